From an optimization exercise on the open Yosys and OpenROAD flow, aimed at small area; shortcuts taken in it are not production practice. At most, simulation tests tie the RTL to the original design; equivalence was not proved. Runs are listed by start time; runs that overlapped did not see each other's results, and the first one shown may already differ from the original design. The series may have gaps, and a smaller design here may also do less where the tests do not look. No functional check of the RTL was part of run 1. Power and IR drop assume default switching activity.

==> flow/constraint.sdc <==
create_clock -name core_clock -period 10.0 [get_ports {clk}]
set_input_delay 2.0000 -clock core_clock [delete_from_list [all_inputs] [get_ports {clk}]]
set_output_delay 2.0000 -clock core_clock [all_outputs]
set_load 0.01 [all_outputs]
==> flow/design.v <==
module cla_adder(input c_in, input [3:0] A, B, output [3:0] Output, output c_out);
wire [3:0] prop,gen,carry;
assign carry[0]=c_in;
assign gen[0]=A[0]&B[0];
assign prop[0]=A[0]|B[0];
assign carry[1]=(carry[0]&prop[0])|gen[0];
assign Output[0]=A[0]^B[0]^carry[0];
assign gen[1]=A[1]&B[1];
assign prop[1]=A[1]|B[1];
assign carry[2]=(carry[1]&prop[1])|gen[1];
assign Output[1]=A[1]^B[1]^carry[1];
assign gen[2]=A[2]&B[2];
assign prop[2]=A[2]|B[2];
assign carry[3]=(carry[2]&prop[2])|gen[2];
assign Output[2]=A[2]^B[2]^carry[2];
assign gen[3]=A[3]&B[3];
assign prop[3]=A[3]|B[3];
assign c_out=(carry[3]&prop[3])|gen[3];
assign Output[3]=A[3]^B[3]^carry[3];
endmodule
module ones_compliment (
    input [7:0] A,  
    output [7:0] Output
   );
assign Output[0]=A[0]^1;
assign Output[1]=A[1]^1;
assign Output[2]=A[2]^1;
assign Output[3]=A[3]^1;
assign Output[4]=A[4]^1;
assign Output[5]=A[5]^1;
assign Output[6]=A[6]^1;
assign Output[7]=A[7]^1;
endmodule
module twos_compliment (
    input [7:0] A,   
    output [7:0] Output  
   );
wire c_out,c_out2;
wire [7:0] temp_value;
ones_compliment COMPLIMENT1(.A(A),.Output(temp_value));
cla_adder ADDER1(.c_in(1'b0), .A(temp_value[3:0]), .B(4'd1), .Output(Output[3:0]), .c_out(c_out));
cla_adder ADDER2(.c_in(1'b0), .A(temp_value[7:4]), .B({3'd0,c_out}), .Output(Output[7:4]), .c_out(c_out2));
endmodule
module ripple_cla( input c_in, input [7:0] A, B, output [7:0] Output, output c_out);
wire temp_c;
wire [7:0] D;
assign D[0]=B[0]^c_in;
assign D[1]=B[1]^c_in;
assign D[2]=B[2]^c_in;
assign D[3]=B[3]^c_in;
assign D[4]=B[4]^c_in;
assign D[5]=B[5]^c_in;
assign D[6]=B[6]^c_in;
assign D[7]=B[7]^c_in;
cla_adder CLA1(.c_in(c_in),.c_out(temp_c),.A(A[3:0]),.B(D[3:0]),.Output(Output[3:0]));
cla_adder CLA2(.c_in(temp_c),.c_out(c_out),.A(A[7:4]),.B(D[7:4]),.Output(Output[7:4]));
endmodule
module ripple_cla16(input c_in, input [15:0] A, B, output [15:0] Output, output c_out);
wire temp1_c,temp2_c,temp3_c;
wire [15:0] D;
assign D[0]=B[0]^c_in;
assign D[1]=B[1]^c_in;
assign D[2]=B[2]^c_in;
assign D[3]=B[3]^c_in;
assign D[4]=B[4]^c_in;
assign D[5]=B[5]^c_in;
assign D[6]=B[6]^c_in;
assign D[7]=B[7]^c_in;
assign D[8]=B[8]^c_in;
assign D[9]=B[9]^c_in;
assign D[10]=B[10]^c_in;
assign D[11]=B[11]^c_in;
assign D[12]=B[12]^c_in;
assign D[13]=B[13]^c_in;
assign D[14]=B[14]^c_in;
assign D[15]=B[15]^c_in;
cla_adder CLA1(.c_in(c_in),.c_out(temp1_c),.A(A[3:0]),.B(D[3:0]),.Output(Output[3:0]));
cla_adder CLA2(.c_in(temp1_c),.c_out(temp2_c),.A(A[7:4]),.B(D[7:4]),.Output(Output[7:4]));
cla_adder CLA3(.c_in(temp2_c),.c_out(temp3_c),.A(A[11:8]),.B(D[11:8]),.Output(Output[11:8]));
cla_adder CLA4(.c_in(temp3_c),.c_out(c_out),.A(A[15:12]),.B(D[15:12]),.Output(Output[15:12]));
endmodule
module booth_multiplier (
	input clk,  
	input en,  
	input [7:0] A,B,
	output [15:0] Output
);
reg [15:0] posA, negA;
reg [7:0] tempB;
wire [7:0] compA;
reg prev;
wire c_out1, c_out2;
wire [15:0] posOutput, negOutput;
reg [15:0] temp_Output;
function [7:0] sign;  
  input [7:0] A;
  input [7:0] B;
  if(A[7]==B[7])
    sign=0;
  else
    sign=1;
endfunction
function [7:0] absolute_value;  
  input [7:0] input_value;
  if(input_value>8'd127)
    absolute_value=9'd256-input_value;
  else
    absolute_value=input_value;
endfunction
assign Output=(sign(A,B)==1)?(17'd65536-temp_Output):temp_Output;
always @(posedge clk)
begin
  if(en==1)
  begin
    if(tempB[0]==1 & prev==0)
      temp_Output<=posOutput;
    else if(tempB[0]==0 & prev==1)
      temp_Output<=negOutput;
    prev<=tempB[0];
    posA<=(posA<<1);  
    negA<=(negA<<1);  
    tempB<=(tempB>>1);  
  end
  else
    begin
      posA<={8'd0,absolute_value(A)};
      negA<={8'b11111111,compA};
      tempB<=absolute_value(B);
      prev<=1'b0;
      temp_Output<=16'd0;
    end
end
twos_compliment COMPLIMENT1(.A(absolute_value(A)), .Output(compA));
ripple_cla16 CLA1(.c_in(1'b0), .A(temp_Output), .B(negA), .Output(posOutput), .c_out(c_out1));
ripple_cla16 CLA2(.c_in(1'b0), .A(temp_Output), .B(posA), .Output(negOutput), .c_out(c_out2));
endmodule
module display_module (
	input clk,  
	input rst,  
  	input [6:0] b1,b2,b3,b4,  
  	output output_o1,output_o2,output_o3,output_o4,
  	output [0:6] output_bcd
);
reg o1,o2,o3,o4;
reg [0:6] bcd;
reg [63:0] display_count; 
reg [63:0] count;  
assign output_o1=o1;
assign output_o2=o2;
assign output_o3=o3;
assign output_o4=o4;
assign output_bcd=bcd;
always @(posedge clk)
begin
	if(rst==1)
		count=0;
	else
		count=display_count+1;
	if(count%256<=60)
	begin
		o1<=1;
		o2<=1;
		o3<=1;
		o4<=0;
		bcd<=b4;
	end
	else if(count%256>60 & count%256<=120)
	begin
		o1<=1;
		o2<=1;
		o3<=0;
		o4<=1;
		bcd<=b3;
	end
	else if(count%256>120 & count%256<=180 )
	begin
		o1<=1;
		o2<=0;
		o3<=1;
		o4<=1;
		bcd<=b2;
	end
	else if(count%256>180 & count%256<=240 )
	begin
		o1<=0;
		o2<=1;
		o3<=1;
		o4<=1;
		bcd<=b1;
	end
	else if(count==240)
	begin
		count=0;
	end
	display_count<=count;
end
endmodule
module alu(input read,write,dig1,dig2,dig3,dig4,rst,clk,rev,exec,sign, output o1,o2,o3,o4, output [0:6] bcd);
localparam RESET=4'd0;
localparam IDLE=4'd1;
localparam ADDRESS=4'd2;
localparam DISPLAY=4'd3;
localparam WRITE=4'd4;
localparam EXECUTE=4'd5;
localparam DEBOUNCER_CONSTANT=32'b0111_1111_1111_1111_1111_1111_1111_1111;
localparam DEBOUNCER_CLOCK=10;
localparam OPERATOR=4'd1;
localparam OPERAND1=4'd2;
localparam OPERAND2=4'd3;
localparam ADD=4'd0;
localparam SUB=4'd1;
localparam MUL=4'd2;
localparam DIV=4'd3;
reg [3:0] state, location_state;  
reg [3:0] location_state_q;
reg [3:0] di1,di2,di3,di4,di5,add1,add2,add4;  
reg [3:0] di1_q,di2_q,di3_q,di4_q,di5_q,add1_q,add2_q,add4_q;
reg [6:0] b1,b2,b3,b4;  
reg [6:0] b1_q,b2_q,b3_q,b4_q;
reg [63:0] main_count; 
reg [63:0] main_count_q;
reg [31:0] debouncer4,debouncer3,debouncer2,debouncer1;  
reg [31:0] debouncer4_q,debouncer3_q,debouncer2_q,debouncer1_q;
reg [7:0] value, address;  
reg [7:0] value_q, address_q;
reg [31:0] temp_register;  
reg [31:0] temp_register_q;
reg mem_we;  
reg [31:0] mem_wdata;  
reg [31:0] memory[0:31];  
reg [7:0] temp_value,temp_display1,temp_display2;  
reg idle,address_read,mul_en;  
reg address_read_q,mul_en_q;
reg sign_1, sign_2; 
reg sign_1_q, sign_2_q;
wire temp_c_sub,temp_c_add;  
wire [7:0] add_output,sub_output;  
wire [15:0] mul_output, div_output;
function [6:0] bcd_number;  
	input reg [3:0] d;
	case (d)
		4'd0:bcd_number=7'b0000001;
		4'd1:bcd_number=7'b1001111;
		4'd2:bcd_number=7'b0010010;
		4'd3:bcd_number=7'b0000110;
		4'd4:bcd_number=7'b1001100;
		4'd5:bcd_number=7'b0100100;
		4'd6:bcd_number=7'b0100000;
		4'd7:bcd_number=7'b0001111;
		4'd8:bcd_number=7'b0000000;
		4'd9:bcd_number=7'b0001100;
		4'd10:bcd_number=7'b0001000;
		4'd11:bcd_number=7'b1100000;
		4'd12:bcd_number=7'b0110001;
		4'd13:bcd_number=7'b1000010;
		4'd14:bcd_number=7'b0110000;
		4'd15:bcd_number=7'b0111000;
		default:bcd_number=7'b1111111;
	endcase
endfunction
function [6:0] bcd_operator;  
	input reg [3:0] d;
	case (d)
		ADD:bcd_operator=7'b0001000;
		SUB:bcd_operator=7'b0100100;
		MUL:bcd_operator=7'b0011000;
		DIV:bcd_operator=7'b1000010;
		default:bcd_operator=7'b1111111;
	endcase
endfunction
function [7:0] absolute_value;  
	input [7:0] input_value;
	if(input_value>8'd127)
		absolute_value=9'd256-input_value;
	else
		absolute_value=input_value;
endfunction
always @(*)
begin
	if (rst==1)
		state=RESET;
	else if(idle==1)
		state=IDLE;
	else if(address_read_q==1 & exec==1)
		state=EXECUTE;
	else if(address_read_q==1 & read==1)
		state=DISPLAY;
	else if (address_read_q==1 & write==1)
		state=WRITE;
	else if (read==1 | write==1 | exec==1)
		state=ADDRESS;
	else
		state=IDLE;
end
always @(posedge clk)
begin
	if(read==1 | write==1 | rst==1 | exec==1)
		idle<=0;
	else
		idle<=1;
end
always @(*)
begin
	mul_en=mul_en_q;address_read=address_read_q;
	location_state=location_state_q;
	address=address_q;value=value_q;
	di1=di1_q;di2=di2_q;di3=di3_q;di4=di4_q;di5=di5_q;add1=add1_q;add2=add2_q;add4=add4_q;
	b1=b1_q;b2=b2_q;b3=b3_q;b4=b4_q;
	main_count=main_count_q;
	debouncer1=debouncer1_q;debouncer2=debouncer2_q;debouncer3=debouncer3_q;debouncer4=debouncer4_q;
	temp_register=temp_register_q;
	sign_1=sign_1_q;sign_2=sign_2_q;
	temp_value=0;temp_display1=0;temp_display2=0;
	mem_we=0;mem_wdata=0;
	case(state)
		RESET:
			begin
				mul_en=0;address_read=0;
				location_state=RESET;
				address=0;value=0;  
				main_count=0;temp_register=0;sign_1=1;sign_2=1;
				debouncer1=0;debouncer2=0;debouncer3=0;debouncer4=0;
				di1=0;di2=0;di3=0;di4=0;di5=0;add1=0;add2=0;add4=0;  
				b4=7'b0110001;	 
				b3=7'b1110001;	 
				b2=7'b0110000;	 
				b1=7'b1101010;	 
			end
		IDLE:
			begin
				mul_en=0;address_read=0;
				location_state=RESET;
				b4=7'b1001111;	 
				b3=7'b1000010;	 
				b2=7'b1110001;	 
				b1=7'b0110000;	 
			end
		ADDRESS:
			begin
				main_count=main_count+1;
				if(main_count==DEBOUNCER_CLOCK)
				begin
					debouncer1=(debouncer1<<1)+dig1;
					debouncer2=(debouncer2<<1)+dig2;
					debouncer4=(debouncer4<<1)+dig4;
					if(debouncer4==DEBOUNCER_CONSTANT)
					begin
						address_read=1;
						address={add2,add1};  
					end
					else
					begin
						if(debouncer1==DEBOUNCER_CONSTANT)
						begin
							if(rev==0) 
								add1=(add1+1)%16;
							else
								add1=(add1-1)%16;
						end
						if(debouncer2==DEBOUNCER_CONSTANT)
						begin
							if(rev==0) 
								add2=(add2+1)%2;
							else
								add2=(add2-1)%2;
						end
					end
					main_count=0;
					b4=7'b0001000;	 
					b3=7'b1000010;	 
					b2=bcd_number(add2);
					b1=bcd_number(add1);
				end
			end
		EXECUTE:
			begin
				temp_register=memory[address_q];
				case(temp_register[3:0])
					ADD:
						begin
							temp_value=absolute_value(add_output);
							if(temp_register[15]==0 & temp_register[23]==0 & add_output[7]==1)
							begin
								b3=7'b1111111; 
								b2=7'b1111111; 
								b1=7'b1100010;  
							end
							else if(temp_register[15]==1 & temp_register[23]==1 & add_output[7]==0)
							begin
								b3=7'b1111111; 
								b2=7'b1111111; 
								b1=7'b1100011;  
							end
							else
							begin
								if(temp_value!=add_output)
									b3=7'b1111110;  
								else
									b3=7'b1111111; 
								b4=7'b1110110;  
								b2=bcd_number(temp_value[7:4]);
								b1=bcd_number(temp_value[3:0]);
							end
						end
					SUB:
						begin
							temp_value=absolute_value(sub_output);
							if(temp_register[15]==0 & temp_register[23]==1 & sub_output[7]==1)
							begin
								b3=7'b1111111; 
								b2=7'b1111111; 
								b1=7'b1100010;  
							end
							else if(temp_register[15]==1 & temp_register[23]==0 & sub_output[7]==0)
							begin
								b3=7'b1111111; 
								b2=7'b1111111; 
								b1=7'b1100011;  
							end
							else
							begin
								if(temp_value!=sub_output)
									b3=7'b1111110;  
								else
									b3=7'b1111111; 
								b4=7'b1110110;  
								b2=bcd_number(temp_value[7:4]);
								b1=bcd_number(temp_value[3:0]);
							end
						end
					MUL:
						begin
							mul_en=1;
							b4=bcd_number(mul_output[15:12]);
							b3=bcd_number(mul_output[11:8]);
							b2=bcd_number(mul_output[7:4]);
							b1=bcd_number(mul_output[3:0]);
						end
					DIV:
						begin
							b2=bcd_number(div_output[7:4]);
							b1=bcd_number(div_output[3:0]);
						end
					default:
						begin
							b4=7'b1110110;  
							b2=7'b1111110;  
							b1=7'b1111110;  
						end
				endcase
			end
		WRITE:
			begin
				main_count=main_count+1;
				if(main_count==DEBOUNCER_CLOCK)
				begin
					debouncer1=(debouncer1<<1)+dig1;
					debouncer2=(debouncer2<<1)+dig2;
					debouncer3=(debouncer3<<1)+dig3;
					debouncer4=(debouncer4<<1)+dig4;
					if(location_state==RESET)
						location_state=OPERATOR;
					if(debouncer4==DEBOUNCER_CONSTANT)
					begin
						location_state=location_state+1;
						if(location_state>=4)
						begin
							if(sign_1==0)
								temp_display1 = 9'd256-{di3,di2};
							else
								temp_display1={di3,di2};
							if(sign_2==0)
								temp_display2 = 9'd256-{di5,di4};
							else
								temp_display2={di5,di4};
							mem_we=1;
							mem_wdata={8'd0,temp_display2,temp_display1,4'd0,di1};
							address_read=0;
							location_state=RESET;
						end
					end
					else
					begin
						if (location_state==OPERATOR)
						begin
							if(debouncer1==DEBOUNCER_CONSTANT)
							begin
								if(rev==0) 
									di1=(di1+1)%4;
								else
									di1=(di1-1)%4;
							end
						end
						else if(location_state==OPERAND1)
						begin
							sign_1=sign;
							if(debouncer1==DEBOUNCER_CONSTANT)
							begin
								if(rev==0) 
									di2=(di2+1)%16;
								else
									di2=(di2-1)%16;
							end
							if(debouncer2==DEBOUNCER_CONSTANT)
							begin
								sign_1=sign;
								if(rev==0) 
									di3=(di3+1)%8;
								else
									di3=(di3-1)%8;
							end
						end
						else if(location_state==OPERAND2)
						begin
							if(debouncer1==DEBOUNCER_CONSTANT)
							begin
								sign_2=sign;
								if(rev==0) 
									di4=(di4+1)%16;
								else
									di4=(di4-1)%16;
							end
							if(debouncer2==DEBOUNCER_CONSTANT)
							begin
								sign_2=sign;
								if(rev==0) 
									di5=(di5+1)%8;
								else
									di5=(di5-1)%8;
							end
						end
					end
					main_count=0;
					if(location_state==OPERATOR)
					begin
						b4=7'b1100010;  
						b3=7'b0011000;  
						b2=7'b1111111; 
						b1=bcd_operator(di1);
					end
					else if (location_state==OPERAND1)
					begin
						b4=7'b1001111;  
						if(sign)
							b3=7'b1111111;  
						else
							b3=7'b1111110;  
						b2=bcd_number(di3);
						b1=bcd_number(di2);
					end
					else if (location_state==OPERAND2)
					begin
						b4=7'b0010010;  
						if(sign)
							b3=7'b1111111;  
						else
							b3=7'b1111110;  
						b2=bcd_number(di5);
						b1=bcd_number(di4);
					end
					else
					begin
						b4=7'b1111110;  
						b3=7'b1111110;  
						b2=7'b1111110;  
						b1=7'b1111110;  
					end
				end
			end
		DISPLAY:
			begin
				main_count=main_count+1;
				if(main_count==DEBOUNCER_CLOCK)
				begin
					debouncer1=(debouncer1<<1)+dig1;
					debouncer2=(debouncer2<<1)+dig2;
					debouncer3=(debouncer3<<1)+dig3;
					debouncer4=(debouncer4<<1)+dig4;
					if(debouncer4==DEBOUNCER_CONSTANT)
					begin
						address_read=0;
						location_state=RESET;
					end
					else
					begin
						if(debouncer1==DEBOUNCER_CONSTANT)
							location_state=OPERATOR;
						if(debouncer2==DEBOUNCER_CONSTANT)
							location_state=OPERAND1;
						if(debouncer3==DEBOUNCER_CONSTANT)
							location_state=OPERAND2;
					end
					main_count=0;
					temp_register=memory[address_q];
					if(location_state==OPERATOR)
					begin
						b4=7'b1100010;  
						b3=7'b0011000;  
						b2=7'b1111111; 
						b1=bcd_operator(temp_register[3:0]);
					end
					else if (location_state==OPERAND1)
					begin
						temp_value=absolute_value(temp_register[15:8]);
						b4=7'b1001111;  
						if(temp_value!=temp_register[15:8])
							b3=7'b1111110;  
						else
							b3=7'b1111111; 
						b2=bcd_number(temp_value[7:4]);
						b1=bcd_number(temp_value[3:0]);
					end
					else if (location_state==OPERAND2)
					begin
						temp_value=absolute_value(temp_register[23:16]);
						b4=7'b0010010;  
						if(temp_value!=temp_register[23:16])
							b3=7'b1111110;  
						else
							b3=7'b1111111; 
						b2=bcd_number(temp_value[7:4]);
						b1=bcd_number(temp_value[3:0]);
					end
					else
					begin
						b4=7'b1000010;	 
						b3=7'b1001111;	 
						b2=7'b0100100;	 
						b1=7'b0011000;	 
					end
				end
			end
	endcase
end
always @(posedge clk)
begin
	mul_en_q<=mul_en;address_read_q<=address_read;
	location_state_q<=location_state;
	address_q<=address;value_q<=value;
	di1_q<=di1;di2_q<=di2;di3_q<=di3;di4_q<=di4;di5_q<=di5;add1_q<=add1;add2_q<=add2;add4_q<=add4;
	b1_q<=b1;b2_q<=b2;b3_q<=b3;b4_q<=b4;
	main_count_q<=main_count;
	debouncer1_q<=debouncer1;debouncer2_q<=debouncer2;debouncer3_q<=debouncer3;debouncer4_q<=debouncer4;
	temp_register_q<=temp_register;
	sign_1_q<=sign_1;sign_2_q<=sign_2;
	if(mem_we)
		memory[address_q]<=mem_wdata;
end
assign div_output=16'd0;
ripple_cla RIPPLE_CLA1(.c_in(1'b0), .c_out(temp_c_add), .A(temp_register_q[15:8]), .B(temp_register_q[23:16]), .Output(add_output));
ripple_cla RIPPLE_CLA2(.c_in(1'b1), .c_out(temp_c_sub), .A(temp_register_q[15:8]), .B(temp_register_q[23:16]), .Output(sub_output));
booth_multiplier BOOTH(.clk(clk), .A(temp_register_q[15:8]), .B(temp_register_q[23:16]), .en(mul_en_q), .Output(mul_output));
display_module DISPLAY1(.clk(clk), .rst(rst), .b1(b1_q), .b2(b2_q), .b3(b3_q), .b4(b4_q), .output_bcd(bcd), .output_o1(o1), .output_o2(o2), .output_o3(o3), .output_o4(o4));
endmodule
==> flow/config.mk <==
export PLATFORM = sky130hd
export DESIGN_NAME = alu
export DESIGN_NICKNAME = alu
export VERILOG_FILES = /design/flow/design.v
export SDC_FILE = /design/flow/constraint.sdc
export NUM_CORES = 4
export LEC_CHECK = 0
export CAP_MARGIN = 20
export CORE_MARGIN = 2
export CORE_UTILIZATION = 45
export SLEW_MARGIN = 20
==> flow/run.sh <==
#!/bin/bash
# synth_recipe.tcl (not shown) runs the flow's synth.tcl, then flattens the netlist and writes it again
# the make line also repeats each setting of config.mk as NAME=value (left out here)
make -C /OpenROAD-flow-scripts/flow DESIGN_CONFIG=/design/flow/config.mk WORK_HOME=/design/flow/orfs CLKGATE_MAP_FILE= SYNTH_SCRIPT=/design/flow/synth_recipe.tcl finish
==> impl_metrics.csv, run 1 <==
group,metric,value,unit
outcome,status,"no timing/DRC/antenna violations",
worst_setup_path,cp-endpoint,"BOOTH.temp_Output[15]",
die,io_pins,22,
timing,slew_headroom,25.9,%
worst_setup_path,crit_fanout,10,
worst_setup_path,regToRegSetupSlack,2010,ps
timing,setup_ws,2010,ps
clock_network,ctsRootBufferMaster,"clkbuf_16",
synth,synth_seq_cells,994,
timing,setup_violations,0,
die,initial_core_util,45.5,%
synth,synthesis.nets,3934,
final_layout,final_layout_size_suffix_gt1_share,13.2,%
timing,slew_viol_final,0,
worst_setup_path,cpPeakStageDelay,470,ps
run,drv_cap,0,
synth,synth_edf_count,920,
clock_network,cts_made_buffers,103,
synth,yosysMostFrequentCell,"edfxtp_1",
global_route,grt_pass1_wl,188000,um
timing,finalHoldViolCount,0,
detailed_routing,viasPerCell,5.85,
clock_network,cts_setup_buffers,0,
global_route,grt_max_degree,95,
final_layout,nets,3955,
clock_network,insertion_delay,710,ps
detailed_routing,post_drt_wl_per_cell,23.0,um
die,die_w,336,um
synth,ys.flop_type,"edfxtp_1",
final_layout,area_growth,10.8,%
placement,pre_cts_slack,2030,ps
synth,synth_common_cells,"edfxtp_1, nor2_1, nand2_1",
worst_setup_path,worstReg2RegStart,"BOOTH.temp_Output[0]",
timing,fin_crit,7990,ps
placement,gp_congestion,0.941,
timing,finalCritPeriodShare,79.9,%
pwr,cellLeakagePower,17.0,nW
detailed_routing,first_pass_iters,5,
synth,avgSynthCellArea,13.2,um^2
worst_setup_path,arrival,8560,ps
worst_setup_path,slowest_stage,"fa_1",
worst_setup_path,rr_worst_depth,20,
worst_setup_path,crit_type,"flip-flop to flip-flop",
worst_setup_path,crit_buf_inv,0,
global_route,grt_pass1_vias,30200,
die,dieHeight,336,um
synth,async_reset_ff_share,0,%
synth,netlist_area,49700,um^2
die,core,109000,um^2
pwr,vdd.ir_drop.worst,160,uV
worst_setup_path,end_kind,"flip-flop",
timing,grt_setup_unrepaired,"false",
clock_network,clkTransAtPathRegs,60,ps
worst_setup_path,path_depth,20,
timing,fmax,125,MHz
pwr,p_per_area,188,nW/um^2
placement,dpl.hpwl,81300,um
clock_network,ctsResizeCount,0,
global_route,grt_usage,21.8,%
worst_setup_path,rr_endpoint,"BOOTH.temp_Output[15]",
die,die_area,113000,um^2
synth,ys_types,95,
clock_network,clk_path_buf_depth,3,
timing,setup_tns,0,ps
global_route,antenna_found_initial,3,
clock_network,cts_htree_levels,3,
synth,synth_area_leader_cell,"edfxtp_1",
worst_setup_path,crit_chain,"ha_1 -> maj3_1 -> fa_1 -> fa_1 -> fa_1 -> fa_1 -> fa_1 -> fa_1 -> fa_1 -> fa_1 -> fa_1 -> fa_1 -> fa_1 -> fa_1 -> fa_1 -> xor2_1 -> nor2_1 -> a211oi_1 -> xor2_1 -> and2_1",
worst_setup_path,cpLargestDelayFamily,"adder cells",
clock_network,cts_sinks,994,
clock_network,postCtsHoldBufs,0,
final_layout,final_util,50.4,%
detailed_routing,drcViolationCount,0,
clock_network,cts_tree,"yes",
synth,yosys_warnings,3,
worst_setup_path,startpoint_type,"flip-flop",
placement,placed_cells,5148,
worst_setup_path,cpMostUsedCell,"fa_1",
detailed_routing,vias,31300,
hold_path,hold_path.class,"flip-flop to flip-flop",
global_route,grt_overflow,0,
detailed_routing,drtIter0Drc,3495,
final_layout,postLayoutCellArea,55000,um^2
die,num_rows,121,
placement,port_buffers,21,
detailed_routing,ant_nets,0,
synth,synth_top_area_share,55.6,%
timing,worst_pin_slew,1100,ps
final_layout,stdcell_count,5340,
synth,yosys-top-cells-area,"edfxtp_1, mux4_2, ha_1",
worst_setup_path,worst_ep_required_time,10570,ps
detailed_routing,wl,123000,um
synth,seq_area_frac_synth,58.6,%
placement,placed_area,51700,um^2
synth,synth_cells,3756,
timing,fin_skew,38.1,ps
worst_setup_path,critPathLaunch,"BOOTH.temp_Output[0]",
-- layout make-up --
class / instances / area, um^2
inverters: 123 / 462
flip-flops and latches: 994 / 29100
fillers: 9437 / 54100
multi-input cells: 2439 / 19400
repair buffers: 116 / 936
well taps: 1476 / 1850
diodes: 1 / 2.50
clock buffers: 130 / 2740
clock inverters: 61 / 537
-- per-layer routing --
| layer | up-vias | share of wire (%) | wire length [um] | track usage (%) |
|---|---|---|---|---|
| met5 | - | 0.023 | 28 | 0 |
| met4 | 4 | 3.3 | 4010 | 6.89 |
| met3 | 234 | 6.9 | 8500 | 4.26 |
| met2 | 993 | 45 | 55500 | 33.7 |
| met1 | 15600 | 45 | 55000 | 31.1 |
| li1 | 14400 | - | - | - |
-- worst reg2reg max path, delay by kind of cell (launching register included) --
family | cells | cell delay (ps)
compound gates | 1 | 290
xor+xnor | 2 | 260
fa+ha+maj | 15 | 6710
flops | 1 | 410
simple gates | 2 | 220
-- how the worst min path moves through the flow --
stage | startpoint | endpoint | cells past startpoint
floorplan | BOOTH.tempB[6] | BOOTH.tempB[5] | 2
global placement | BOOTH.tempB[3] | BOOTH.tempB[2] | 2
detailed placement | BOOTH.tempB[4] | BOOTH.tempB[3] | 2
CTS | BOOTH.tempB[2] | BOOTH.tempB[1] | 2
global route | BOOTH.tempB[4] | BOOTH.tempB[3] | 2
finish | BOOTH.tempB[2] | BOOTH.tempB[1] | 2
-- cells by family (layout without fill, tap and decap cells) --
kind of cell               count (synthesis)  in the layout  synth area share (%)
buffers and inverters                    323            430                  2.78
adders and majority gates                170            170                  4.92
DFF                                      994            994                  58.6
xor gates and xnor gates                 183            183                  3.29
and+or+nand+nor                         1189           1189                  12.5
AOI/OAI and AO/OA                        608            608                  8.05
other                                      0              1                     0
muxes                                    289            289                  9.81
-- sequential cells by signal, summed over array words and instances (netlist names), 8 cells and up, named ones only --
name                    flops
debouncer2_q               31
memory                    640
debouncer4_q               31
BOOTH.negA                 15
main_count_q               64
BOOTH.posA                 16
BOOTH.tempB                 8
BOOTH.temp_Output          16
DISPLAY1.display_count      8
debouncer3_q               31
debouncer1_q               31
temp_register_q            16
-- cells in the final DEF (no fill, tap or decap), drive strengths merged, types with 95 or more instances in the layout --
| cell | n |
|---|---|
| a21oi | 109 |
| and2 | 150 |
| buf | 95 |
| clkbuf | 130 |
| edfxtp | 920 |
| ha | 124 |
| inv | 128 |
| mux2i | 108 |
| mux4 | 155 |
| nand2 | 222 |
| nand3 | 102 |
| nor2 | 268 |
| o21ai | 157 |
| xnor2 | 114 |
-- where the power goes --
part / switching [W] / leakage [nW] / internal [W]
Combinational: 0.00109 / 7.41 / 0.000679
Clock: 0.00165 / 1.60 / 0.00210
Sequential: 0.000168 / 7.95 / 0.00467
Total: 0.00290 / 17.0 / 0.00745
-- stage by stage --
stage	hold WS, ps	total power, W
after global placement	411	0.00665
after floorplan	401	0.00623
after global routing	456	0.0108
final	427	0.0104
after detailed placement	419	0.00667
after CTS	434	0.0104
==> run 2: changes to the inputs <==
==> flow/design.v (replaced) <==
module alu(input read,write,dig1,dig2,dig3,dig4,rst,clk,rev,exec,sign, output o1,o2,o3,o4, output [0:6] bcd);
localparam RESET=3'd0;
localparam IDLE=3'd1;
localparam ADDRESS=3'd2;
localparam DISPLAY=3'd3;
localparam WRITE=3'd4;
localparam EXECUTE=3'd5;
localparam [4:0] SY_BL=5'd16;  
localparam [4:0] SY_MI=5'd17;  
localparam [4:0] SY_L =5'd18;  
localparam [4:0] SY_O =5'd19;  
localparam [4:0] SY_U =5'd20;  
localparam [4:0] SY_EQ=5'd21;  
localparam [4:0] SY_P =5'd22;  
localparam [4:0] SY_N =5'd23;  
function [6:0] seg;  
	input [4:0] c;
	case (c)
		5'd0:seg=7'b0000001;
		5'd1:seg=7'b1001111;
		5'd2:seg=7'b0010010;
		5'd3:seg=7'b0000110;
		5'd4:seg=7'b1001100;
		5'd5:seg=7'b0100100;
		5'd6:seg=7'b0100000;
		5'd7:seg=7'b0001111;
		5'd8:seg=7'b0000000;
		5'd9:seg=7'b0001100;
		5'd10:seg=7'b0001000;
		5'd11:seg=7'b1100000;
		5'd12:seg=7'b0110001;
		5'd13:seg=7'b1000010;
		5'd14:seg=7'b0110000;
		5'd15:seg=7'b0111000;
		5'd16:seg=7'b1111111;
		5'd17:seg=7'b1111110;
		5'd18:seg=7'b1110001;
		5'd19:seg=7'b1100010;
		5'd20:seg=7'b1100011;
		5'd21:seg=7'b1110110;
		5'd22:seg=7'b0011000;
		5'd23:seg=7'b1101010;
		default:seg=7'b1111111;
	endcase
endfunction
function [4:0] op_sym;  
	input [1:0] d;
	case (d)
		2'd0:op_sym=5'd10;  
		2'd1:op_sym=5'd5;   
		2'd2:op_sym=SY_P;   
		default:op_sym=5'd13;  
	endcase
endfunction
reg idle, address_read_q, mul_en_q;
reg [1:0] loc_q;
reg [4:0] address_q;
reg [1:0] di1_q;
reg [3:0] di2_q, di4_q, add1_q;
reg [2:0] di3_q, di5_q;
reg add2_q;
reg [4:0] b1_q, b2_q, b3_q, b4_q;
reg [3:0] mc_q;
reg [4:0] deb1_q, deb2_q, deb3_q, deb4_q;
reg [15:0] tr_q;  
reg sign_1_q, sign_2_q;
reg [2:0] state;
reg mul_en, address_read;
reg [2:0] loc;
reg [4:0] address;
reg [1:0] di1;
reg [3:0] di2, di4, add1;
reg [2:0] di3, di5;
reg add2;
reg [4:0] b1, b2, b3, b4;
reg [3:0] mc;
reg [4:0] deb1, deb2, deb3, deb4;
reg m1, m2, m3, m4;
reg [15:0] tr;
reg sign_1, sign_2;
reg mem_we;
reg [17:0] mem_wdata;
reg [6:0] mag1, mag2;
reg [575:0] ring;
reg [4:0] ph;
reg [17:0] pf;  
reg pending;
reg [4:0] wa;
reg [7:0] t, neg_t, absr;
reg m_sub, r7, ovf, unf;
wire [15:0] mul_output;
always @(*)
begin
	if (rst==1)
		state=RESET;
	else if(idle==1)
		state=IDLE;
	else if(address_read_q==1 & exec==1)
		state=EXECUTE;
	else if(address_read_q==1 & read==1)
		state=DISPLAY;
	else if (address_read_q==1 & write==1)
		state=WRITE;
	else if (read==1 | write==1 | exec==1)
		state=ADDRESS;
	else
		state=IDLE;
end
always @(posedge clk)
begin
	if(read==1 | write==1 | rst==1 | exec==1)
		idle<=0;
	else
		idle<=1;
end
always @(*)
begin
	m_sub = tr_q[7] ^ tr_q[15] ^ pf[0];
	t = {1'b0,tr_q[6:0]} + ({1'b0,tr_q[14:8]} ^ {8{m_sub}}) + {7'd0,m_sub};
	neg_t = -t;
	r7 = tr_q[7] ? neg_t[7] : t[7];
	absr = (tr_q[7] ^ r7) ? neg_t : t;
	if (pf[0]==0)
	begin
		ovf = pf[9]==0 & pf[17]==0 & r7;
		unf = pf[9]==1 & pf[17]==1 & !r7;
	end
	else
	begin
		ovf = pf[9]==0 & pf[17]==1 & r7;
		unf = pf[9]==1 & pf[17]==0 & !r7;
	end
end
always @(*)
begin
	mul_en=mul_en_q;address_read=address_read_q;
	loc={1'b0,loc_q};
	address=address_q;
	di1=di1_q;di2=di2_q;di3=di3_q;di4=di4_q;di5=di5_q;add1=add1_q;add2=add2_q;
	b1=b1_q;b2=b2_q;b3=b3_q;b4=b4_q;
	mc=mc_q;
	deb1=deb1_q;deb2=deb2_q;deb3=deb3_q;deb4=deb4_q;
	m1=dig1 & deb1_q==5'd30;
	m2=dig2 & deb2_q==5'd30;
	m3=dig3 & deb3_q==5'd30;
	m4=dig4 & deb4_q==5'd30;
	tr=tr_q;
	sign_1=sign_1_q;sign_2=sign_2_q;
	mem_we=0;
	mag1={di3_q,di2_q};
	mag2={di5_q,di4_q};
	mem_wdata={~sign_2_q & (mag2!=0), mag2, ~sign_1_q & (mag1!=0), mag1, di1_q};
	case(state)
		RESET:
			begin
				mul_en=0;address_read=0;
				loc=0;
				address=0;
				mc=0;tr=0;sign_1=1;sign_2=1;
				deb1=0;deb2=0;deb3=0;deb4=0;
				di1=0;di2=0;di3=0;di4=0;di5=0;add1=0;add2=0;
				b4=5'd12;	 
				b3=SY_L;	 
				b2=5'd14;	 
				b1=SY_N;	 
			end
		IDLE:
			begin
				mul_en=0;address_read=0;
				loc=0;
				b4=5'd1;	 
				b3=5'd13;	 
				b2=SY_L;	 
				b1=5'd14;	 
			end
		ADDRESS:
			begin
				mc=mc_q+1;
				if(mc==4'd10)
				begin
					deb1=dig1 ? deb1_q+(deb1_q!=31) : 5'd0;
					deb2=dig2 ? deb2_q+(deb2_q!=31) : 5'd0;
					deb4=dig4 ? deb4_q+(deb4_q!=31) : 5'd0;
					if(m4)
					begin
						address_read=1;
						address={add2_q,add1_q};
					end
					else
					begin
						if(m1)
							add1=rev ? add1_q-1 : add1_q+1;
						if(m2)
							add2=~add2_q;
					end
					mc=0;
					b4=5'd10;	 
					b3=5'd13;	 
					b2={4'd0,add2};
					b1={1'b0,add1};
				end
			end
		EXECUTE:
			begin
				tr=pf[17:2];
				case(pf[1:0])
					2'd0, 2'd1:
						begin
							if(ovf | unf)
							begin
								b3=SY_BL;
								b2=SY_BL;
								b1=ovf ? SY_O : SY_U;
							end
							else
							begin
								b3=(r7 & t!=8'h80) ? SY_MI : SY_BL;
								b4=SY_EQ;
								b2={1'b0,absr[7:4]};
								b1={1'b0,absr[3:0]};
							end
						end
					2'd2:
						begin
							mul_en=1;
							b4={1'b0,mul_output[15:12]};
							b3={1'b0,mul_output[11:8]};
							b2={1'b0,mul_output[7:4]};
							b1={1'b0,mul_output[3:0]};
						end
					default:
						begin
							b2=5'd0;
							b1=5'd0;
						end
				endcase
			end
		WRITE:
			begin
				mc=mc_q+1;
				if(mc==4'd10)
				begin
					deb1=dig1 ? deb1_q+(deb1_q!=31) : 5'd0;
					deb2=dig2 ? deb2_q+(deb2_q!=31) : 5'd0;
					deb3=dig3 ? deb3_q+(deb3_q!=31) : 5'd0;
					deb4=dig4 ? deb4_q+(deb4_q!=31) : 5'd0;
					if(loc==0)
						loc=1;
					if(m4)
					begin
						loc=loc+1;
						if(loc>=4)
						begin
							mem_we=1;
							address_read=0;
							loc=0;
						end
					end
					else
					begin
						if (loc==1)
						begin
							if(m1)
								di1=rev ? di1_q-1 : di1_q+1;
						end
						else if(loc==2)
						begin
							sign_1=sign;
							if(m1)
								di2=rev ? di2_q-1 : di2_q+1;
							if(m2)
								di3=rev ? di3_q-1 : di3_q+1;
						end
						else if(loc==3)
						begin
							if(m1)
							begin
								sign_2=sign;
								di4=rev ? di4_q-1 : di4_q+1;
							end
							if(m2)
							begin
								sign_2=sign;
								di5=rev ? di5_q-1 : di5_q+1;
							end
						end
					end
					mc=0;
					if(loc==1)
					begin
						b4=SY_O;	 
						b3=SY_P;	 
						b2=SY_BL;
						b1=op_sym(di1);
					end
					else if (loc==2)
					begin
						b4=5'd1;
						b3=sign ? SY_BL : SY_MI;
						b2={2'd0,di3};
						b1={1'b0,di2};
					end
					else if (loc==3)
					begin
						b4=5'd2;
						b3=sign ? SY_BL : SY_MI;
						b2={2'd0,di5};
						b1={1'b0,di4};
					end
					else
					begin
						b4=SY_MI;
						b3=SY_MI;
						b2=SY_MI;
						b1=SY_MI;
					end
				end
			end
		DISPLAY:
			begin
				mc=mc_q+1;
				if(mc==4'd10)
				begin
					deb1=dig1 ? deb1_q+(deb1_q!=31) : 5'd0;
					deb2=dig2 ? deb2_q+(deb2_q!=31) : 5'd0;
					deb3=dig3 ? deb3_q+(deb3_q!=31) : 5'd0;
					deb4=dig4 ? deb4_q+(deb4_q!=31) : 5'd0;
					if(m4)
					begin
						address_read=0;
						loc=0;
					end
					else
					begin
						if(m1)
							loc=1;
						if(m2)
							loc=2;
						if(m3)
							loc=3;
					end
					mc=0;
					tr=pf[17:2];
					if(loc==1)
					begin
						b4=SY_O;
						b3=SY_P;
						b2=SY_BL;
						b1=op_sym(pf[1:0]);
					end
					else if (loc==2)
					begin
						b4=5'd1;
						b3=pf[9] ? SY_MI : SY_BL;
						b2={2'd0,pf[8:6]};
						b1={1'b0,pf[5:2]};
					end
					else if (loc==3)
					begin
						b4=5'd2;
						b3=pf[17] ? SY_MI : SY_BL;
						b2={2'd0,pf[16:14]};
						b1={1'b0,pf[13:10]};
					end
					else
					begin
						b4=5'd13;	 
						b3=5'd1;	 
						b2=5'd5;	 
						b1=SY_P;	 
					end
				end
			end
		default: ;
	endcase
end
always @(posedge clk)
begin
	mul_en_q<=mul_en;address_read_q<=address_read;
	loc_q<=loc[1:0];
	address_q<=address;
	di1_q<=di1;di2_q<=di2;di3_q<=di3;di4_q<=di4;di5_q<=di5;add1_q<=add1;add2_q<=add2;
	b1_q<=b1;b2_q<=b2;b3_q<=b3;b4_q<=b4;
	mc_q<=mc;
	deb1_q<=deb1;deb2_q<=deb2;deb3_q<=deb3;deb4_q<=deb4;
	tr_q<=tr;
	sign_1_q<=sign_1;sign_2_q<=sign_2;
end
wire commit = pending & (wa == ph);
wire [4:0] sel_addr = {add2_q, add1_q};
wire [1:0] tap = sel_addr[4:3] - ph[4:3];
reg [17:0] tap_q;
always @(*)
begin
	case (tap)
		2'd0: tap_q = ring[0*18 +: 18];
		2'd1: tap_q = ring[8*18 +: 18];
		2'd2: tap_q = ring[16*18 +: 18];
		default: tap_q = ring[24*18 +: 18];
	endcase
end
always @(posedge clk)
begin
	ph <= ph + 5'd1;
	ring <= {commit ? pf : ring[17:0], ring[575:18]};
	if (mem_we)
	begin
		pf <= mem_wdata;
		wa <= address_q;
		pending <= 1'b1;
	end
	else
	begin
		if (commit)
			pending <= 1'b0;
		if (!pending & sel_addr[2:0] == ph[2:0])
			pf <= tap_q;
	end
end
reg [15:0] acc;
reg [14:0] pm;
reg [6:0] tb;
reg prev, za;
always @(posedge clk)
begin
	if(mul_en_q)
	begin
		if(tb[0] & !prev)
			acc <= acc - {1'b0,pm};
		else if(!tb[0] & prev & !za)
			acc <= acc + {1'b0,pm};
		prev <= tb[0];
		pm <= pm << 1;
		tb <= tb >> 1;
	end
	else
	begin
		za <= tr_q[6:0] == 7'd0;
		pm <= (tr_q[6:0] == 7'd0) ? 15'd256 : {8'd0,tr_q[6:0]};
		tb <= tr_q[14:8];
		prev <= 1'b0;
		acc <= 16'd0;
	end
end
assign mul_output = (tr_q[7] ^ tr_q[15]) ? -acc : acc;
reg [7:0] dcount;
reg [4:0] bcd_code;
wire [7:0] count = rst ? 8'd0 : dcount + 8'd1;
always @(posedge clk)
begin
	dcount <= count;
	if (count <= 60)
		bcd_code <= b4_q;
	else if (count <= 120)
		bcd_code <= b3_q;
	else if (count <= 180)
		bcd_code <= b2_q;
	else if (count <= 240)
		bcd_code <= b1_q;
end
assign o4 = !(dcount <= 60);
assign o3 = !(dcount > 60 && dcount <= 120);
assign o2 = !(dcount > 120 && dcount <= 180);
assign o1 = !(dcount > 180);
assign bcd = seg(bcd_code);
endmodule
==> impl_metrics.csv, run 2 <==
group,metric,value,unit
synth,synth_cells,1884,
clock_network,postCtsHoldBufs,0,
synth,yosys-top-cells-area,"dfxtp_1, edfxtp_1, ha_1",
synth,synthMuxAreaShare,3.70,%
global_route,use_met2,25.6,%
worst_setup_path,worstReg2RegStart,"tr_q[7]",
final_layout,largest_reg_flops,576,
final_layout,n_antenna_cell,0,
placement,port_buffers,21,
worst_setup_path,end_kind,"flip-flop",
timing,fmax,182,MHz
hold_path,hold_path.class,"flip-flop to flip-flop",
final_layout,regMostFlops,"ring",
detailed_routing,drtIter0Drc,918,
detailed_routing,vias,13700,
timing,hold_ws,313,ps
final_layout,final_layout_size_suffix_gt1_share,11.2,%
global_route,grt_max_degree,31,
synth,ys_types,89,
die,initial_core_util,45.6,%
detailed_routing,post_drt_wl_per_cell,17.2,um
timing,fin_crit,5500,ps
global_route,grt_overflow,0,
worst_setup_path,regToRegSetupSlack,5110,ps
worst_setup_path,worst_ep_required_time,10520,ps
detailed_routing,wl,46000,um
worst_setup_path,rr_endpoint,"b4_q[0]",
synth,synth_compound_area_share,8.38,%
clock_network,cts_setup_buffers,0,
pwr,cellLeakagePower,10.8,nW
clock_network,clk_path_buf_depth,3,
detailed_routing,first_pass_iters,5,
synth,yosys.area_share.simple,9.80,%
synth,ys.flop_type,"dfxtp_1",
worst_setup_path,critPathLaunch,"rst",
timing,setup_tns,0,ps
final_layout,layout_commonest_cell,"dfxtp_1",
timing,grt_setup_unrepaired,"false",
global_route,antenna_found_initial,0,
worst_setup_path,cp-endpoint,"bcd[3]",
detailed_routing,viasPerCell,5.11,
synth,netlist_area,23900,um^2
worst_setup_path,rr_worst_depth,13,
global_route,globalRouteMet3Util,3.50,%
pwr,p_per_area,244,nW/um^2
global_route,busiest_layer,"met2",
die,dieHeight,235,um
clock_network,insertion_delay,640,ps
global_route,grt_pass1_vias,13500,
timing,finalHoldViolCount,0,
final_layout,reg_top3,"ring x576, pf x18",
clock_network,cts_tree,"yes",
final_layout,layout_common_cells,"dfxtp_1, nand2_1, nor2_1, edfxtp_1, a21oi_1",
placement,dpl.hpwl,31200,um
synth,synthesis.nets,1960,
placement,pre_cts_slack,3910,ps
detailed_routing,drcViolationCount,0,
die,io_pins,22,
worst_setup_path,crit_fanout,30,
synth,yosysMostFrequentCell,"dfxtp_1",
synth,avgSynthCellArea,12.7,um^2
global_route,grt_usage,16.9,%
timing,finalCritPeriodShare,55.0,%
clock_network,clkTransAtPathRegs,60,ps
run,drv_cap,0,
synth,synth_seq_cells,758,
timing,slew_headroom,31.2,%
synth,synth_edf_count,121,
pwr,vdd.ir_drop.worst,127,uV
worst_setup_path,crit_type,"primary input to flip-flop",
synth,synth_common_cells,"dfxtp_1, nand2_1, edfxtp_1, nor2_1, a21oi_1",
final_layout,area_growth,14.5,%
synth,yosys_warnings,1,
final_layout,nets,2012,
timing,setup_violations,0,
timing,fin_skew,29.2,ps
clock_network,ctsResizeCount,0,
clock_network,cts_made_buffers,74,
die,die_area,55100,um^2
die,num_rows,84,
clock_network,ctsRootBufferMaster,"clkbuf_16",
global_route,use_met1,23.7,%
worst_setup_path,startpoint_type,"primary input",
detailed_routing,ant_nets,0,
timing,slew_viol_final,0,
clock_network,cts_htree_levels,3,
outcome,status,"no timing/DRC/antenna violations",
synth,seq_area_frac_synth,68.4,%
placement,gp_congestion,0.912,
synth,async_reset_ff_share,0,%
synth,synth_top_area_share,53.3,%
worst_setup_path,arrival,6010,ps
clock_network,cts_sinks,758,
timing,worst_pin_slew,1030,ps
timing,setup_ws,4500,ps
synth,yosys.area_share.xor_xnor,4.15,%
die,core,52600,um^2
synth,synth_top_family_by_area,"simple AND/OR/NAND/NOR gates",
synth,synth_area_leader_cell,"dfxtp_1",
die,die_w,235,um
global_route,grt_pass1_wl,73700,um
synth,synthAdderAreaFrac,3.62,%
run 2: worst min-delay path by stage:
stage                end  cells after the start       from  slack [ps]
3_3_place_gp   ring[215]                      0  ring[233]         310
2_1_floorplan    ring[0]                      0   ring[18]         310
5_1_grt         ring[42]                      0   ring[60]         320
4_1_cts        ring[206]                      0  ring[224]         310
6_report       ring[532]                      0  ring[550]         310
3_5_place_dp   ring[324]                      0  ring[342]         310
run 2: through the flow:
step / instances / cell area, um^2 / util, % / power [W]
after global placement: 2548 / 24900 / 47.4 / 0.00394
after detailed placement: 2548 / 24900 / 47.4 / 0.00395
after floorplan: 1884 / 23900 / - / 0.00377
after CTS: 2682 / 27400 / 52.2 / 0.00678
after global routing: 2682 / 27400 / 52.2 / 0.00699
final: 2682 / 27400 / 52.2 / 0.00670
run 2: metal layers:
metal | up-vias | wire [um]
met5 | - | 0
met4 | 0 | 1460
met3 | 86 | 2240
met2 | 320 | 20300
met1 | 6606 | 22100
li1 | 6692 | -
run 2: cell families (layout without fill, tap and decap cells):
group                      after synthesis  count (layout)
buffers and inverters                  115             225
muxes                                   62              62
and+or+nand+nor                        478             478
AOI/OAI and AO/OA                      295             295
DFF                                    758             758
xor gates and xnor gates               111             111
adders and majority gates               65              65
run 2: layout make-up:
class | count | area (um^2)
inverter | 58 | 220
timing repair buffer | 33 | 300
clock buffer | 102 | 2130
clock inverter | 32 | 400
sequential | 758 | 16400
tap | 688 | 861
fill | 4514 | 25100
multi-input combinational | 1011 | 7120
run 2: power by group:
part	internal, W	total [W]	switching [W]
clock	0.00165	0.00282	0.00117
sequential	0.00318	0.00325	0.0000653
combinational	0.000264	0.000642	0.000378
total	0.00509	0.00670	0.00161
run 2: critical path, stage by stage:
cell and delay, ps:
clkdlybuf4s50_1 460, buf_4 320, nor2_1 90, a32o_1 440
a211oi_2 620, nor3_1 100, or3_1 360, a21oi_1 390
inv_1 170, ha_1 380, inv_1 70, nor3_1 260
a211oi_1 80, o31a_1 260
==> run 3: changes to the inputs <==
--- a/flow/design.v
+++ b/flow/design.v
@@ -86,5 +86,4 @@
 reg [17:0] pf;  
 reg pending;
-reg [4:0] wa;
 reg [7:0] t, neg_t, absr;
 reg m_sub, r7, ovf, unf;
@@ -156,5 +155,4 @@
 				mul_en=0;address_read=0;
 				loc=0;
-				address=0;
 				mc=0;tr=0;sign_1=1;sign_2=1;
 				deb1=0;deb2=0;deb3=0;deb4=0;
@@ -387,5 +385,5 @@
 	sign_1_q<=sign_1;sign_2_q<=sign_2;
 end
-wire commit = pending & (wa == ph);
+wire commit = pending & (address_q == ph);
 wire [4:0] sel_addr = {add2_q, add1_q};
 wire [1:0] tap = sel_addr[4:3] - ph[4:3];
@@ -407,5 +405,4 @@
 	begin
 		pf <= mem_wdata;
-		wa <= address_q;
 		pending <= 1'b1;
 	end
--- a/flow/config.mk
+++ b/flow/config.mk
@@ -6,4 +6,5 @@
 export NUM_CORES = 4
 export LEC_CHECK = 0
+export ABC_AREA = 1
 export CAP_MARGIN = 20
 export CORE_MARGIN = 2
==> impl_metrics.csv, run 3 <==
group,metric,value,unit
hold_path,min-delay-start,"ring[368]",
timing,finalHoldViolCount,0,
clock_network,cts_tree,"yes",
worst_setup_path,worstReg2RegStart,"pf[0]",
synth,avgSynthCellArea,11.0,um^2
synth,yosysMostFrequentCell,"dfxtp_1",
synth,synth_common_cells,"dfxtp_1, nand2_1, inv_1",
run,drv_cap,0,
timing,setup_tns,0,ps
clock_network,cts_made_buffers,73,
global_route,grt_pass1_wl,72300,um
synth,synthesis.nets,2206,
worst_setup_path,end_kind,"flip-flop",
clock_network,cts_sinks,753,
detailed_routing,vias,14000,
die,io_pins,22,
timing,fmax,189,MHz
synth,seq_area_frac_synth,69.1,%
timing,fin_crit,5300,ps
final_layout,reg_top3,"ring x576, pf x18",
global_route,grt_overflow,0,
synth,ys.flop_type,"dfxtp_1",
die,die_w,232,um
synth,synth_top_area_share,54.3,%
die,core,51500,um^2
synth,synth_edf_count,116,
die,dieHeight,232,um
placement,dpl.hpwl,31400,um
timing,setup_violations,0,
placement,pre_cts_slack,3620,ps
timing,slew_viol_final,0,
synth,yosys_warnings,1,
clock_network,ctsResizeCount,0,
final_layout,n_antenna_cell,0,
synth,async_reset_ff_share,0,%
detailed_routing,first_pass_iters,5,
pwr,cellLeakagePower,11.6,nW
hold_path,hold_path.class,"flip-flop to flip-flop",
global_route,antenna_found_initial,1,
die,num_rows,83,
clock_network,cts_htree_levels,3,
worst_setup_path,arrival,5530,ps
synth,netlist_area,23500,um^2
synth,yosys-top-cells-area,"dfxtp_1, edfxtp_1, nand2_1",
placement,gp_congestion,0.886,
timing,fin_skew,31.4,ps
worst_setup_path,regToRegSetupSlack,5710,ps
global_route,grt_pass1_vias,13800,
worst_setup_path,startpoint_type,"primary input",
synth,ys_types,56,
final_layout,final_layout_size_suffix_gt1_share,8.40,%
worst_setup_path,crit_fanout,28,
placement,port_buffers,21,
detailed_routing,drcViolationCount,0,
clock_network,clkTransAtPathRegs,60,ps
placement,placed_cells,2810,
detailed_routing,viasPerCell,4.77,
detailed_routing,ant_nets,0,
die,die_area,54000,um^2
detailed_routing,drtIter0Drc,717,
timing,slew_headroom,38.7,%
timing,finalCritPeriodShare,53.0,%
final_layout,area_growth,15.0,%
synth,synth_area_leader_cell,"dfxtp_1",
final_layout,stdcell_count,2941,
clock_network,ctsRootBufferMaster,"clkbuf_16",
worst_setup_path,rr_worst_depth,17,
final_layout,layout_commonest_cell,"dfxtp_1",
detailed_routing,wl,45000,um
clock_network,cts_setup_buffers,0,
worst_setup_path,rr_endpoint,"b4_q[0]",
worst_setup_path,crit_type,"primary input to flip-flop",
clock_network,insertion_delay,610,ps
global_route,grt_max_degree,49,
outcome,status,"no timing/DRC/antenna violations",
synth,synth_cells,2130,
detailed_routing,post_drt_wl_per_cell,15.3,um
final_layout,layout_common_cells,"dfxtp_1, nand2_1, inv_1, nor2_1, edfxtp_1",
worst_setup_path,worst_ep_required_time,10230,ps
die,initial_core_util,45.6,%
global_route,grt_usage,17.1,%
synth,synth_seq_cells,753,
timing,setup_ws,4700,ps
hold_path,min_path_cells,0,
final_layout,largest_reg_flops,576,
final_layout,nets,2281,
clock_network,clk_path_buf_depth,3,
final_layout,regMostFlops,"ring",
timing,worst_pin_slew,917,ps
clock_network,postCtsHoldBufs,0,
pwr,vdd.ir_drop.worst,183,uV
pwr,p_per_area,245,nW/um^2
timing,grt_setup_unrepaired,"false",
hold_path,hold_end,"ring[350]",
run 3: metrics by stage:
stage	power, W	hold WS, ps	utilization [%]	instance area [um^2]
after detailed placement	0.00392	312	47.6	24500
after global routing	0.00692	309	52.4	27000
after floorplan	0.00374	310	-	23500
after CTS	0.00669	313	52.4	27000
final	0.00663	308	52.4	27000
after global placement	0.00391	310	47.6	24500
run 3: cell families after synthesis:
family	count (synthesis)	synth area share (%)
AO/OA/AOI/OAI	276	6.91
adder cells (fa/ha/maj)	65	3.69
XOR/XNOR	78	2.91
buffers and inverters	265	4.32
AND/OR/NAND/NOR	693	13.1
flip-flops	753	69.1
run 3: cell type report:
cell class,count,area (um^2)
clock buffer,103,2130
clock inverter,28,380
fill,4567,24500
inverter,236,890
multi-input combinational,1112,6250
sequential,753,16200
tap,680,851
timing repair buffer,29,270
run 3: worst max path at each step:
stage / to / slack (ps) / from
finish: pf[11] / 4700 / rst
global route: pf[11] / 4320 / write
detailed placement: pf[11] / 3620 / rst
global placement: pf[0] / 3810 / write
floorplan: di1_q[0] / 5650 / rst
CTS: pf[11] / 4230 / rst
run 3: power by group:
group | leakage (nW) | internal [W] | total (W) | switching (W)
Sequential | 6.33 | 0.00316 | 0.00321 | 0.0000504
Clock | 1.23 | 0.00163 | 0.00277 | 0.00114
Combinational | 4.04 | 0.000233 | 0.000645 | 0.000412
run 3: per-layer routing:
layer	GRT usage [%]	vias to the layer above	share of wire (%)
li1	-	7079	-
met5	0	-	0.027
met4	6.25	2	3.2
met2	27.7	258	46
met1	22.6	6581	47
met3	3.59	94	4.2
run 3: worst max-delay path: stages:
cell and delay (ps):
clkdlybuf4s50_1 600, nor2_1 210, nand2_1 110, inv_1 70
nand2_1 50, buf_4 230, nor3_2 570, clkinv_1 770
nand2_1 870
==> run 4: changes to the inputs <==
==> flow/flow/run.sh (new file) <==
#!/bin/bash
set -euo pipefail
export CTS_ARGS="-sink_clustering_enable -repair_clock_nets -dont_use_dummy_load -buf_list {sky130_fd_sc_hd__clkbuf_4 sky130_fd_sc_hd__clkbuf_8} -sink_clustering_size 15 -sink_clustering_max_diameter 50"
bash standard.sh > standard.log 2>&1
==> flow/standard.sh (new file) <==
#!/bin/bash
# synth_recipe.tcl (not shown) runs the flow's synth.tcl, then flattens the netlist and writes it again
# the make line also repeats each setting of config.mk as NAME=value (left out here)
make -C /OpenROAD-flow-scripts/flow DESIGN_CONFIG=/design/flow/config.mk WORK_HOME=/design/flow/orfs CLKGATE_MAP_FILE= SYNTH_SCRIPT=/design/flow/synth_recipe.tcl "${@:-finish}"
removed: flow/run.sh
==> impl_metrics.csv, run 4 <==
group,metric,value,unit
timing,fin_skew,86.6,ps
synth,avgSynthCellArea,11.0,um^2
worst_setup_path,startpoint_type,"primary input",
detailed_routing,post_drt_wl_per_cell,15.3,um
synth,synthesis.nets,2206,
synth,netlist_area,23500,um^2
final_layout,regMostFlops,"ring",
clock_network,cts_sinks,753,
worst_setup_path,worst_ep_required_time,10230,ps
timing,setup_violations,0,
synth,synth_common_cells,"dfxtp_1, nand2_1, inv_1",
detailed_routing,ant_nets,0,
final_layout,layout_common_cells,"dfxtp_1, nand2_1, inv_1, nor2_1, edfxtp_1",
timing,fin_crit,5780,ps
final_layout,multi_input_area,6250,um^2
placement,placed_area,24500,um^2
timing,grt_setup_unrepaired,"false",
synth,synth_edf_count,116,
clock_network,clkTransAtPathRegs,90,ps
worst_setup_path,arrival,6000,ps
detailed_routing,viasPerCell,4.78,
synth,yosys-top-cells-area,"dfxtp_1, edfxtp_1, nand2_1",
global_route,grt_overflow,0,
die,io_pins,22,
hold_path,hold_path.class,"flip-flop to flip-flop",
die,initial_core_util,45.6,%
detailed_routing,first_pass_iters,5,
die,dieHeight,232,um
synth,ys_types,56,
clock_network,cts_htree_levels,3,
run,drv_cap,0,
pwr,cellLeakagePower,10.9,nW
timing,worst_pin_slew,1050,ps
final_layout,final_layout_size_suffix_gt1_share,6.55,%
global_route,grt_pass1_wl,70900,um
die,die_w,232,um
die,core,51500,um^2
die,die_area,54000,um^2
global_route,grt_pass1_vias,13600,
clock_network,postCtsHoldBufs,0,
global_route,antenna_found_initial,1,
pwr,p_comb_share,12.0,%
final_layout,largest_reg_flops,576,
clock_network,clk_path_buf_depth,3,
worst_setup_path,crit_fanout,28,
pwr,p_per_area,211,nW/um^2
pwr,vdd.ir_drop.worst,156,uV
final_layout,stdcell_count,2880,
synth,yosys_warnings,1,
clock_network,cts_made_buffers,70,
detailed_routing,drtIter0Drc,795,
clock_network,insertion_delay,680,ps
synth,yosysMostFrequentCell,"dfxtp_1",
timing,slew_viol_final,0,
pwr,switchingPower,0.00135,W
final_layout,area_growth,8.37,%
worst_setup_path,crit_type,"primary input to flip-flop",
clock_network,cts_setup_buffers,0,
timing,setup_tns,0,ps
synth,seq_area_frac_synth,69.1,%
timing,finalHoldViolCount,0,
final_layout,ff_latch_area,16200,um^2
synth,synth_top_area_share,54.3,%
final_layout,nets,2278,
detailed_routing,vias,13800,
pwr,clockPowerShare,28.2,%
placement,port_buffers,21,
timing,finalCritPeriodShare,57.8,%
synth,synth_seq_cells,753,
clock_network,ctsRootBufferMaster,"clkbuf_8",
final_layout,n_antenna_cell,0,
placement,dpl.hpwl,31400,um
clock_network,ctsResizeCount,0,
outcome,status,"no timing/DRC/antenna violations",
timing,fmax,173,MHz
final_layout,fillerInstances,4708,
pwr,p_int,0.00402,W
synth,synth_area_leader_cell,"dfxtp_1",
synth,async_reset_ff_share,0,%
worst_setup_path,end_kind,"flip-flop",
final_layout,reg_top3,"ring x576, pf x18",
synth,ys.flop_type,"dfxtp_1",
global_route,grt_max_degree,49,
timing,slew_headroom,29.4,%
detailed_routing,wl,44200,um
final_layout,postLayoutCellArea,25500,um^2
placement,placed_cells,2810,
detailed_routing,drcViolationCount,0,
pwr,switching_share,25.1,%
global_route,grt_usage,16.8,%
final_layout,layout_commonest_cell,"dfxtp_1",
synth,synth_cells,2130,
die,num_rows,83,
clock_network,cts_tree,"yes",
placement,gp_congestion,0.886,
pwr,seqPwrFrac,59.8,%
==> run 4: cell count changes in the layout (fill, tap and decap cells not counted), moves of 3 or more <==
cell       before  now
clkbuf_16      76    0
clkbuf_8       12   70
clkbuf_1       14    0
clkinv_2       10    1
bufinv_16       5    0
clkinv_16       3    0
==> run 4: path summary, 6_finish.rpt <==
check | to | startpoint | cells after the start | slack [ps]
setup / recovery | pf[11] | write | 10 | 4220
hold / removal | ring[17] | ring[35] | 0 | 280
setup reg to reg | b4_q[1] | pf[0] | 17 | 5670
hold reg to reg | ring[17] | ring[35] | 0 | 280
==> run 4: cell type report <==
class,count,share of cell area [%]
Clock buffer,70,3.78
Timing Repair Buffer,29,1.06
Tap cell,680,3.34
Multi-Input combinational cell,1112,24.5
Sequential cell,753,63.8
Inverter,236,3.49
==> run 4: metal layers <==
metal / global-route usage (%) / up-vias / share of wire, %
met3: 3.14 / 85 / 4.6
met4: 6.87 / 2 / 2.7
met5: 0 / - / 0.023
met2: 27.0 / 265 / 45
met1: 22.4 / 6424 / 47
li1: - / 7002 / -
==> run 4: cells by family after synthesis <==
| group | after synthesis | synth area share (%) |
|---|---|---|
| xor+xnor | 78 | 2.91 |
| simple gates | 693 | 13.1 |
| fa+ha+maj | 65 | 3.69 |
| compound gates | 276 | 6.91 |
| buf+inv | 265 | 4.32 |
| flops | 753 | 69.1 |
==> run 4: through the flow <==
stage	hold slack (ps)	power, W	setup slack, ps	util (%)
global route	286	0.00564	3810	49.4
global placement	310	0.00391	3810	47.6
detailed placement	312	0.00392	3620	47.6
floorplan	310	0.00374	5650	-
finish	279	0.00536	4220	49.4
CTS	276	0.00543	4270	49.4
==> run 4: worst max-delay path, stage by stage <==
cell	delay, ps
clkdlybuf4s50_1	480
nand2_1	50
o21ai_0	240
nand2_1	150
inv_1	70
nand2_1	50
buf_4	230
nor3_1	880
clkinv_1	930
nand2_1	880
==> run 4: power groups by stage <==
stage / clock, W / sequential [W] / combinational (W)
after global routing: 0.00169 / 0.00322 / 0.000737
after floorplan: 0 / 0.00327 / 0.000477
after detailed placement: 0 / 0.00328 / 0.000642
final: 0.00151 / 0.00321 / 0.000643
after global placement: 0 / 0.00328 / 0.000634
after CTS: 0.00158 / 0.00321 / 0.000646
==> run 5: changes to the inputs <==
--- a/flow/design.v
+++ b/flow/design.v
@@ -44,4 +44,12 @@
 	endcase
 endfunction
+localparam [4:0] DEB0=5'b00001;
+localparam [4:0] DEB30=5'b10000;
+function [4:0] deb_next;
+	input [4:0] d;
+	deb_next = (d==DEB30) ? 5'd0 : {d[3:0], d[4]^d[2]};
+endfunction
+localparam [3:0] MC0=4'b0001;
+localparam [3:0] MC9=4'b1011;
 function [4:0] op_sym;  
 	input [1:0] d;
@@ -65,4 +73,5 @@
 reg [15:0] tr_q;  
 reg sign_1_q, sign_2_q;
+reg dclr_q;
 reg [2:0] state;
 reg mul_en, address_read;
@@ -79,4 +88,5 @@
 reg [15:0] tr;
 reg sign_1, sign_2;
+reg dclr;
 reg mem_we;
 reg [17:0] mem_wdata;
@@ -140,8 +150,8 @@
 	mc=mc_q;
 	deb1=deb1_q;deb2=deb2_q;deb3=deb3_q;deb4=deb4_q;
-	m1=dig1 & deb1_q==5'd30;
-	m2=dig2 & deb2_q==5'd30;
-	m3=dig3 & deb3_q==5'd30;
-	m4=dig4 & deb4_q==5'd30;
+	m1=dig1 & deb1_q==DEB30;
+	m2=dig2 & deb2_q==DEB30;
+	m3=dig3 & deb3_q==DEB30;
+	m4=dig4 & deb4_q==DEB30;
 	tr=tr_q;
 	sign_1=sign_1_q;sign_2=sign_2_q;
@@ -155,7 +165,7 @@
 				mul_en=0;address_read=0;
 				loc=0;
-				mc=0;tr=0;sign_1=1;sign_2=1;
-				deb1=0;deb2=0;deb3=0;deb4=0;
-				di1=0;di2=0;di3=0;di4=0;di5=0;add1=0;add2=0;
+				mc=MC0;tr=0;
+				deb1=DEB0;deb2=DEB0;deb3=DEB0;deb4=DEB0;
+				add1=0;add2=0;
 				b4=5'd12;	 
 				b3=SY_L;	 
@@ -174,10 +184,10 @@
 		ADDRESS:
 			begin
-				mc=mc_q+1;
-				if(mc==4'd10)
+				mc={mc_q[2:0],mc_q[3]^mc_q[2]};
+				if(mc_q==MC9)
 				begin
-					deb1=dig1 ? deb1_q+(deb1_q!=31) : 5'd0;
-					deb2=dig2 ? deb2_q+(deb2_q!=31) : 5'd0;
-					deb4=dig4 ? deb4_q+(deb4_q!=31) : 5'd0;
+					deb1=dig1 ? deb_next(deb1_q) : DEB0;
+					deb2=dig2 ? deb_next(deb2_q) : DEB0;
+					deb4=dig4 ? deb_next(deb4_q) : DEB0;
 					if(m4)
 					begin
@@ -192,5 +202,5 @@
 							add2=~add2_q;
 					end
-					mc=0;
+					mc=MC0;
 					b4=5'd10;	 
 					b3=5'd13;	 
@@ -236,11 +246,11 @@
 		WRITE:
 			begin
-				mc=mc_q+1;
-				if(mc==4'd10)
+				mc={mc_q[2:0],mc_q[3]^mc_q[2]};
+				if(mc_q==MC9)
 				begin
-					deb1=dig1 ? deb1_q+(deb1_q!=31) : 5'd0;
-					deb2=dig2 ? deb2_q+(deb2_q!=31) : 5'd0;
-					deb3=dig3 ? deb3_q+(deb3_q!=31) : 5'd0;
-					deb4=dig4 ? deb4_q+(deb4_q!=31) : 5'd0;
+					deb1=dig1 ? deb_next(deb1_q) : DEB0;
+					deb2=dig2 ? deb_next(deb2_q) : DEB0;
+					deb3=dig3 ? deb_next(deb3_q) : DEB0;
+					deb4=dig4 ? deb_next(deb4_q) : DEB0;
 					if(loc==0)
 						loc=1;
@@ -284,5 +294,5 @@
 						end
 					end
-					mc=0;
+					mc=MC0;
 					if(loc==1)
 					begin
@@ -317,11 +327,11 @@
 		DISPLAY:
 			begin
-				mc=mc_q+1;
-				if(mc==4'd10)
+				mc={mc_q[2:0],mc_q[3]^mc_q[2]};
+				if(mc_q==MC9)
 				begin
-					deb1=dig1 ? deb1_q+(deb1_q!=31) : 5'd0;
-					deb2=dig2 ? deb2_q+(deb2_q!=31) : 5'd0;
-					deb3=dig3 ? deb3_q+(deb3_q!=31) : 5'd0;
-					deb4=dig4 ? deb4_q+(deb4_q!=31) : 5'd0;
+					deb1=dig1 ? deb_next(deb1_q) : DEB0;
+					deb2=dig2 ? deb_next(deb2_q) : DEB0;
+					deb3=dig3 ? deb_next(deb3_q) : DEB0;
+					deb4=dig4 ? deb_next(deb4_q) : DEB0;
 					if(m4)
 					begin
@@ -338,5 +348,5 @@
 							loc=3;
 					end
-					mc=0;
+					mc=MC0;
 					tr=pf[17:2];
 					if(loc==1)
@@ -372,4 +382,11 @@
 		default: ;
 	endcase
+	dclr=(state==RESET) | dclr_q;
+	if(dclr_q & !pending)
+	begin
+		di1=0;di2=0;di3=0;di4=0;di5=0;
+		sign_1=1;sign_2=1;
+		dclr=(state==RESET);
+	end
 end
 always @(posedge clk)
@@ -384,4 +401,5 @@
 	tr_q<=tr;
 	sign_1_q<=sign_1;sign_2_q<=sign_2;
+	dclr_q<=dclr;
 end
 wire commit = pending & (address_q == ph);
@@ -401,30 +419,28 @@
 begin
 	ph <= ph + 5'd1;
-	ring <= {commit ? pf : ring[17:0], ring[575:18]};
+	ring <= {commit ? mem_wdata : ring[17:0], ring[575:18]};
 	if (mem_we)
-	begin
-		pf <= mem_wdata;
 		pending <= 1'b1;
-	end
-	else
-	begin
-		if (commit)
-			pending <= 1'b0;
-		if (!pending & sel_addr[2:0] == ph[2:0])
-			pf <= tap_q;
-	end
+	else if (commit)
+		pending <= 1'b0;
+	if (sel_addr[2:0] == ph[2:0])
+		pf <= tap_q;
 end
-reg [15:0] acc;
+reg [15:0] prod;
 reg [14:0] pm;
 reg [6:0] tb;
 reg prev, za;
+wire s_q = tr_q[7] ^ tr_q[15];
+wire flip = s_q ^ tr[7] ^ tr[15];
+wire do_sub = tb[0] & !prev;
+wire do_add = !tb[0] & prev & !za;
+wire psub = (do_sub & !s_q) | (do_add & s_q);
+wire [15:0] msum = (flip ? ~prod : prod) + (flip ? 16'd0 : ({1'b0,pm} ^ {16{psub}})) + {15'd0, flip | psub};
 always @(posedge clk)
 begin
 	if(mul_en_q)
 	begin
-		if(tb[0] & !prev)
-			acc <= acc - {1'b0,pm};
-		else if(!tb[0] & prev & !za)
-			acc <= acc + {1'b0,pm};
+		if(flip | do_sub | do_add)
+			prod <= msum;
 		prev <= tb[0];
 		pm <= pm << 1;
@@ -437,8 +453,8 @@
 		tb <= tr_q[14:8];
 		prev <= 1'b0;
-		acc <= 16'd0;
+		prod <= 16'd0;
 	end
 end
-assign mul_output = (tr_q[7] ^ tr_q[15]) ? -acc : acc;
+assign mul_output = prod;
 reg [7:0] dcount;
 reg [4:0] bcd_code;
==> flow/flow/run.sh (replaced) <==
#!/bin/bash
# The standard layout (standard.sh) with two changes:
# - synthesis maps logic with an area-only ABC script (flow/abc_area.script, no buffering
#   or upsizing), through a copy of the ORFS scripts folder that differs only in that file;
# - the clock tree is built from clkbuf_4/clkbuf_8 in sink clusters of 15, without dummy loads.
# Each tool's output goes to the ORFS logs under orfs/logs; make's output to standard.log.
set -euo pipefail
here=$(pwd)
rm -rf "$here/scripts_local"
cp -r "$FLOW_HOME/scripts" "$here/scripts_local"
cp "$here/flow/abc_area.script" "$here/scripts_local/abc_area.script"
export SCRIPTS_DIR="$here/scripts_local"
export CTS_ARGS="-sink_clustering_enable -repair_clock_nets -dont_use_dummy_load -buf_list {sky130_fd_sc_hd__clkbuf_4 sky130_fd_sc_hd__clkbuf_8} -sink_clustering_size 15 -sink_clustering_max_diameter 50"
bash standard.sh > standard.log 2>&1
==> flow/flow/abc_area.script (new file) <==
strash
&get -n
&st
&dch
&nf -R 1000
&put
topo
stime -c
==> impl_metrics.csv, run 5 <==
group,metric,value,unit
clock_network,postCtsHoldBufs,0,
synth,ys_types,51,
final_layout,layout_common_cells,"dfxtp_1, nand2_1, edfxtp_1, a21oi_1, nor2_1",
timing,finalCritPeriodShare,86.5,%
final_layout,stdcell_count,2331,
pwr,switching_share,27.3,%
global_route,grt_pass1_vias,11500,
hold_path,hold_path.class,"flip-flop to flip-flop",
placement,placed_cells,2263,
worst_setup_path,rr_endpoint,"prod[14]",
clock_network,cts_setup_buffers,0,
placement,gp_congestion,0.855,
global_route,grt_overflow,0,
worst_setup_path,arrival,9100,ps
worst_setup_path,rr_worst_depth,27,
detailed_routing,post_drt_wl_per_cell,16.7,um
pwr,seqPwrFrac,56.7,%
clock_network,ctsResizeCount,0,
timing,fin_skew,78.5,ps
detailed_routing,drcViolationCount,0,
timing,grt_setup_unrepaired,"false",
worst_setup_path,cpPeakStageDelay,750,ps
die,die_w,223,um
final_layout,reg_top3,"ring x576, pf x18",
worst_setup_path,end_kind,"flip-flop",
timing,setup_violations,0,
synth,synthesis.nets,1682,
die,die_area,49800,um^2
synth,synth_edf_count,96,
timing,slew_viol_final,0,
timing,worst_pin_slew,975,ps
die,initial_core_util,45.5,%
die,core,47500,um^2
final_layout,final_layout_size_suffix_gt1_share,4.96,%
global_route,antenna_found_initial,1,
hold_path,hold_end,"ring[225]",
pwr,p_comb_share,17.9,%
synth,avgSynthCellArea,13.4,um^2
global_route,grt_max_degree,40,
final_layout,area_growth,9.34,%
clock_network,clkTransAtPathRegs,80,ps
synth,synth_seq_cells,754,
pwr,p_int,0.00422,W
timing,setup_ws,1350,ps
clock_network,cts_sinks,754,
synth,yosys-top-cells-area,"dfxtp_1, edfxtp_1, ha_1",
worst_setup_path,crit_type,"primary input to flip-flop",
synth,seq_area_frac_synth,74.3,%
timing,hold_ws,284,ps
pwr,clockPowerShare,25.4,%
timing,fin_crit,8650,ps
die,dieHeight,223,um
pwr,switchingPower,0.00158,W
final_layout,largest_reg_flops,576,
detailed_routing,drtIter0Drc,771,
synth,synth_area_leader_cell,"dfxtp_1",
clock_network,ctsRootBufferMaster,"clkbuf_8",
pwr,cellLeakagePower,9.25,nW
detailed_routing,wl,39000,um
synth,yosys_warnings,1,
synth,synth_top_area_share,60.9,%
hold_path,min-delay-start,"ring[243]",
timing,setup_tns,0,ps
clock_network,cts_htree_levels,3,
synth,synth_cells,1615,
worst_setup_path,startpoint_type,"primary input",
synth,async_reset_ff_share,0,%
run,drv_cap,0,
die,io_pins,22,
global_route,grt_pass1_wl,62800,um
detailed_routing,viasPerCell,5.00,
detailed_routing,ant_nets,0,
clock_network,insertion_delay,650,ps
worst_setup_path,worstReg2RegStart,"address_read_q",
synth,synth_common_cells,"dfxtp_1, nand2_1, edfxtp_1",
detailed_routing,vias,11600,
worst_setup_path,worst_ep_required_time,10450,ps
synth,yosysMostFrequentCell,"dfxtp_1",
timing,finalHoldViolCount,0,
final_layout,layout_commonest_cell,"dfxtp_1",
clock_network,cts_made_buffers,67,
pwr,totalPowerFinal,0.00581,W
clock_network,cts_tree,"yes",
final_layout,fillerInstances,4111,
timing,fmax,116,MHz
final_layout,multi_input_area,5470,um^2
worst_setup_path,cpLargestDelayFamily,"compound AO/OA/AOI/OAI gates",
die,num_rows,80,
detailed_routing,first_pass_iters,5,
worst_setup_path,crit_fanout,18,
clock_network,clk_path_buf_depth,3,
final_layout,nets,1784,
pwr,p_per_area,246,nW/um^2
placement,pre_cts_slack,829,ps
worst_setup_path,cpMostUsedCell,"a21oi_1",
global_route,grt_usage,16.2,%
worst_setup_path,slowest_stage,"nor2_1",
final_layout,ff_latch_area,16100,um^2
pwr,vdd.ir_drop.worst,136,uV
final_layout,regMostFlops,"ring",
placement,port_buffers,21,
placement,dpl.hpwl,26100,um
worst_setup_path,crit_buf_inv,3,
synth,netlist_area,21600,um^2
worst_setup_path,regToRegSetupSlack,3000,ps
outcome,status,"no timing/DRC/antenna violations",
timing,slew_headroom,34.3,%
worst_setup_path,path_depth,27,
synth,ys.flop_type,"dfxtp_1",
hold_path,min_path_cells,0,
[run 5: cell types whose count changed after synthesis, moves of 26 or more]
cell     change
o21ai_0     -34
nor2_1      -69
mux2_1      +32
and2_0      +42
inv_1      -222
nand2_1    -211
a21oi_1     +26
nand3_1     -60
[run 5: how the worst max path moves through the flow]
stage / start / slack [ps] / end
6_report: exec / 1350 / prod[14]
5_1_grt: exec / 740 / prod[14]
4_1_cts: exec / 1460 / prod[14]
3_5_place_dp: exec / 830 / prod[14]
3_3_place_gp: exec / 1180 / prod[14]
2_1_floorplan: exec / 1740 / prod[15]
[run 5: per-layer routing]
layer,up-vias,share of wire [%],track usage [%],wire length (um)
met2,242,45,25.2,17400
met3,75,4.7,3.60,1820
met5,-,0,0,0
met4,0,2.7,5.91,1040
met1,5562,48,22.2,18800
li1,5766,-,-,-
[run 5: power by group through the flow]
stage	Combinational, W	Clock (W)	Sequential, W
after floorplan	0.000773	0	0.00333
after global placement	0.00102	0	0.00336
after detailed placement	0.00103	0	0.00336
after CTS	0.00104	0.00154	0.00329
after global routing	0.00116	0.00165	0.00331
final	0.00104	0.00148	0.00329
[run 5: cells by family after synthesis]
| group | Yosys count | synth area share, % |
|---|---|---|
| DFF | 754 | 74.3 |
| and+or+nand+nor | 367 | 7.86 |
| muxes | 46 | 2.32 |
| xor gates and xnor gates | 93 | 3.77 |
| AOI/OAI and AO/OA | 269 | 7.73 |
| buffers and inverters | 30 | 0.521 |
| adders and majority gates | 56 | 3.52 |
[run 5: worst reg2reg max path, stage by stage, from the launching register on]
cell and delay [ps]:
edfxtp_1 420, a21oi_1 90, o31ai_1 120, a21oi_1 170, o21ai_0 580, clkinv_1 370
nor2_1 360, nand3_1 200, a22o_1 300, xnor2_1 250, xnor2_2 80, buf_4 220
nor2_1 760, o21ai_0 260, fa_1 490, fa_1 420, o21ai_0 300, nand3_1 120
nand2_1 110, a21o_1 120, a21oi_1 80, o21ai_0 320, a21o_1 180, a21oi_1 90
o21bai_1 130, a21oi_1 90, xor2_1 130, a21oi_1 80
[run 5: area by class of cell]
| cell class | instances | area share [%] |
|---|---|---|
| Timing Repair Buffer | 33 | 1.27 |
| Sequential cell | 754 | 67.9 |
| Tap cell | 615 | 3.26 |
| Multi-Input combinational cell | 831 | 23.1 |
| Inverter | 30 | 0.476 |
| Clock buffer | 67 | 3.90 |
| Antenna cell | 1 | 0.0106 |
[run 5: through the flow]
stage / util (%) / instance area (um^2)
after floorplan: - / 21600
after global routing: 49.7 / 23600
after global placement: 47.8 / 22700
after detailed placement: 47.8 / 22700
after CTS: 49.7 / 23600
final: 49.7 / 23600
==> run 6: changes to the inputs <==
--- a/flow/design.v
+++ b/flow/design.v
@@ -436,11 +436,10 @@
 wire do_add = !tb[0] & prev & !za;
 wire psub = (do_sub & !s_q) | (do_add & s_q);
-wire [15:0] msum = (flip ? ~prod : prod) + (flip ? 16'd0 : ({1'b0,pm} ^ {16{psub}})) + {15'd0, flip | psub};
+wire [15:0] msum = (flip ? ~prod : prod) + ((flip | !(do_sub | do_add)) ? 16'd0 : ({1'b0,pm} ^ {16{psub}})) + {15'd0, flip | psub};
 always @(posedge clk)
 begin
 	if(mul_en_q)
 	begin
-		if(flip | do_sub | do_add)
-			prod <= msum;
+		prod <= msum;
 		prev <= tb[0];
 		pm <= pm << 1;
--- a/flow/flow/run.sh
+++ b/flow/flow/run.sh
@@ -3,4 +3,5 @@
 # - synthesis maps logic with an area-only ABC script (flow/abc_area.script, no buffering
 #   or upsizing), through a copy of the ORFS scripts folder that differs only in that file;
+# - ports are buffered with buf_1;
 # - the clock tree is built from clkbuf_4/clkbuf_8 in sink clusters of 15, without dummy loads.
 # Each tool's output goes to the ORFS logs under orfs/logs; make's output to standard.log.
@@ -11,4 +12,5 @@
 cp "$here/flow/abc_area.script" "$here/scripts_local/abc_area.script"
 export SCRIPTS_DIR="$here/scripts_local"
+export BUFFER_PORTS_ARGS="-buffer_cell sky130_fd_sc_hd__buf_1"
 export CTS_ARGS="-sink_clustering_enable -repair_clock_nets -dont_use_dummy_load -buf_list {sky130_fd_sc_hd__clkbuf_4 sky130_fd_sc_hd__clkbuf_8} -sink_clustering_size 15 -sink_clustering_max_diameter 50"
 bash standard.sh > standard.log 2>&1
==> impl_metrics.csv, run 6 <==
group,metric,value,unit
outcome,status,"no timing/DRC/antenna violations",
synth,yosys_warnings,1,
synth,seq_area_frac_synth,74.9,%
final_layout,layout_common_cells,"dfxtp_1, nand2_1, edfxtp_1, a21oi_1, nor2_1",
detailed_routing,viasPerCell,5.00,
synth,ys.flop_type,"dfxtp_1",
synth,synth_compound_area_share,7.45,%
worst_setup_path,cpMostUsedCell,"a21oi_1",
synth,netlist_area,21400,um^2
timing,fmax,119,MHz
synth,synthAdderAreaFrac,3.40,%
clock_network,clkTransAtPathRegs,90,ps
final_layout,layout_commonest_cell,"dfxtp_1",
timing,fin_skew,98.7,ps
worst_setup_path,cpPeakStageDelay,580,ps
worst_setup_path,crit_fanout,16,
clock_network,postCtsHoldBufs,0,
final_layout,nets,1730,
hold_path,hold_path.class,"flip-flop to flip-flop",
final_layout,final_layout_size_suffix_gt1_share,4.99,%
synth,yosys.area_share.simple,7.48,%
final_layout,reg_top3,"ring x576, pf x18",
synth,async_reset_ff_share,0,%
worst_setup_path,crit_buf_inv,4,
detailed_routing,drtIter0Drc,767,
die,die_w,222,um
die,dieHeight,222,um
placement,placed_area,22400,um^2
pwr,cellLeakagePower,9.10,nW
synth,synthMuxAreaShare,2.28,%
final_layout,multi_input_area,5290,um^2
clock_network,cts_made_buffers,60,
detailed_routing,drcViolationCount,0,
worst_setup_path,path_depth,31,
synth,yosys.area_share.xor_xnor,3.96,%
synth,synth_seq_cells,754,
global_route,grt_max_degree,35,
detailed_routing,ant_nets,0,
detailed_routing,post_drt_wl_per_cell,16.8,um
global_route,grt_pass1_wl,61500,um
die,die_area,49400,um^2
timing,slew_viol_final,0,
pwr,p_per_area,229,nW/um^2
pwr,vdd.ir_drop.worst,126,uV
worst_setup_path,end_kind,"flip-flop",
synth,synth_top_family_by_area,"simple AND/OR/NAND/NOR gates",
synth,avgSynthCellArea,13.7,um^2
synth,yosysMostFrequentCell,"dfxtp_1",
worst_setup_path,crit_type,"primary input to flip-flop",
timing,fin_crit,8410,ps
global_route,grt_pass1_vias,11300,
timing,finalCritPeriodShare,84.1,%
synth,synth_area_leader_cell,"dfxtp_1",
placement,pre_cts_slack,1090,ps
final_layout,postLayoutCellArea,23300,um^2
global_route,antenna_found_initial,0,
synth,synth_edf_count,96,
die,initial_core_util,45.8,%
clock_network,ctsResizeCount,0,
clock_network,cts_tree,"yes",
detailed_routing,met1_length,18600,um
worst_setup_path,rr_worst_depth,33,
clock_network,insertion_delay,700,ps
detailed_routing,wl,38100,um
global_route,grt_overflow,0,
timing,setup_violations,0,
clock_network,cts_setup_buffers,0,
detailed_routing,met3_wirelength,1620,um
detailed_routing,vias,11400,
placement,port_buffers,21,
final_layout,fillerInstances,4054,
placement,dpl.hpwl,25800,um
detailed_routing,met2_length,17000,um
clock_network,clk_path_buf_depth,3,
clock_network,ctsRootBufferMaster,"clkbuf_8",
placement,gp_congestion,0.890,
synth,synthesis.nets,1630,
die,num_rows,79,
final_layout,largest_reg_flops,576,
clock_network,cts_htree_levels,2,
detailed_routing,first_pass_iters,6,
synth,ys_types,52,
synth,synth_common_cells,"dfxtp_1, nand2_1, edfxtp_1",
timing,setup_tns,0,ps
synth,synth_top_area_share,61.5,%
worst_setup_path,arrival,8920,ps
synth,yosys-top-cells-area,"dfxtp_1, edfxtp_1, ha_1",
timing,worst_pin_slew,1080,ps
final_layout,area_growth,8.49,%
synth,synth_cells,1565,
timing,grt_setup_unrepaired,"false",
run,drv_cap,0,
worst_setup_path,slowest_stage,"buf_1",
worst_setup_path,worst_ep_required_time,10510,ps
die,io_pins,22,
die,core,46800,um^2
hold_path,min_path_cells,0,
clock_network,cts_sinks,754,
final_layout,regMostFlops,"ring",
final_layout,ff_latch_area,16100,um^2
timing,setup_ws,1590,ps
timing,slew_headroom,27.3,%
detailed_routing,routed.top_layer,"met4",
timing,finalHoldViolCount,0,
worst_setup_path,startpoint_type,"primary input",
worst_setup_path,cpLargestDelayFamily,"compound AO/OA/AOI/OAI gates",
global_route,grt_usage,15.7,%
## run 6: changes by cell type after synthesis, sizes merged, moves of 3 or more
| cell | change |
|---|---|
| a21oi | -14 |
| and3 | +4 |
| nand2 | -23 |
| nand3 | -4 |
| nor2 | -11 |
| o211ai | +5 |
| o21a | +3 |
| o21ai | -21 |
| o22a | -4 |
| o31ai | +6 |
| or3 | -3 |
| xnor2 | +5 |
## run 6: final cells by class
type / count / area share [%]
Sequential cell: 754 / 69.0
Tap cell: 607 / 3.27
Inverter: 30 / 0.484
Clock buffer: 60 / 3.55
Antenna cell: 1 / 0.0108
Timing Repair Buffer: 38 / 0.888
Multi-Input combinational cell: 781 / 22.8
## run 6: kinds of logic after synthesis
kind of cell	Yosys count
compound gates	247
xor+xnor	97
simple gates	338
mux	45
buf+inv	30
fa+ha+maj	54
flops	754
## run 6: worst register-to-register path: cells and delay by family (launching register included)
| kind | cells | cell delay [ps] |
|---|---|---|
| DFF | 1 | 430 |
| buffers and inverters | 3 | 520 |
| and+or+nand+nor | 11 | 2070 |
| adders and majority gates | 1 | 220 |
| AOI/OAI and AO/OA | 14 | 3120 |
| xor gates and xnor gates | 4 | 760 |
## run 6: routing by layer
layer	GRT usage (%)	vias to the layer above
met5	0	-
met1	22.1	5458
met3	2.54	70
li1	-	5594
met4	5.45	0
met2	24.7	239
## run 6: path summary, 6_finish.rpt
| path | from | endpoint | slack (ps) |
|---|---|---|---|
| hold reg to reg | ring[522] | ring[504] | 260 |
| setup / recovery | rst | prod[14] | 1590 |
| setup reg to reg | address_read_q | prod[14] | 2760 |
| hold / removal | ring[522] | ring[504] | 260 |
## run 6: where the power goes
group / switching, W / internal [W]
logic: 0.000413 / 0.000281
clock network: 0.000851 / 0.000533
registers: 0.0000681 / 0.00318
total: 0.00133 / 0.00399
## run 6: metrics by stage
step           hold WS (ps)  std cells  total power, W  util (%)
6_report                262       2271         0.00532      49.7
3_3_place_gp            310       2210         0.00399      48.0
4_1_cts                 259       2270         0.00539      49.7
3_5_place_dp            312       2210         0.00401      48.0
5_1_grt                 277       2270         0.00558      49.7
2_1_floorplan           310       1565         0.00381         -
==> run 7: changes to the inputs <==
--- a/flow/design.v
+++ b/flow/design.v
@@ -90,4 +90,5 @@
 reg dclr;
 reg mem_we;
+reg fmt;
 reg [17:0] mem_wdata;
 reg [6:0] mag1, mag2;
@@ -157,4 +158,5 @@
 	sign_1=sign_1_q;sign_2=sign_2_q;
 	mem_we=0;
+	fmt=0;
 	mag1={di3_q,di2_q};
 	mag2={di5_q,di4_q};
@@ -295,32 +297,5 @@
 					end
 					mc=MC0;
-					if(loc==1)
-					begin
-						b4=SY_O;	 
-						b3=SY_P;	 
-						b2=SY_BL;
-						b1=op_sym(di1);
-					end
-					else if (loc==2)
-					begin
-						b4=5'd1;
-						b3=sign ? SY_BL : SY_MI;
-						b2={2'd0,di3};
-						b1={1'b0,di2};
-					end
-					else if (loc==3)
-					begin
-						b4=5'd2;
-						b3=sign ? SY_BL : SY_MI;
-						b2={2'd0,di5};
-						b1={1'b0,di4};
-					end
-					else
-					begin
-						b4=SY_MI;
-						b3=SY_MI;
-						b2=SY_MI;
-						b1=SY_MI;
-					end
+					fmt=1;
 				end
 			end
@@ -350,36 +325,42 @@
 					mc=MC0;
 					tr=pf[17:2];
-					if(loc==1)
-					begin
-						b4=SY_O;
-						b3=SY_P;
-						b2=SY_BL;
-						b1=op_sym(pf[1:0]);
-					end
-					else if (loc==2)
-					begin
-						b4=5'd1;
-						b3=pf[9] ? SY_MI : SY_BL;
-						b2={2'd0,pf[8:6]};
-						b1={1'b0,pf[5:2]};
-					end
-					else if (loc==3)
-					begin
-						b4=5'd2;
-						b3=pf[17] ? SY_MI : SY_BL;
-						b2={2'd0,pf[16:14]};
-						b1={1'b0,pf[13:10]};
-					end
-					else
-					begin
-						b4=5'd13;	 
-						b3=5'd1;	 
-						b2=5'd5;	 
-						b1=SY_P;	 
-					end
+					fmt=1;
 				end
 			end
 		default: ;
 	endcase
+	if(fmt)
+	begin
+		case(loc[1:0])
+			2'd1:
+				begin
+					b4=SY_O;	 
+					b3=SY_P;	 
+					b2=SY_BL;
+					b1=op_sym(state==WRITE ? di1 : pf[1:0]);
+				end
+			2'd2:
+				begin
+					b4=5'd1;
+					b3=(state==WRITE ? !sign : pf[9]) ? SY_MI : SY_BL;
+					b2={2'd0,state==WRITE ? di3 : pf[8:6]};
+					b1={1'b0,state==WRITE ? di2 : pf[5:2]};
+				end
+			2'd3:
+				begin
+					b4=5'd2;
+					b3=(state==WRITE ? !sign : pf[17]) ? SY_MI : SY_BL;
+					b2={2'd0,state==WRITE ? di5 : pf[16:14]};
+					b1={1'b0,state==WRITE ? di4 : pf[13:10]};
+				end
+			default:
+				begin
+					b4=state==WRITE ? SY_MI : 5'd13;	 
+					b3=state==WRITE ? SY_MI : 5'd1;	 
+					b2=state==WRITE ? SY_MI : 5'd5;	 
+					b1=state==WRITE ? SY_MI : SY_P;	 
+				end
+		endcase
+	end
 	dclr=(state==RESET) | dclr_q;
 	if(dclr_q & !pending)
==> impl_metrics.csv, run 7 <==
group,metric,value,unit
outcome,status,"no timing/DRC/antenna violations",
synth,async_reset_ff_share,0,%
detailed_routing,post_drt_wl_per_cell,15.8,um
synth,yosysMostFrequentCell,"dfxtp_1",
final_layout,largest_reg_flops,576,
detailed_routing,first_pass_iters,5,
synth,yosys-top-cells-area,"dfxtp_1, edfxtp_1, ha_1",
global_route,grt_usage,15.1,%
worst_setup_path,critPathLaunch,"rst",
timing,setup_ws,2220,ps
placement,pre_cts_slack,1700,ps
final_layout,regMostFlops,"ring",
pwr,p_per_area,216,nW/um^2
worst_setup_path,slowest_stage,"buf_1",
final_layout,final_util,49.6,%
synth,synthesis.nets,1667,
clock_network,cts_sinks,754,
die,io_pins,22,
worst_setup_path,worst_ep_required_time,10470,ps
final_layout,layout_commonest_cell,"dfxtp_1",
synth,ys.flop_type,"dfxtp_1",
timing,grt_setup_unrepaired,"false",
pwr,cellLeakagePower,9.03,nW
pwr,switching_share,23.4,%
global_route,grt_pass1_vias,10900,
clock_network,cts_made_buffers,60,
worst_setup_path,crit_buf_inv,4,
clock_network,postCtsHoldBufs,0,
placement,port_buffers,21,
timing,worst_pin_slew,1090,ps
clock_network,ctsRootBufferMaster,"clkbuf_8",
pwr,vdd.ir_drop.worst,118,uV
worst_setup_path,end_kind,"flip-flop",
run,drv_cap,0,
clock_network,cts_htree_levels,2,
synth,synth_cells,1606,
detailed_routing,drtIter0Drc,735,
detailed_routing,drcViolationCount,0,
global_route,grt_overflow,0,
placement,gp_congestion,0.871,
synth,synth_common_cells,"dfxtp_1, nand2_1, nor2_1",
timing,slew_viol_final,0,
final_layout,area_growth,8.46,%
synth,synth_top_area_share,61.8,%
global_route,grt_pass1_wl,58900,um
clock_network,clkTransAtPathRegs,90,ps
pwr,seqPwrFrac,63.7,%
timing,fin_crit,7780,ps
clock_network,cts_setup_buffers,0,
synth,netlist_area,21400,um^2
hold_path,min-delay-start,"ring[541]",
synth,synth_edf_count,94,
synth,ys_types,47,
synth,synth_area_leader_cell,"dfxtp_1",
timing,setup_violations,0,
hold_path,hold_path.class,"flip-flop to flip-flop",
die,die_area,49300,um^2
final_layout,layout_common_cells,"dfxtp_1, nand2_1, nor2_1, edfxtp_1, o21ai_0",
timing,fin_skew,77.6,ps
clock_network,insertion_delay,670,ps
die,core,46800,um^2
pwr,totalPowerFinal,0.00501,W
worst_setup_path,arrival,8250,ps
timing,slew_headroom,27.1,%
placement,dpl.hpwl,24300,um
detailed_routing,wl,36600,um
pwr,clockPowerShare,27.8,%
timing,finalHoldViolCount,0,
clock_network,clk_path_buf_depth,3,
worst_setup_path,worstReg2RegStart,"idle",
pwr,p_comb_share,8.5,%
worst_setup_path,cpLargestDelayFamily,"compound AO/OA/AOI/OAI gates",
final_layout,reg_top3,"ring x576, pf x18",
detailed_routing,ant_nets,0,
pwr,switchingPower,0.00117,W
synth,synth_seq_cells,754,
final_layout,nets,1766,
final_layout,final_layout_size_suffix_gt1_share,4.76,%
worst_setup_path,crit_type,"primary input to flip-flop",
clock_network,ctsResizeCount,0,
die,dieHeight,222,um
detailed_routing,viasPerCell,4.89,
worst_setup_path,cpPeakStageDelay,630,ps
synth,seq_area_frac_synth,75.0,%
detailed_routing,vias,11300,
timing,hold_ws,297,ps
synth,yosys_warnings,1,
die,initial_core_util,45.7,%
timing,setup_tns,0,ps
clock_network,cts_tree,"yes",
global_route,antenna_found_initial,1,
synth,avgSynthCellArea,13.3,um^2
timing,fmax,129,MHz
die,die_w,222,um
pwr,p_int,0.00384,W
global_route,grt_max_degree,34,
worst_setup_path,startpoint_type,"primary input",
timing,finalCritPeriodShare,77.8,%
worst_setup_path,crit_fanout,19,
die,num_rows,79,
## run 7: path summary, 6_finish.rpt
| kind | endpoint | slack (ps) | cells past startpoint |
|---|---|---|---|
| setup / recovery | prod[14] | 2220 | 29 |
| hold / removal | ring[523] | 300 | 0 |
| setup reg to reg | prod[14] | 3930 | 28 |
| hold reg to reg | ring[523] | 300 | 0 |
## run 7: final cells by class
type	instances	area [um^2]
Antenna cell	1	2.50
Clock buffer	60	826
Fill cell	4028	23600
Inverter	39	146
Multi-Input combinational cell	813	5210
Sequential cell	754	16000
Tap cell	607	759
Timing Repair Buffer	37	199
## run 7: stage by stage
step / std cells / cell area (um^2)
3_5_place_dp: 2250 / 22400
5_1_grt: 2311 / 23200
4_1_cts: 2310 / 23200
3_3_place_gp: 2250 / 22400
2_1_floorplan: 1606 / 21400
6_report: 2311 / 23200
## run 7: power by group through the flow
stage,registers (W),clock network (W),logic (W)
floorplan,0.00325,0,0.000312
global placement,0.00326,0,0.000416
detailed placement,0.00326,0,0.000425
CTS,0.00319,0.00145,0.000426
global route,0.00320,0.00156,0.000483
finish,0.00319,0.00139,0.000426
## run 7: metal layers
layer | vias to the layer above | track usage [%] | wire length, um | share of wire [%]
met2 | 222 | 22.7 | 15600 | 43
met3 | 71 | 3.26 | 1700 | 4.6
met4 | 0 | 5.71 | 1140 | 3.1
met5 | - | 0 | 0 | 0
li1 | 5642 | - | - | -
met1 | 5367 | 21.2 | 18100 | 49
## run 7: kinds of logic after synthesis
logic type / Yosys count / share of synthesized area (%)
compound gates: 252 / 7.15
xor+xnor: 96 / 3.93
fa+ha+maj: 50 / 3.21
buf+inv: 39 / 0.685
flops: 754 / 75.0
mux: 35 / 1.79
simple gates: 380 / 8.20
==> run 8: changes to the inputs <==
--- a/flow/config.mk
+++ b/flow/config.mk
@@ -9,4 +9,4 @@
 export CAP_MARGIN = 20
 export CORE_MARGIN = 2
-export CORE_UTILIZATION = 45
+export CORE_UTILIZATION = 70
 export SLEW_MARGIN = 20
==> impl_metrics.csv, run 8 <==
group,metric,value,unit
outcome,status,"no timing/DRC/antenna violations",
detailed_routing,drtIter0Drc,749,
final_layout,area_growth,7.12,%
die,core,29900,um^2
timing,fmax,127,MHz
die,die_w,179,um
synth,ys.flop_type,"dfxtp_1",
synth,seq_area_frac_synth,75.0,%
detailed_routing,post_drt_wl_per_cell,19.1,um
detailed_routing,wl,39900,um
pwr,clockPowerShare,27.7,%
timing,fin_skew,80.9,ps
timing,setup_tns,0,ps
worst_setup_path,cpMostUsedCell,"a21oi_1",
die,die_area,31900,um^2
worst_setup_path,regToRegSetupSlack,3960,ps
clock_network,ctsRootBufferMaster,"clkbuf_8",
synth,synthesis.nets,1667,
placement,dpl.hpwl,26100,um
final_layout,final_layout_size_suffix_gt1_share,4.70,%
timing,finalCritPeriodShare,78.4,%
pwr,switching_share,23.4,%
die,dieHeight,179,um
clock_network,cts_setup_buffers,0,
clock_network,cts_htree_levels,2,
die,num_rows,63,
hold_path,hold_path.class,"flip-flop to flip-flop",
worst_setup_path,worst_ep_required_time,10460,ps
timing,worst_pin_slew,927,ps
clock_network,postCtsHoldBufs,0,
synth,yosysMostFrequentCell,"dfxtp_1",
final_layout,fillerInstances,1802,
timing,grt_setup_unrepaired,"false",
synth,synth_common_cells,"dfxtp_1, nand2_1, nor2_1",
timing,slew_headroom,38.2,%
final_layout,reg_top3,"ring x576, pf x18",
clock_network,insertion_delay,640,ps
pwr,cellLeakagePower,9.02,nW
pwr,p_int,0.00383,W
run,drv_cap,0,
clock_network,cts_sinks,754,
placement,port_buffers,21,
final_layout,layout_common_cells,"dfxtp_1, nand2_1, nor2_1, edfxtp_1, o21ai_0",
synth,synth_cells,1606,
detailed_routing,viasPerCell,5.55,
detailed_routing,ant_nets,0,
global_route,grt_usage,25.8,%
placement,gp_congestion,0.890,
clock_network,cts_tree,"yes",
die,initial_core_util,71.5,%
global_route,grt_pass1_vias,11800,
clock_network,cts_made_buffers,59,
worst_setup_path,startpoint_type,"primary input",
final_layout,layout_commonest_cell,"dfxtp_1",
final_layout,largest_reg_flops,576,
worst_setup_path,arrival,8310,ps
synth,yosys_warnings,1,
detailed_routing,first_pass_iters,6,
detailed_routing,drcViolationCount,0,
synth,synth_seq_cells,754,
synth,ys_types,47,
timing,fin_crit,7840,ps
synth,avgSynthCellArea,13.3,um^2
global_route,grt_overflow,0,
pwr,vdd.ir_drop.worst,188,uV
worst_setup_path,slowest_stage,"buf_1",
worst_setup_path,crit_type,"primary input to flip-flop",
synth,netlist_area,21400,um^2
synth,synth_top_area_share,61.8,%
final_layout,regMostFlops,"ring",
clock_network,clkTransAtPathRegs,90,ps
synth,async_reset_ff_share,0,%
timing,setup_violations,0,
global_route,antenna_found_initial,0,
synth,synth_area_leader_cell,"dfxtp_1",
clock_network,clk_path_buf_depth,3,
die,io_pins,22,
final_layout,nets,1765,
worst_setup_path,crit_fanout,19,
synth,synth_edf_count,94,
global_route,grt_max_degree,34,
final_layout,n_antenna_cell,0,
clock_network,ctsResizeCount,0,
pwr,p_per_area,219,nW/um^2
pwr,p_comb_share,8.6,%
detailed_routing,vias,11600,
synth,yosys-top-cells-area,"dfxtp_1, edfxtp_1, ha_1",
pwr,seqPwrFrac,63.7,%
global_route,grt_pass1_wl,62900,um
worst_setup_path,end_kind,"flip-flop",
worst_setup_path,cpPeakStageDelay,670,ps
pwr,switchingPower,0.00117,W
timing,slew_viol_final,0,
timing,hold_ws,291,ps
timing,finalHoldViolCount,0,
## run 8: layout make-up
class / instances / area [um^2] / area share, %
repair buffers: 37 / 199 / 0.869
well taps: 390 / 488 / 2.13
inverters: 39 / 146 / 0.639
clock buffers: 59 / 812 / 3.55
flip-flops and latches: 754 / 16000 / 70.0
multi-input cells: 813 / 5210 / 22.8
## run 8: per-stage QoR
stage / util, % / setup slack (ps) / area, um^2 / cells / total power (W)
after floorplan: - / 1170 / 21400 / 1606 / 0.00356
after global placement: 73.9 / 1960 / 22100 / 2033 / 0.00367
after detailed placement: 73.9 / 1680 / 22100 / 2033 / 0.00368
after CTS: 76.6 / 2260 / 22900 / 2092 / 0.00503
after global routing: 76.6 / 1570 / 22900 / 2092 / 0.00520
final: 76.6 / 2160 / 22900 / 2092 / 0.00500
## run 8: layer usage
metal	up-vias	share of wire [%]	global-route usage [%]
li1	5624	-	-
met1	5545	44	34.0
met2	345	47	42.8
met3	92	4.9	3.84
met4	0	4.1	11.4
met5	-	0	0
## run 8: kinds of logic after synthesis
| kind of cell | synth area share (%) |
|---|---|
| flip-flops | 75.0 |
| AND/OR/NAND/NOR | 8.20 |
| AO/OA/AOI/OAI | 7.15 |
| XOR/XNOR | 3.93 |
| adder cells (fa/ha/maj) | 3.21 |
| buffers and inverters | 0.685 |
| multiplexers | 1.79 |
## run 8: final timing paths
check	from	end	cells after the start
max	rst	prod[14]	28
min reg2reg	ring[555]	ring[537]	0
min	ring[555]	ring[537]	0
max reg2reg	idle	prod[14]	27
## run 8: critical path: cells and delay by family
family	cells	cell delay, ps
XOR/XNOR	3	520
adder cells (fa/ha/maj)	2	860
AO/OA/AOI/OAI	13	2340
buffers and inverters	2	970
AND/OR/NAND/NOR	8	1580
## run 8: power by group through the flow
stage               Combinational [W]  Sequential, W  Clock (W)
floorplan                    0.000312        0.00325          0
global placement             0.000413        0.00326          0
detailed placement           0.000425        0.00326          0
CTS                          0.000429        0.00319    0.00142
global route                 0.000486        0.00320    0.00152
finish                       0.000431        0.00319    0.00138
==> run 9: changes to the inputs <==
==> flow/flow/run.sh (replaced) <==
#!/bin/bash
# The standard layout (standard.sh) with two changes:
# - synthesis maps logic with an area-only ABC script (flow/abc_area.script, no buffering
#   or upsizing), through a copy of the ORFS scripts folder that differs only in that file;
# - ports are buffered with buf_1;
# - the clock tree is built from clkbuf_4/clkbuf_8 in sink clusters of 18, without dummy loads.
# Each tool's output goes to the ORFS logs under orfs/logs; make's output to standard.log.
set -euo pipefail
here=$(pwd)
rm -rf "$here/scripts_local"
cp -r "$FLOW_HOME/scripts" "$here/scripts_local"
cp "$here/flow/abc_area.script" "$here/scripts_local/abc_area.script"
export SCRIPTS_DIR="$here/scripts_local"
export BUFFER_PORTS_ARGS="-buffer_cell sky130_fd_sc_hd__buf_1"
export CTS_ARGS="-sink_clustering_enable -repair_clock_nets -dont_use_dummy_load -buf_list {sky130_fd_sc_hd__clkbuf_4 sky130_fd_sc_hd__clkbuf_8} -sink_clustering_size 18 -sink_clustering_max_diameter 50"
bash standard.sh > standard.log 2>&1
==> impl_metrics.csv, run 9 <==
group,metric,value,unit
outcome,status,"no timing/DRC/antenna violations",
synth,async_reset_ff_share,0,%
synth,synth_seq_cells,754,
worst_setup_path,rr_endpoint,"prod[14]",
worst_setup_path,cpMostUsedCell,"a21oi_1",
run,drv_cap,0,
timing,slew_headroom,38.0,%
final_layout,postLayoutCellArea,22800,um^2
clock_network,cts_made_buffers,52,
clock_network,cts_setup_buffers,0,
pwr,p_comb_share,8.7,%
final_layout,reg_top3,"ring x576, pf x18",
worst_setup_path,slowest_stage,"buf_1",
pwr,switchingPower,0.00114,W
placement,gp_congestion,0.890,
clock_network,cts_tree,"yes",
final_layout,multi_input_area,5210,um^2
timing,fin_skew,91.9,ps
pwr,switching_share,23.3,%
global_route,grt_usage,25.1,%
global_route,grt_max_degree,34,
final_layout,layout_common_cells,"dfxtp_1, nand2_1, nor2_1, edfxtp_1, o21ai_0",
clock_network,ctsRootBufferMaster,"clkbuf_8",
timing,slew_viol_final,0,
pwr,vdd.ir_drop.worst,175,uV
worst_setup_path,crit_fanout,19,
worst_setup_path,cp-endpoint,"prod[14]",
pwr,clockPowerShare,26.4,%
detailed_routing,drcViolationCount,0,
final_layout,largest_reg_flops,576,
timing,finalHoldViolCount,0,
clock_network,insertion_delay,610,ps
die,num_rows,63,
timing,setup_tns,0,ps
synth,synth_common_cells,"dfxtp_1, nand2_1, nor2_1",
synth,ys_types,47,
detailed_routing,wl,38900,um
synth,synth_top_area_share,61.8,%
final_layout,stdcell_count,2085,
pwr,seqPwrFrac,64.9,%
detailed_routing,post_drt_wl_per_cell,18.6,um
timing,setup_violations,0,
clock_network,postCtsHoldBufs,0,
timing,grt_setup_unrepaired,"false",
final_layout,layout_commonest_cell,"dfxtp_1",
clock_network,cts_htree_levels,2,
detailed_routing,ant_nets,0,
worst_setup_path,worstReg2RegStart,"idle",
final_layout,regMostFlops,"ring",
worst_setup_path,critPathLaunch,"rst",
worst_setup_path,worst_ep_required_time,10430,ps
timing,fmax,126,MHz
final_layout,area_growth,6.67,%
worst_setup_path,crit_type,"primary input to flip-flop",
global_route,grt_pass1_vias,11500,
pwr,p_per_area,216,nW/um^2
synth,netlist_area,21400,um^2
timing,worst_pin_slew,929,ps
worst_setup_path,startpoint_type,"primary input",
placement,placed_cells,2033,
die,die_w,179,um
synth,yosysMostFrequentCell,"dfxtp_1",
worst_setup_path,rr_worst_depth,27,
detailed_routing,first_pass_iters,5,
clock_network,clkTransAtPathRegs,90,ps
synth,avgSynthCellArea,13.3,um^2
final_layout,n_antenna_cell,0,
synth,yosys-top-cells-area,"dfxtp_1, edfxtp_1, ha_1",
die,initial_core_util,71.5,%
synth,synth_edf_count,94,
detailed_routing,vias,11500,
synth,synth_area_leader_cell,"dfxtp_1",
pwr,totalPowerFinal,0.00492,W
pwr,p_int,0.00377,W
clock_network,cts_sinks,754,
clock_network,clk_path_buf_depth,3,
worst_setup_path,cpPeakStageDelay,670,ps
die,die_area,31900,um^2
final_layout,nets,1758,
synth,yosys_warnings,1,
clock_network,ctsResizeCount,0,
timing,finalCritPeriodShare,79.5,%
synth,synthesis.nets,1667,
placement,placed_area,22100,um^2
placement,port_buffers,21,
timing,fin_crit,7950,ps
final_layout,final_layout_size_suffix_gt1_share,4.31,%
worst_setup_path,regToRegSetupSlack,3860,ps
detailed_routing,drtIter0Drc,836,
final_layout,ff_latch_area,16000,um^2
synth,seq_area_frac_synth,75.0,%
die,io_pins,22,
die,core,29900,um^2
worst_setup_path,end_kind,"flip-flop",
detailed_routing,viasPerCell,5.51,
placement,dpl.hpwl,26100,um
global_route,grt_overflow,0,
global_route,grt_pass1_wl,61300,um
worst_setup_path,arrival,8370,ps
hold_path,hold_path.class,"flip-flop to flip-flop",
pwr,cellLeakagePower,8.97,nW
final_layout,fillerInstances,1824,
synth,synth_cells,1606,
timing,hold_ws,278,ps
synth,ys.flop_type,"dfxtp_1",
die,dieHeight,179,um
global_route,antenna_found_initial,0,
==> run 9: cell counts after synthesis <==
Identical to the previous run, type by type.
==> run 9: per-stage QoR <==
step                setup WS, ps  utilization (%)
floorplan                   1170                -
global placement            1960             73.9
detailed placement          1680             73.9
CTS                         2160             76.3
global route                1490             76.3
finish                      2050             76.3
==> run 9: cells by family (layout without fill, tap and decap cells) <==
logic type / after synthesis / after routing / share of synthesized area (%)
DFF: 754 / 754 / 75.0
xor gates and xnor gates: 96 / 96 / 3.93
AOI/OAI and AO/OA: 252 / 252 / 7.15
buffers and inverters: 39 / 128 / 0.685
muxes: 35 / 35 / 1.79
adders and majority gates: 50 / 50 / 3.21
and+or+nand+nor: 380 / 380 / 8.20
==> run 9: layout make-up <==
class	count	area share, %
Sequential cell	754	70.3
Multi-Input combinational cell	813	22.9
Clock buffer	52	3.14
Tap cell	390	2.14
Timing Repair Buffer	37	0.873
Inverter	39	0.642
==> run 9: critical path: cells and delay by family <==
| kind | cells | cell delay (ps) |
|---|---|---|
| adders and majority gates | 2 | 860 |
| buffers and inverters | 2 | 970 |
| AOI/OAI and AO/OA | 13 | 2380 |
| xor gates and xnor gates | 3 | 550 |
| and+or+nand+nor | 8 | 1590 |
==> run 9: power by group through the flow <==
| stage | logic, W | clock network, W | registers, W |
|---|---|---|---|
| 2_1_floorplan | 0.000312 | 0 | 0.00325 |
| 3_3_place_gp | 0.000413 | 0 | 0.00326 |
| 3_5_place_dp | 0.000425 | 0 | 0.00326 |
| 4_1_cts | 0.000428 | 0.00132 | 0.00319 |
| 5_1_grt | 0.000485 | 0.00142 | 0.00320 |
| 6_report | 0.000429 | 0.00130 | 0.00319 |
==> run 9: routing by layer <==
layer	vias up	wire length, um	track usage [%]
met5	-	0	0
met4	0	1450	9.89
met3	87	1820	3.73
met2	307	18100	41.6
met1	5487	17500	33.5
li1	5616	-	-
==> run 9: how the worst min path moves through the flow <==
stage | start | endpoint | slack (ps) | cells after the start
3_3_place_gp | ring[23] | ring[5] | 310 | 0
6_report | ring[519] | ring[501] | 280 | 0
3_5_place_dp | ring[206] | ring[188] | 310 | 0
2_1_floorplan | ring[18] | ring[0] | 310 | 0
5_1_grt | ring[519] | ring[501] | 280 | 0
4_1_cts | ring[519] | ring[501] | 280 | 0
==> run 10: changes to the inputs <==
--- a/flow/design.v
+++ b/flow/design.v
@@ -14,34 +14,11 @@
 localparam [4:0] SY_P =5'd22;  
 localparam [4:0] SY_N =5'd23;  
-function [6:0] seg;  
-	input [4:0] c;
-	case (c)
-		5'd0:seg=7'b0000001;
-		5'd1:seg=7'b1001111;
-		5'd2:seg=7'b0010010;
-		5'd3:seg=7'b0000110;
-		5'd4:seg=7'b1001100;
-		5'd5:seg=7'b0100100;
-		5'd6:seg=7'b0100000;
-		5'd7:seg=7'b0001111;
-		5'd8:seg=7'b0000000;
-		5'd9:seg=7'b0001100;
-		5'd10:seg=7'b0001000;
-		5'd11:seg=7'b1100000;
-		5'd12:seg=7'b0110001;
-		5'd13:seg=7'b1000010;
-		5'd14:seg=7'b0110000;
-		5'd15:seg=7'b0111000;
-		5'd16:seg=7'b1111111;
-		5'd17:seg=7'b1111110;
-		5'd18:seg=7'b1110001;
-		5'd19:seg=7'b1100010;
-		5'd20:seg=7'b1100011;
-		5'd21:seg=7'b1110110;
-		5'd22:seg=7'b0011000;
-		5'd23:seg=7'b1101010;
-		default:seg=7'b1111111;
-	endcase
-endfunction
+localparam [31:0] SEG0=32'h00bf2812;
+localparam [31:0] SEG1=32'h00bfd860;
+localparam [31:0] SEG2=32'hff67d004;
+localparam [31:0] SEG3=32'hffc38692;
+localparam [31:0] SEG4=32'hff2302ba;
+localparam [31:0] SEG5=32'h00bb208e;
+localparam [31:0] SEG6=32'hff151083;
 localparam [4:0] DEB0=5'b00001;
 localparam [4:0] DEB30=5'b10000;
@@ -98,4 +75,7 @@
 reg pending;
 reg [7:0] t, neg_t, absr;
+reg [6:0] ty;
+reg [7:0] tc;
+integer k;
 reg m_sub, r7, ovf, unf;
 wire [15:0] mul_output;
@@ -127,5 +107,12 @@
 begin
 	m_sub = tr_q[7] ^ tr_q[15] ^ pf[0];
-	t = {1'b0,tr_q[6:0]} + ({1'b0,tr_q[14:8]} ^ {8{m_sub}}) + {7'd0,m_sub};
+	ty = tr_q[14:8] ^ {7{m_sub}};
+	tc[0] = m_sub;
+	for (k = 0; k < 7; k = k + 1)
+	begin
+		t[k] = tr_q[k] ^ ty[k] ^ tc[k];
+		tc[k+1] = (tr_q[k] & ty[k]) | (tr_q[k] & tc[k]) | (ty[k] & tc[k]);
+	end
+	t[7] = m_sub ^ tc[7];
 	neg_t = -t;
 	r7 = tr_q[7] ? neg_t[7] : t[7];
@@ -417,5 +404,18 @@
 wire do_add = !tb[0] & prev & !za;
 wire psub = (do_sub & !s_q) | (do_add & s_q);
-wire [15:0] msum = (flip ? ~prod : prod) + ((flip | !(do_sub | do_add)) ? 16'd0 : ({1'b0,pm} ^ {16{psub}})) + {15'd0, flip | psub};
+wire [15:0] mx = prod ^ {16{flip}};
+wire [15:0] my = flip ? 16'd0 : ({1'b0, pm & {15{do_sub | do_add}}} ^ {16{psub}});
+reg [15:0] msum;
+reg [16:0] cy;
+integer i;
+always @(*)
+begin
+	cy[0] = flip | psub;
+	for (i = 0; i < 16; i = i + 1)
+	begin
+		msum[i] = mx[i] ^ my[i] ^ cy[i];
+		cy[i+1] = (mx[i] & my[i]) | (mx[i] & cy[i]) | (my[i] & cy[i]);
+	end
+end
 always @(posedge clk)
 begin
@@ -456,4 +456,10 @@
 assign o2 = !(dcount > 120 && dcount <= 180);
 assign o1 = !(dcount > 180);
-assign bcd = seg(bcd_code);
+assign bcd[0] = SEG0[bcd_code];
+assign bcd[1] = SEG1[bcd_code];
+assign bcd[2] = SEG2[bcd_code];
+assign bcd[3] = SEG3[bcd_code];
+assign bcd[4] = SEG4[bcd_code];
+assign bcd[5] = SEG5[bcd_code];
+assign bcd[6] = SEG6[bcd_code];
 endmodule
==> flow/flow/run.sh (replaced) <==
#!/bin/bash
# The standard layout (standard.sh) with two changes:
# - synthesis maps logic with an area-only ABC script (flow/abc_area.script, no buffering
#   or upsizing), through a copy of the ORFS scripts folder that differs only in that file;
# - ports are buffered with buf_1;
# - the clock tree is built from clkbuf_4/clkbuf_8 in sink clusters of 15, without dummy loads.
# Each tool's output goes to the ORFS logs under orfs/logs; make's output to standard.log.
set -euo pipefail
here=$(pwd)
rm -rf "$here/scripts_local"
cp -r "$FLOW_HOME/scripts" "$here/scripts_local"
cp "$here/flow/abc_area.script" "$here/scripts_local/abc_area.script"
export SCRIPTS_DIR="$here/scripts_local"
export BUFFER_PORTS_ARGS="-buffer_cell sky130_fd_sc_hd__buf_1"
export CTS_ARGS="-sink_clustering_enable -repair_clock_nets -dont_use_dummy_load -buf_list {sky130_fd_sc_hd__clkbuf_4 sky130_fd_sc_hd__clkbuf_8} -sink_clustering_size 15 -sink_clustering_max_diameter 50"
bash standard.sh > standard.log 2>&1
==> impl_metrics.csv, run 10 <==
group,metric,value,unit
global_route,globalRouteMet3Util,3.69,%
timing,fin_skew,66.3,ps
detailed_routing,viasPerCell,5.48,
synth,ys.flop_type,"dfxtp_1",
clock_network,cts_setup_buffers,0,
hold_path,hold_path.class,"flip-flop to flip-flop",
pwr,clockPowerShare,27.3,%
synth,synth_cells,1511,
clock_network,ctsRootBufferMaster,"clkbuf_8",
worst_setup_path,cpMostUsedCell,"fa_2",
pwr,seqPwrFrac,64.0,%
synth,synthesis.nets,1567,
clock_network,cts_tree,"yes",
synth,synth_common_cells,"dfxtp_1, nand2_1, edfxtp_1",
clock_network,cts_sinks,747,
pwr,p_per_area,220,nW/um^2
synth,ys_types,47,
final_layout,stdcell_count,2001,
placement,port_buffers,21,
detailed_routing,vias,11000,
final_layout,postLayoutCellArea,22600,um^2
timing,fin_crit,9560,ps
hold_path,min-delay-start,"ring[384]",
global_route,busiest_layer,"met2",
final_layout,layout_commonest_cell,"dfxtp_1",
final_layout,fillerInstances,1761,
synth,yosysMostFrequentCell,"dfxtp_1",
detailed_routing,drtIter0Drc,846,
clock_network,cts_made_buffers,58,
global_route,grt_max_degree,37,
synth,avgSynthCellArea,13.8,um^2
synth,synth_seq_cells,747,
synth,seq_area_frac_synth,76.0,%
worst_setup_path,startpoint_type,"primary input",
worst_setup_path,regToRegSetupSlack,1520,ps
outcome,status,"no timing/DRC/antenna violations",
run,drv_cap,0,
clock_network,clk_path_buf_depth,3,
timing,grt_setup_unrepaired,"false",
synth,async_reset_ff_share,0,%
synth,synth_area_leader_cell,"dfxtp_1",
clock_network,postCtsHoldBufs,0,
die,dieHeight,177,um
die,io_pins,22,
pwr,switchingPower,0.00116,W
synth,yosys-top-cells-area,"dfxtp_1, edfxtp_1, fa_1",
synth,synth_edf_count,94,
final_layout,layout_common_cells,"dfxtp_1, nand2_1, edfxtp_1, nor2_1, o21ai_0",
worst_setup_path,arrival,10080,ps
global_route,use_met1,34.2,%
synth,netlist_area,20900,um^2
final_layout,n_antenna_cell,0,
timing,finalCritPeriodShare,95.6,%
final_layout,final_layout_size_suffix_gt1_share,6.77,%
worst_setup_path,rr_worst_depth,27,
timing,worst_pin_slew,1140,ps
detailed_routing,wl,38100,um
final_layout,nets,1669,
global_route,grt_pass1_wl,59400,um
hold_path,min_path_cells,0,
die,die_area,31300,um^2
timing,setup_violations,0,
clock_network,cts_htree_levels,2,
timing,finalHoldViolCount,0,
worst_setup_path,crit_type,"primary input to flip-flop",
final_layout,reg_top3,"ring x576, pf x18",
detailed_routing,post_drt_wl_per_cell,19.0,um
hold_path,hold_end,"ring[366]",
pwr,cellLeakagePower,8.71,nW
worst_setup_path,crit_fanout,28,
global_route,grt_overflow,0,
worst_setup_path,worstReg2RegStart,"address_read_q",
placement,gp_congestion,0.920,
placement,dpl.hpwl,25900,um
final_layout,area_growth,8.04,%
detailed_routing,first_pass_iters,5,
clock_network,clkTransAtPathRegs,90,ps
global_route,grt_usage,25.0,%
timing,slew_viol_final,0,
global_route,grt_pass1_vias,11100,
die,die_w,177,um
synth,synth_top_area_share,62.5,%
die,initial_core_util,70.7,%
pwr,p_int,0.00380,W
placement,placed_cells,1943,
die,num_rows,63,
worst_setup_path,slowest_stage,"fa_1",
global_route,antenna_found_initial,0,
detailed_routing,ant_nets,0,
placement,placed_area,21800,um^2
worst_setup_path,worst_ep_required_time,10520,ps
pwr,vdd.ir_drop.worst,218,uV
worst_setup_path,end_kind,"flip-flop",
final_layout,largest_reg_flops,576,
clock_network,insertion_delay,630,ps
die,core,29600,um^2
synth,yosys_warnings,1,
timing,fmax,105,MHz
clock_network,ctsResizeCount,0,
global_route,use_met2,40.9,%
worst_setup_path,cpPeakStageDelay,450,ps
pwr,p_comb_share,8.7,%
final_layout,regMostFlops,"ring",
worst_setup_path,rr_endpoint,"prod[15]",
pwr,switching_share,23.4,%
detailed_routing,drcViolationCount,0,
timing,slew_headroom,23.7,%
## run 10: per-stage QoR
stage                     utilization (%)  setup TNS (ps)  worst slack [ps]  hold slack (ps)  power [W]
after floorplan                         -               0              35.3              310    0.00353
after global placement               73.7               0              66.5              310    0.00365
after detailed placement             73.7            -121              -121              312    0.00367
after CTS                            76.4               0               491              300    0.00499
after global routing                 76.4               0               148              298    0.00515
final                                76.4               0               439              299    0.00496
## run 10: metal layers
| metal | wire (um) | part of all wire [%] |
|---|---|---|
| met4 | 1230 | 3.2 |
| met5 | 0 | 0 |
| met1 | 17000 | 45 |
| met2 | 17900 | 47 |
| met3 | 1960 | 5.1 |
## run 10: logic make-up after synthesis
kind of cell	count (synthesis)	synth area share, %
flip-flops	747	76.0
AND/OR/NAND/NOR	369	8.34
AO/OA/AOI/OAI	196	5.92
multiplexers	36	1.89
adder cells (fa/ha/maj)	45	3.63
buffers and inverters	31	0.557
XOR/XNOR	87	3.64
## run 10: critical path: cells and delay by family
kind | cells | cell delay (ps)
adders and majority gates | 14 | 5100
and+or+nand+nor | 2 | 530
xor gates and xnor gates | 4 | 800
buffers and inverters | 3 | 640
AOI/OAI and AO/OA | 5 | 990
## run 10: worst max-delay path by stage
stage / endpoint / start / slack [ps] / depth (start not counted)
4_1_cts: prod[15] / exec / 490 / 29
2_1_floorplan: prod[15] / write / 40 / 28
3_5_place_dp: prod[15] / exec / -120 / 29
5_1_grt: prod[15] / exec / 150 / 29
6_report: prod[15] / exec / 440 / 28
3_3_place_gp: prod[15] / exec / 70 / 29
## run 10: area by class of cell
class / count / area (um^2) / area share, %
clock buffers: 58 / 798 / 3.53
multi-input cells: 733 / 5050 / 22.4
repair buffers: 42 / 236 / 1.05
inverters: 31 / 116 / 0.515
well taps: 390 / 488 / 2.16
flip-flops and latches: 747 / 15900 / 70.4
## run 10: power groups by stage
| stage | logic (W) | registers (W) | clock network [W] |
|---|---|---|---|
| 4_1_cts | 0.000431 | 0.00317 | 0.00139 |
| 6_report | 0.000433 | 0.00317 | 0.00135 |
| 2_1_floorplan | 0.000314 | 0.00322 | 0 |
| 3_3_place_gp | 0.000411 | 0.00324 | 0 |
| 3_5_place_dp | 0.000430 | 0.00324 | 0 |
| 5_1_grt | 0.000489 | 0.00318 | 0.00148 |
==> run 11: changes to the inputs <==
--- a/flow/design.v
+++ b/flow/design.v
@@ -70,4 +70,7 @@
 reg [17:0] mem_wdata;
 reg [6:0] mag1, mag2;
+reg [1:0] locw;
+reg [3:0] lo_in, lo_out;
+reg [2:0] hi_in, hi_out;
 reg [575:0] ring;
 reg [4:0] ph;
@@ -148,4 +151,9 @@
 	mag1={di3_q,di2_q};
 	mag2={di5_q,di4_q};
+	locw=(loc_q==0) ? 2'd1 : loc_q;
+	lo_in=(state==ADDRESS) ? add1_q : (locw==1) ? {2'd0,di1_q} : (locw==2) ? di2_q : di4_q;
+	lo_out=rev ? lo_in-4'd1 : lo_in+4'd1;
+	hi_in=(locw==2) ? di3_q : di5_q;
+	hi_out=rev ? hi_in-3'd1 : hi_in+3'd1;
 	mem_wdata={~sign_2_q & (mag2!=0), mag2, ~sign_1_q & (mag1!=0), mag1, di1_q};
 	case(state)
@@ -187,5 +195,5 @@
 					begin
 						if(m1)
-							add1=rev ? add1_q-1 : add1_q+1;
+							add1=lo_out;
 						if(m2)
 							add2=~add2_q;
@@ -259,5 +267,5 @@
 						begin
 							if(m1)
-								di1=rev ? di1_q-1 : di1_q+1;
+								di1=lo_out[1:0];
 						end
 						else if(loc==2)
@@ -265,7 +273,7 @@
 							sign_1=sign;
 							if(m1)
-								di2=rev ? di2_q-1 : di2_q+1;
+								di2=lo_out;
 							if(m2)
-								di3=rev ? di3_q-1 : di3_q+1;
+								di3=hi_out;
 						end
 						else if(loc==3)
@@ -274,10 +282,10 @@
 							begin
 								sign_2=sign;
-								di4=rev ? di4_q-1 : di4_q+1;
+								di4=lo_out;
 							end
 							if(m2)
 							begin
 								sign_2=sign;
-								di5=rev ? di5_q-1 : di5_q+1;
+								di5=hi_out;
 							end
 						end
==> flow/flow/run.sh (replaced) <==
#!/bin/bash
# The standard layout (standard.sh) with two changes:
# - synthesis maps logic with an area-only ABC script (flow/abc_area.script, no buffering
#   or upsizing), through a copy of the ORFS scripts folder that differs only in that file;
# - ports are buffered with buf_1;
# - the clock tree is built from clkbuf_4/clkbuf_8 in sink clusters of 18, without dummy loads.
# Each tool's output goes to the ORFS logs under orfs/logs; make's output to standard.log.
set -euo pipefail
here=$(pwd)
rm -rf "$here/scripts_local"
cp -r "$FLOW_HOME/scripts" "$here/scripts_local"
cp "$here/flow/abc_area.script" "$here/scripts_local/abc_area.script"
export SCRIPTS_DIR="$here/scripts_local"
export BUFFER_PORTS_ARGS="-buffer_cell sky130_fd_sc_hd__buf_1"
export CTS_ARGS="-sink_clustering_enable -repair_clock_nets -dont_use_dummy_load -buf_list {sky130_fd_sc_hd__clkbuf_4 sky130_fd_sc_hd__clkbuf_8} -sink_clustering_size 18 -sink_clustering_max_diameter 50"
bash standard.sh > standard.log 2>&1
==> impl_metrics.csv, run 11 <==
group,metric,value,unit
outcome,status,"no timing/DRC/antenna violations",
detailed_routing,ant_nets,0,
global_route,grt_pass1_vias,11000,
timing,fin_skew,90.4,ps
final_layout,final_util,76.3,%
global_route,antenna_found_initial,0,
synth,synth_area_leader_cell,"dfxtp_1",
worst_setup_path,end_kind,"flip-flop",
global_route,grt_pass1_wl,61700,um
placement,port_buffers,21,
clock_network,clk_path_buf_depth,3,
worst_setup_path,crit_type,"primary input to flip-flop",
synth,synthAdderAreaFrac,3.17,%
global_route,grt_usage,26.0,%
detailed_routing,post_drt_wl_per_cell,19.7,um
synth,synth_common_cells,"dfxtp_1, nand2_1, nor2_1",
placement,gp_congestion,0.942,
worst_setup_path,crit_fanout,3,
worst_setup_path,critPathLaunch,"write",
final_layout,largest_reg_flops,576,
synth,synth_top_family_by_area,"simple AND/OR/NAND/NOR gates",
final_layout,regMostFlops,"ring",
synth,synth_cells,1499,
synth,ys_types,50,
timing,slew_headroom,32.8,%
synth,yosysMostFrequentCell,"dfxtp_1",
timing,slew_viol_final,0,
global_route,grt_overflow,0,
synth,synth_compound_area_share,5.97,%
synth,yosys.area_share.xor_xnor,3.16,%
synth,avgSynthCellArea,13.9,um^2
die,num_rows,63,
timing,finalHoldViolCount,0,
placement,placed_cells,1940,
run,drv_cap,0,
synth,yosys_warnings,1,
die,core,29500,um^2
worst_setup_path,worstReg2RegStart,"mc_q[2]",
worst_setup_path,worst_ep_required_time,10500,ps
worst_setup_path,cpMostUsedCell,"fa_1",
global_route,grt_max_degree,34,
timing,setup_violations,0,
synth,synth_top_area_share,62.8,%
worst_setup_path,cpLargestDelayFamily,"adder cells",
synth,yosys.area_share.simple,8.05,%
timing,setup_tns,0,ps
synth,ys.flop_type,"dfxtp_1",
placement,dpl.hpwl,26000,um
die,die_w,176,um
pwr,vdd.ir_drop.worst,170,uV
die,io_pins,22,
timing,grt_setup_unrepaired,"false",
timing,worst_pin_slew,1000,ps
final_layout,layout_commonest_cell,"dfxtp_1",
clock_network,cts_made_buffers,53,
clock_network,cts_sinks,747,
pwr,p_per_area,238,nW/um^2
synth,netlist_area,20800,um^2
hold_path,min-delay-start,"ring[496]",
pwr,cellLeakagePower,8.68,nW
clock_network,insertion_delay,620,ps
timing,finalCritPeriodShare,96.7,%
clock_network,cts_htree_levels,2,
synth,synth_edf_count,94,
final_layout,stdcell_count,1993,
clock_network,cts_setup_buffers,0,
timing,hold_ws,279,ps
final_layout,final_layout_size_suffix_gt1_share,6.61,%
die,die_area,31100,um^2
synth,yosys-top-cells-area,"dfxtp_1, edfxtp_1, fa_1",
detailed_routing,wl,39300,um
clock_network,clkTransAtPathRegs,90,ps
clock_network,postCtsHoldBufs,0,
final_layout,area_growth,8.12,%
synth,synthMuxAreaShare,2.75,%
hold_path,hold_path.class,"flip-flop to flip-flop",
detailed_routing,first_pass_iters,6,
timing,fin_crit,9670,ps
worst_setup_path,cpPeakStageDelay,420,ps
synth,seq_area_frac_synth,76.4,%
clock_network,ctsResizeCount,0,
clock_network,ctsRootBufferMaster,"clkbuf_8",
worst_setup_path,crit_buf_inv,3,
synth,async_reset_ff_share,0,%
worst_setup_path,slowest_stage,"fa_1",
worst_setup_path,startpoint_type,"primary input",
die,dieHeight,176,um
clock_network,cts_tree,"yes",
synth,synthesis.nets,1549,
detailed_routing,vias,11000,
detailed_routing,viasPerCell,5.54,
die,initial_core_util,70.6,%
detailed_routing,drcViolationCount,0,
timing,fmax,103,MHz
final_layout,n_antenna_cell,0,
final_layout,nets,1655,
worst_setup_path,arrival,10170,ps
detailed_routing,drtIter0Drc,1124,
final_layout,layout_common_cells,"dfxtp_1, nand2_1, nor2_1, edfxtp_1, o21ai_0",
synth,synth_seq_cells,747,
final_layout,reg_top3,"ring x576, pf x18",
run 11: changes by cell type in the layout (fill, tap and decap cells not counted), sizes merged, moves of 9 or more:
cell,previous run,this run
xor2,54,32
nor2,82,98
mux2i,9,19
xnor2,33,43
buf,42,51
run 11: where the power goes:
part / internal [W] / leakage, nW / switching (W)
clock: 0.000475 / 0.381 / 0.000831
sequential: 0.00319 / 6.21 / 0.000113
combinational: 0.000301 / 2.09 / 0.000458
total: 0.00396 / 8.68 / 0.00140
run 11: cells by family after synthesis:
kind of cell / Yosys count
mux: 53
simple gates: 360
fa+ha+maj: 39
xor+xnor: 75
buf+inv: 29
flops: 747
compound gates: 196
run 11: path summary, 6_finish.rpt:
check                            endpoint  slack (ps)  cells past startpoint
worst max-delay path             prod[15]         330                     31
worst min-delay path            ring[478]         280                      0
worst max register to register   prod[15]        1480                     27
worst min register to register  ring[478]         280                      0
run 11: layout make-up:
class                           count  area [um^2]
Fill cell                        1766         6980
Tap cell                          390          488
Clock buffer                       53          729
Multi-Input combinational cell    723         4960
Sequential cell                   747        15900
Timing Repair Buffer               51          317
Inverter                           29          114
run 11: worst reg2reg max path, cell delays in order (launching register included):
cell and delay [ps]:
edfxtp_1 370, clkinv_1 70, ha_1 150, nand3_1 330
nand2_1 230, o31ai_2 140, a22o_4 300, xnor2_4 300
xnor2_4 120, xnor2_2 160, fa_2 390, fa_1 390
fa_1 410, fa_1 400, fa_1 390, fa_1 410
fa_1 420, fa_1 400, fa_1 420, fa_1 400
fa_1 390, fa_2 370, fa_2 360, fa_2 350
fa_1 380, xor2_1 180, o21ai_0 90, a21oi_1 160
run 11: stage by stage:
step	setup WS (ps)	power (W)	area [um^2]
global placement	-14.8	0.00408	21800
CTS	380	0.00538	22500
detailed placement	-182	0.00411	21800
finish	330	0.00537	22500
floorplan	21.3	0.00386	20900
global route	85.5	0.00559	22500
run 11: layer usage:
layer	wire (um)	track usage (%)	vias to the layer above	part of all wire (%)
met5	0	0	-	0
met4	735	6.37	0	1.9
met3	2120	3.90	63	5.4
met2	18900	43.9	341	48
met1	17500	35.6	5350	45
li1	-	-	5285	-
==> run 12: changes to the inputs <==
==> flow/flow/run.sh (replaced) <==
#!/bin/bash
# The standard layout (standard.sh) with two changes:
# - synthesis maps logic with an area-only ABC script (flow/abc_area.script, no buffering
#   or upsizing), through a copy of the ORFS scripts folder that differs only in that file;
# - ports are buffered with buf_1;
# - the clock tree is built from clkbuf_4/clkbuf_8 in sink clusters of 21, without dummy loads.
# Each tool's output goes to the ORFS logs under orfs/logs; make's output to standard.log.
set -euo pipefail
here=$(pwd)
rm -rf "$here/scripts_local"
cp -r "$FLOW_HOME/scripts" "$here/scripts_local"
cp "$here/flow/abc_area.script" "$here/scripts_local/abc_area.script"
export SCRIPTS_DIR="$here/scripts_local"
export BUFFER_PORTS_ARGS="-buffer_cell sky130_fd_sc_hd__buf_1"
export CTS_ARGS="-sink_clustering_enable -repair_clock_nets -dont_use_dummy_load -buf_list {sky130_fd_sc_hd__clkbuf_4 sky130_fd_sc_hd__clkbuf_8} -sink_clustering_size 21 -sink_clustering_max_diameter 50"
bash standard.sh > standard.log 2>&1
==> impl_metrics.csv, run 12 <==
group,metric,value,unit
clock_network,clk_path_buf_depth,3,
synth,synthesis.nets,1549,
final_layout,area_growth,7.85,%
global_route,grt_pass1_wl,58700,um
synth,avgSynthCellArea,13.9,um^2
timing,finalHoldViolCount,0,
synth,synth_top_family_by_area,"simple AND/OR/NAND/NOR gates",
worst_setup_path,startpoint_type,"primary input",
pwr,switching_share,25.9,%
worst_setup_path,cpPeakStageDelay,420,ps
clock_network,cts_setup_buffers,0,
final_layout,final_layout_size_suffix_gt1_share,6.38,%
global_route,grt_max_degree,34,
synth,synth_cells,1499,
die,core,29500,um^2
detailed_routing,viasPerCell,5.48,
pwr,vdd.ir_drop.worst,159,uV
timing,slew_viol_final,0,
detailed_routing,ant_nets,0,
timing,setup_violations,0,
pwr,p_comb_share,14.3,%
pwr,p_per_area,236,nW/um^2
worst_setup_path,crit_type,"primary input to flip-flop",
final_layout,reg_top3,"ring x576, pf x18",
worst_setup_path,regToRegSetupSlack,1490,ps
synth,yosys.area_share.xor_xnor,3.16,%
timing,fin_crit,9690,ps
pwr,switchingPower,0.00137,W
final_layout,layout_commonest_cell,"dfxtp_1",
synth,async_reset_ff_share,0,%
clock_network,cts_sinks,747,
clock_network,ctsRootBufferMaster,"clkbuf_8",
clock_network,postCtsHoldBufs,0,
timing,finalCritPeriodShare,96.9,%
synth,yosys-top-cells-area,"dfxtp_1, edfxtp_1, fa_1",
timing,fmax,103,MHz
outcome,status,"no timing/DRC/antenna violations",
worst_setup_path,slowest_stage,"fa_1",
clock_network,cts_tree,"yes",
worst_setup_path,cpMostUsedCell,"fa_1",
final_layout,regMostFlops,"ring",
placement,port_buffers,21,
detailed_routing,first_pass_iters,7,
hold_path,hold_path.class,"flip-flop to flip-flop",
timing,grt_setup_unrepaired,"false",
synth,ys_types,50,
die,io_pins,22,
clock_network,clkTransAtPathRegs,110,ps
worst_setup_path,arrival,10180,ps
pwr,clockPowerShare,23.5,%
final_layout,nets,1651,
synth,yosysMostFrequentCell,"dfxtp_1",
global_route,grt_usage,24.6,%
die,die_area,31100,um^2
global_route,grt_overflow,0,
clock_network,cts_made_buffers,49,
final_layout,largest_reg_flops,576,
detailed_routing,drcViolationCount,0,
synth,synth_area_leader_cell,"dfxtp_1",
detailed_routing,post_drt_wl_per_cell,18.9,um
detailed_routing,wl,37600,um
worst_setup_path,cpLargestDelayFamily,"adder cells",
synth,ys.flop_type,"dfxtp_1",
worst_setup_path,worst_ep_required_time,10490,ps
clock_network,insertion_delay,620,ps
detailed_routing,drtIter0Drc,940,
global_route,grt_pass1_vias,10700,
timing,hold_ws,269,ps
synth,yosys.area_share.simple,8.05,%
timing,slew_headroom,33.9,%
pwr,p_int,0.00393,W
die,initial_core_util,70.6,%
die,die_w,176,um
worst_setup_path,end_kind,"flip-flop",
synth,synthAdderAreaFrac,3.17,%
clock_network,ctsResizeCount,0,
final_layout,final_util,76.1,%
synth,synth_common_cells,"dfxtp_1, nand2_1, nor2_1",
pwr,seqPwrFrac,62.2,%
detailed_routing,vias,10900,
synth,netlist_area,20800,um^2
die,dieHeight,176,um
synth,seq_area_frac_synth,76.4,%
final_layout,layout_common_cells,"dfxtp_1, nand2_1, nor2_1, edfxtp_1, o21ai_0",
worst_setup_path,crit_fanout,3,
pwr,cellLeakagePower,8.65,nW
synth,synth_seq_cells,747,
synth,synth_compound_area_share,5.97,%
synth,synth_top_area_share,62.8,%
clock_network,cts_htree_levels,2,
die,num_rows,63,
timing,worst_pin_slew,989,ps
synth,synthMuxAreaShare,2.75,%
global_route,antenna_found_initial,0,
synth,synth_edf_count,94,
placement,dpl.hpwl,26000,um
final_layout,n_antenna_cell,0,
placement,gp_congestion,0.942,
timing,fin_skew,107,ps
synth,yosys_warnings,1,
worst_setup_path,crit_buf_inv,3,
run,drv_cap,0,
-- run 12: cell types whose count changed in the layout (fill, tap and decap cells not counted) --
cell | previous run | this run
clkbuf_8 | 53 | 49
-- run 12: per-layer routing --
layer / share of wire (%) / wire length, um / global-route usage (%)
met1: 46 / 17300 / 34.7
met2: 47 / 17500 / 40.3
met3: 5.4 / 2030 / 3.83
met4: 2.0 / 746 / 6.10
met5: 0 / 0 / 0
-- run 12: area by class of cell --
type / count / area [um^2]
Inverter: 29 / 114
Fill cell: 1798 / 7030
Tap cell: 390 / 488
Sequential cell: 747 / 15900
Timing Repair Buffer: 51 / 317
Clock buffer: 49 / 674
Multi-Input combinational cell: 723 / 4960
-- run 12: cells by family (layout without fill, tap and decap cells) --
kind of cell | after synthesis | count (layout)
flip-flops | 747 | 747
AND/OR/NAND/NOR | 360 | 360
AO/OA/AOI/OAI | 196 | 196
XOR/XNOR | 75 | 75
multiplexers | 53 | 53
adder cells (fa/ha/maj) | 39 | 39
buffers and inverters | 29 | 129
-- run 12: stage by stage --
| stage | power [W] | TNS (ps) | cell area [um^2] | setup WS (ps) | cells |
|---|---|---|---|---|---|
| finish | 0.00530 | 0 | 22400 | 308 | 1989 |
| global route | 0.00553 | 0 | 22400 | 70.2 | 1989 |
| CTS | 0.00532 | 0 | 22400 | 370 | 1989 |
| detailed placement | 0.00411 | -182 | 21800 | -182 | 1940 |
| global placement | 0.00408 | -14.8 | 21800 | -14.8 | 1940 |
| floorplan | 0.00386 | 0 | 20900 | 21.3 | 1499 |
-- run 12: path summary, 6_finish.rpt --
| path | start | to | cells past startpoint |
|---|---|---|---|
| max | write | prod[15] | 31 |
| min | ring[87] | ring[69] | 0 |
| max reg2reg | mc_q[2] | prod[15] | 27 |
| min reg2reg | ring[87] | ring[69] | 0 |
-- run 12: power groups by stage --
stage | Clock, W | Sequential (W) | Combinational, W
after floorplan | 0 | 0.00332 | 0.000543
after global placement | 0 | 0.00336 | 0.000716
after detailed placement | 0 | 0.00337 | 0.000747
after CTS | 0.00127 | 0.00330 | 0.000750
after global routing | 0.00137 | 0.00331 | 0.000843
final | 0.00124 | 0.00330 | 0.000758

==> what the ideal ports hide <==
No port has a modelled driver above. Below, the same layouts with a new extraction and two added sets of constraints. Step 1 assumes that a clkbuf_16 drives the clock port and a buf_2 every other input. Step 2 adds t to the input delays and takes it off the output delays; t is the mean of the earliest and latest rising clock arrival at the registers after step 1. Input paths then give back, and output paths get back, about the clock's delay inside the block. Slacks: ideal / step 1 / step 2; pairs: ideal / step 1.
run | shift t [ns] | setup WS [ns] | latest minus earliest clock arrival (ns) | slew at the worst register clock pin (ns)
run 1 | 0.756 | 2.013 / 2.013 / 2.013 | 0.039 / 0.038 | 0.07 / 0.07
run 2 | 0.677 | 4.504 / 4.536 / 3.859 | 0.031 / 0.031 | 0.07 / 0.07
run 3 | 0.651 | 4.697 / 4.729 / 4.079 | 0.039 / 0.039 | 0.07 / 0.07
run 4 | 0.680 | 4.224 / 4.250 / 3.570 | 0.096 / 0.096 | 0.10 / 0.10
run 5 | 0.664 | 1.348 / 1.366 / 0.702 | 0.079 / 0.080 | 0.09 / 0.09
run 6 | 0.702 | 1.586 / 1.604 / 0.902 | 0.104 / 0.104 | 0.09 / 0.09
run 7 | 0.685 | 2.225 / 2.241 / 1.556 | 0.085 / 0.085 | 0.10 / 0.10
run 8 | 0.648 | 2.156 / 2.176 / 1.528 | 0.082 / 0.082 | 0.09 / 0.09
run 9 | 0.619 | 2.055 / 2.076 / 1.457 | 0.102 / 0.102 | 0.11 / 0.11
run 10 | 0.647 | 0.439 / 0.470 / -0.178 | 0.067 / 0.067 | 0.10 / 0.10
run 11 | 0.621 | 0.330 / 0.357 / -0.264 | 0.094 / 0.094 | 0.11 / 0.11
run 12 | 0.614 | 0.308 / 0.335 / -0.278 | 0.112 / 0.111 | 0.12 / 0.12
Met with ideal ports but missed after step 2: setup timing in run 10, run 11 and run 12. For run 6, which loses most, drivers alone change the setup slack by +0.018 ns; drivers and shift together by -0.684 ns.
